This is an optimization exercise on Yosys and OpenROAD, whose aim is a short achievable clock period and few clock cycles, not a production implementation. In this exercise RTL edits were held to simulation tests only and were not proved equivalent to the original. The runs stand in the order in which they began. Some may have run side by side, so a run need not build on the results above it, and the first need not be the original design. The series may have gaps, and a smaller design here may also do less where the tests do not look.

File: design/flow/config.mk
export PLATFORM = sky130hd
export DESIGN_NAME = Multi_CPU
export DESIGN_NICKNAME = Multi_CPU
export VERILOG_FILES = /design/flow/design.v
export SDC_FILE = /design/flow/constraint.sdc
export NUM_CORES = 4
export LEC_CHECK = 0
export CAP_MARGIN = 20
export CORE_MARGIN = 2
export CORE_UTILIZATION = 40
export PLACE_DENSITY = 0.6
export SLEW_MARGIN = 20
File: design/flow/constraint.sdc
create_clock -name core_clock -period 9.0 [get_ports {clk}]
set_input_delay 1.8000 -clock core_clock [delete_from_list [all_inputs] [get_ports {clk}]]
set_output_delay 1.8000 -clock core_clock [all_outputs]
set_load 0.01 [all_outputs]
File: design/flow/design.v
`timescale 1ns / 1ps
module Ext_32(
	imm_16, SorZ, imm_32
    );
input wire [15:0] imm_16;
input wire SorZ;  
output reg [31:0] imm_32;
always @* begin
	case (SorZ)
		1'b0: begin  
			imm_32 <= {{16'd0}, {imm_16}};
		end
		1'b1: begin  
			imm_32 <= {{16{imm_16[15]}}, {imm_16}};
		end
	endcase
end
endmodule
`timescale 1ns / 1ps
module REG_32(
	input wire clk, rst, EN,
	input wire [31:0] D,
	output reg [31:0] Q
    );
always @ (posedge clk) begin
	if (rst) begin
		Q <= 32'h00000000;
	end
	else if (EN) begin
		Q <= D;
	end
end
endmodule
module alu(	input wire [31:0] A, B,
			input wire [2:0] ALU_operation,
			output reg [31:0] res,
			output wire zero, overflow,
			output reg C
		);
wire sign_xor;
parameter one = 32'h00000001, zero_0 = 32'h00000000;
assign zero = (res == zero_0)? 1'b1 : 1'b0;
assign sign_xor = A[31] ^ B[31];
assign overflow = (~sign_xor) & (A[31] ^ res[31]); 
always @(A, B, ALU_operation) begin
	C = 1'b0;
	case (ALU_operation)
		3'b000: res = A & B;
		3'b001: res = A | B;
		3'b010: {C, res} = A + B ;
		3'b011: res = A ^ B;
		3'b100: res = ~(A | B);
		3'b101: res = A >> B[10:6];
		3'b110: begin res = A - B; C = (A < B)? 1'b1 : 1'b0; end
		3'b111: res = (A < B) ? one : zero_0;
		default: res = {32{1'bx}};
	endcase
end
endmodule
`timescale 1ns / 1ps
module regs(
	input wire clk, rst, WE,
	input wire [4:0] R_addr_A, R_addr_B, W_addr,
	input wire [31:0] W_data,
	output wire [31:0] rdata_A, rdata_B
    );
reg [31:0] R_array [31:0];
integer i;
assign rdata_A = R_array[R_addr_A];
assign rdata_B = R_array[R_addr_B];
always @ (posedge clk) begin
	if (rst) begin
		for (i = 0; i < 32; i = i+1) begin
			R_array[i] <= 32'h00000000;
		end
	end
	else if (WE) begin
		R_array[W_addr] <= W_data;
	end
end
endmodule
`timescale 1ns / 1ps
module ctrl(	input  clk,
				input  reset,
				input  [31:0] Inst_in,
				input  zero,
				input  overflow,
				input  MIO_ready,
				output reg MemRead,
				output reg MemWrite,
				output reg[2:0]ALU_operation,
				output [4:0]state_out,				
				output reg IorD,
				output reg IRWrite,
				output reg [1:0]RegDst,
				output reg RegWrite,
				output reg [1:0]MemtoReg,
				output reg ALUSrcA,
				output reg [1:0]ALUSrcB,
				output reg [1:0]PCSource,
				output reg PCWrite,
				output reg [1:0] Branch
				);
parameter ST_IF = 5'd0;  
parameter ST_ID = 5'd1;  
parameter ST_ERR = 5'd31;  
parameter ST_JP = 5'd2;  
parameter ST_JAL_WB = 5'd10;  
parameter ST_JAL_CPL = 5'd11;  
parameter ST_BEQ = 5'd3;  
parameter ST_BNE = 5'd12;  
parameter ST_R_EXE = 5'd4;  
parameter ST_R_CPL = 5'd5;  
parameter ST_R_JR = 5'd13;  
parameter ST_R_JALR = 5'd14;  
parameter ST_R_SRL = 5'd18;  
parameter ST_I_EXE = 5'd15;  
parameter ST_I_CPL = 5'd16;  
parameter ST_LUI = 5'd17;  
parameter ST_M_ADDR = 5'd6;  
parameter ST_M_SW_ACS = 5'd7;  
parameter ST_M_LW_ACS = 5'd8;  
parameter ST_M_LW_WB = 5'd9;  
parameter ALU_AND = 3'b000;
parameter ALU_OR = 3'b001;
parameter ALU_ADD = 3'b010;
parameter ALU_XOR = 3'b011;
parameter ALU_NOR = 3'b100;
parameter ALU_SRL = 3'b101;
parameter ALU_SUB = 3'b110;
parameter ALU_SLT = 3'b111;
parameter JUMP_INS_OPCD = 6'b000010;
parameter BEQ_INS_OPCD = 6'b000100;
parameter BNQ_INS_OPCD = 6'b001001;  
parameter LW_INS_OPCD = 6'b100011;
parameter SW_INS_OPCD = 6'b101011;
parameter R_TYPE_OPCD = 6'b000000;
parameter JAL_INS_OPCD = 6'b000011;
parameter ADDI_INS_OPCD = 6'b001000;  
parameter ANDI_INS_OPCD = 6'b001100;  
parameter ORI_INS_OPCD = 6'b001101;  
parameter XORI_INS_OPCD = 6'b001110;  
parameter SLTI_INS_OPCD = 6'b001010;  
parameter LUI_INS_OPCD = 6'b001111;  
parameter AND_INS_FUNC = 6'b100100;  
parameter OR_INS_FUNC = 6'b100101;  
parameter ADD_INS_FUNC = 6'b100000;  
parameter XOR_INS_FUNC = 6'b100110;  
parameter NOR_INS_FUNC = 6'b100111;  
parameter SUB_INS_FUNC = 6'b100010;  
parameter SLT_INS_FUNC = 6'b101010;  
parameter SRL_INS_FUNC = 6'b000010;  
parameter JR_INS_FUNC = 6'b001000;  
parameter JALR_INS_FUNC = 6'b001001;  
reg [4:0] State;
assign state_out = State;
always @(posedge clk) begin
	if (reset == 1'b1) begin
		State <= ST_IF;
	end
	else begin
		case (State)
			ST_IF: begin
				if (MIO_ready == 1'b1) begin
					State <= ST_ID;
				end
				else begin
					State <= ST_IF;
				end
			end
			ST_LUI: begin
				State <= ST_IF;
			end
			ST_ID: begin  
				case (Inst_in[31:26])
					LUI_INS_OPCD: begin
						State <= ST_LUI;
					end
					ANDI_INS_OPCD: begin
						State <= ST_I_EXE;
					end
					ADDI_INS_OPCD: begin
						State <= ST_I_EXE;
					end
					ORI_INS_OPCD: begin
						State <= ST_I_EXE;
					end
					XORI_INS_OPCD: begin
						State <= ST_I_EXE;
					end
					SLTI_INS_OPCD: begin
						State <= ST_I_EXE;
					end
					R_TYPE_OPCD: begin
						State <= ST_R_EXE;
					end
					JUMP_INS_OPCD: begin
						State <= ST_JP;
					end
					JAL_INS_OPCD: begin
						State <= ST_JAL_WB;
					end
					BEQ_INS_OPCD: begin
						State <= ST_BEQ;
					end
					BNQ_INS_OPCD: begin
						State <= ST_BNE;
					end
					SW_INS_OPCD: begin
						State <= ST_M_ADDR;
					end
					LW_INS_OPCD: begin
						State <= ST_M_ADDR;
					end
				endcase
			end
			ST_JP: begin
				State <= ST_IF;
			end
			ST_JAL_WB: begin
				State <= ST_JAL_CPL;
			end
			ST_JAL_CPL: begin
				State <= ST_IF;
			end
			ST_BEQ: begin
				State <= ST_IF;
			end
			ST_BNE: begin
				State <= ST_IF;
			end
			ST_I_EXE: begin
				State <= ST_I_CPL;
			end
			ST_I_CPL: begin
				State <= ST_IF;
			end
			ST_R_EXE: begin
				if (Inst_in[5:0] == JR_INS_FUNC)
					State <= ST_R_JR;
				else if (Inst_in[5:0] == JALR_INS_FUNC)
					State <= ST_R_JALR;
				else
					State <= ST_R_CPL;
			end
			ST_R_JR: begin
				State <= ST_IF;
			end
			ST_R_JALR: begin
				State <= ST_IF;
			end
			ST_R_CPL: begin
				State <= ST_IF;
			end
			ST_M_ADDR: begin
				if (Inst_in[31:26] == SW_INS_OPCD) begin
					State <= ST_M_SW_ACS;
				end
				else begin  
					State <= ST_M_LW_ACS;
				end
			end
			ST_M_SW_ACS: begin
				State <= ST_IF;
			end
			ST_M_LW_ACS: begin
				State <= ST_M_LW_WB;
			end
			ST_M_LW_WB: begin
				State <= ST_IF;
			end
			default: State <= ST_ERR;
		endcase
	end
end
always @* begin
	ALU_operation <= ALU_ADD;  
	if (State == ST_BEQ || State == ST_BNE) begin
		ALU_operation <= ALU_SUB;
	end
	else if (State == ST_R_EXE) begin
		case (Inst_in[5:0])  
			AND_INS_FUNC: begin
				ALU_operation <= ALU_AND;
			end
			ADD_INS_FUNC: begin
				ALU_operation <= ALU_ADD;
			end
			SUB_INS_FUNC: begin
				ALU_operation <= ALU_SUB;
			end
			OR_INS_FUNC: begin
				ALU_operation <= ALU_OR;
			end
			SLT_INS_FUNC: begin
				ALU_operation <= ALU_SLT;
			end
			NOR_INS_FUNC: begin
				ALU_operation <= ALU_NOR;
			end
		endcase
	end
	else if (State == ST_I_EXE) begin
		case (Inst_in[31:26])
			ADDI_INS_OPCD: begin
				ALU_operation <= ALU_ADD;	
			end
			ANDI_INS_OPCD: begin
				ALU_operation <= ALU_AND;
			end
			ORI_INS_OPCD: begin
				ALU_operation <= ALU_OR;
			end
			XORI_INS_OPCD: begin
				ALU_operation <= ALU_XOR;
			end
			SLTI_INS_OPCD: begin  
				ALU_operation <= ALU_SLT;
			end
		endcase
	end
end
always @* begin
	RegDst <= 2'b00;
	if (State == ST_R_CPL)
		RegDst <= 2'b01;
	else if (State == ST_JAL_WB || State == ST_R_JALR)
		RegDst <= 2'b10;
end
always @* begin
	MemtoReg <= 2'b00;
	if (State == ST_M_LW_WB)
		MemtoReg <= 2'b01;
	else if (State == ST_JAL_WB || State == ST_R_JALR)
		MemtoReg <= 2'b11;
	else if (State == ST_LUI) 
		MemtoReg <= 2'b10;
end
always @* begin
	ALUSrcB <= 2'b00;
	if (State == ST_IF)
		ALUSrcB <= 2'b01;
	else if (State == ST_ID)  
		ALUSrcB <= 2'b11;
	else if (State == ST_M_ADDR || State == ST_I_EXE)  
		ALUSrcB <= 2'b10;
end
always @* begin
	PCSource <= 2'b00;
	if (State == ST_BEQ || State == ST_BNE)
		PCSource <= 2'b01;
	else if (State == ST_JP || State == ST_JAL_CPL)
		PCSource <= 2'b10;
	else if (State == ST_R_JR || State == ST_R_JALR)
		PCSource <= 2'b11;
end
always @* begin
	MemRead <= (State == ST_IF) || (State == ST_M_LW_ACS);
	MemWrite <= (State == ST_M_SW_ACS);
	IorD <= (State == ST_M_LW_ACS) || (State == ST_M_SW_ACS);
	IRWrite <= (State == ST_IF);
	RegWrite <= (State == ST_R_CPL) || (State == ST_M_LW_WB) || (State == ST_JAL_WB) || (State == ST_R_JALR) || (State == ST_LUI) || (State == ST_I_CPL);
	PCWrite <= (State == ST_IF) || (State == ST_JP) || (State == ST_JAL_CPL) || (State == ST_R_JR) || (State == ST_R_JALR);  
	ALUSrcA <= (State == ST_R_EXE) || (State == ST_M_ADDR) || (State == ST_BEQ) || (State == ST_BNE) || (State == ST_I_EXE);
	Branch[0] <= (State == ST_BEQ);
	Branch[1] <= (State == ST_BNE);
end
endmodule
`timescale 1ns / 1ps
module M_datapath(	   input clk,
					   input reset,
					   input MIO_ready,		 
					   input IorD,
					   input IRWrite,
					   input[1:0] RegDst,
					   input RegWrite,
					   input[1:0]MemtoReg,
					   input ALUSrcA,
					   input[1:0]ALUSrcB,
					   input[1:0]PCSource,
					   input PCWrite,
					   input [1:0] Branch,
					   input[2:0]ALU_operation,
					   input[31:0]data2CPU,
					   output[31:0]PC_Current,  
					   output[31:0]Inst,  
					   output[31:0]data_out,  
					   output[31:0]M_addr,  
					   output zero,
					   output overflow
					  );	
wire [31:0] 
	alu_O_result,
	rf_O_A, rf_O_B,
	alu_reg_O,
	IR_O,
	DR_O,
	ext_O, ext_O_sl2,
	lui,
	jump_addr;
wire [4:0]
	rf_I_addrA, rf_I_addrB;
wire 
	alu_O_zero, alu_O_overflow, alu_O_carry;
reg 
	_PCWrite;
reg [4:0]
	rf_I_addrW;
reg [31:0]
	alu_I_opA, alu_I_opB, rf_I_data, PC_I;
assign rf_I_addrA = Inst[25:21];  
assign rf_I_addrB = Inst[20:16];  
assign ext_O_sl2 = {ext_O[29:0], 2'b00};
assign lui = {Inst[15:0], 16'h0000};
assign jump_addr = {PC_Current[31:28], Inst[25:0], 2'b00};
assign zero = alu_O_zero;
assign Inst = IR_O; 
assign overflow = alu_O_overflow;
assign data_out = rf_O_B;
assign M_addr = (IorD == 1'b0)? PC_Current : alu_reg_O;
REG_32
IR(	
	.clk(clk), .rst(reset), .EN(IRWrite), 
	.D(data2CPU), 
	.Q(IR_O)
	);
REG_32
DR(	
	.clk(clk), .rst(reset), .EN(1'b1),
	.D(data2CPU), 
	.Q(DR_O)
	);
REG_32
ALUOut(	
	.clk(clk), .rst(reset), .EN(1'b1),
	.D(alu_O_result),
	.Q(alu_reg_O)
	);
REG_32 
PC(	
	.clk(clk), .rst(reset), .EN(_PCWrite),
	.D(PC_I), 
	.Q(PC_Current)
	);
alu
alu_unit(
	.ALU_operation(ALU_operation),
	.A(alu_I_opA), .B(alu_I_opB), 
	.res(alu_O_result), .zero(alu_O_zero), .overflow(alu_O_overflow), .C(alu_O_carry)
	);
regs
register_file(
	.clk(clk), .rst(reset), .WE(RegWrite),
	.R_addr_A(rf_I_addrA), .R_addr_B(rf_I_addrB), .W_addr(rf_I_addrW), .W_data(rf_I_data),
	.rdata_A(rf_O_A), .rdata_B(rf_O_B)
	);
Ext_32
ext(
	.imm_16(Inst[15:0]), .SorZ(1'b1),
	.imm_32(ext_O)
		);
always @* begin
	if (MIO_ready == 1'b0) begin
		_PCWrite <= 1'b0;
	end
	else if (PCWrite == 1'b1) begin
		_PCWrite <= 1'b1;
	end
	else begin
		_PCWrite <= (Branch[0] && alu_O_zero) || (Branch[1] && (!alu_O_zero));  
	end
end
always @* begin
	case (PCSource)
		2'b00: begin
			PC_I <= alu_O_result;
		end
		2'b01: begin
			PC_I <= alu_reg_O;
		end
		2'b10: begin
			PC_I <= jump_addr;
		end
		2'b11: begin
			PC_I <= alu_reg_O;
		end
	endcase
end
always @* begin
	case (ALUSrcA) 
		1'b0: begin
			alu_I_opA <= PC_Current;
		end
		1'b1: begin
			alu_I_opA <= rf_O_A;
		end
	endcase
end
always @* begin
	case (ALUSrcB) 
		2'b00: begin
			alu_I_opB <= rf_O_B;
		end
		2'b01: begin
			alu_I_opB <= 32'd4;
		end
		2'b10: begin
			alu_I_opB <= ext_O;
		end
		2'b11: begin
			alu_I_opB <= ext_O_sl2;
		end
	endcase
end
always @* begin
	case (RegDst)
		2'b00: begin  
			rf_I_addrW <= Inst[20:16];
		end
		2'b01: begin  
			rf_I_addrW <= Inst[15:11];
		end
		2'b10: begin  
			rf_I_addrW <= 5'b11111;
		end
		2'b11: begin  
			rf_I_addrW <= 5'd0;
		end
	endcase
end
always @* begin 
	case(MemtoReg)
		2'b00: begin  
			rf_I_data <= alu_reg_O;
		end
		2'b01: begin  
			rf_I_data <= DR_O;
		end
		2'b10: begin  
			rf_I_data <= lui; 
		end
		2'b11: begin  
			rf_I_data <= PC_Current;
		end
	endcase
end
endmodule
`timescale 1ns / 1ps
module Multi_CPU(
	input wire clk, reset,
	input wire [31:0] Data_in, 
	output wire mem_w,
	output wire [31:0] Data_out, Addr_out
    );
wire MIO_ready = 1'b1;
wire [31:0] PC_out, inst_out;
wire [4:0] state;
wire zero, overflow, MemRead, MemWrite, IorD, IRWrite, RegWrite, ALUSrcA, PCWrite;
wire [1:0] RegDst, MemtoReg, ALUSrcB, PCSource, Branch;
wire [2:0] ALU_operation;
assign mem_w = MemWrite & (~MemRead);
ctrl
ctrl_multi_cycle(.clk(clk), .reset(reset), .zero(zero), .overflow(overflow), .MIO_ready(MIO_ready), .Inst_in(inst_out),
				.MemRead(MemRead), .MemWrite(MemWrite), .IorD(IorD), .IRWrite(IRWrite), .RegWrite(RegWrite), .ALUSrcA(ALUSrcA),
				.PCWrite(PCWrite), .Branch(Branch), .RegDst(RegDst), .MemtoReg(MemtoReg), .ALUSrcB(ALUSrcB), .PCSource(PCSource),
				.ALU_operation(ALU_operation), .state_out(state));
M_datapath
M_datapath_multi_cycle(.clk(clk), .reset(reset), .MIO_ready(MIO_ready), .IorD(IorD), .IRWrite(IRWrite), .RegWrite(RegWrite), .ALUSrcA(ALUSrcA),
				.PCWrite(PCWrite), .Branch(Branch), .RegDst(RegDst), .MemtoReg(MemtoReg) , .ALUSrcB(ALUSrcB), .PCSource(PCSource),
				.ALU_operation(ALU_operation), .data2CPU(Data_in),
				.zero(zero), .overflow(overflow), .PC_Current(PC_out), .Inst(inst_out), .data_out(Data_out) , .M_addr(Addr_out)) ;
endmodule
File: design/flow/run.sh
#!/bin/bash
# synth_recipe.tcl (not shown) runs the flow's synth.tcl, then flattens the netlist and writes it again
# the make line also repeats each setting of config.mk as NAME=value (left out here)
make -C /OpenROAD-flow-scripts/flow DESIGN_CONFIG=/design/flow/config.mk WORK_HOME=/design/flow/orfs CLKGATE_MAP_FILE= SYNTH_SCRIPT=/design/flow/synth_recipe.tcl finish
==> qor.txt, run 1 <==
Critical path required time: 9.64 ns
Mapped Cells: 5072
Clk pin slew, worst setup/hold paths: 0.07 ns
RSZ-0062 raised after global routing: false
Fillers: 14.6k
Overflow after GRT: 0
Warnings from Yosys: 6
Reg2Reg Launch Point: ctrl_multi_cycle.State[3]
Top_reg_cell synth: edfxtp_1
CP Max Fanout: 17
WS Path Type: flip-flop to flip-flop
Number of port buffers: 98
Share of cells above drive strength 1: 24.2%
Final wirelength: 264000 µm
Clock sink total: 1167
Max-Cap Viols: 0
Synth Area per Inst: 12.9 µm²
Postcts setup bufs: 0
Vias per inst: 6.61
Worst path cell trace: nor4bb_1 -> o21a_1 -> nor3_2 -> buf_4 -> nor2_1 -> a21oi_1 -> ha_1 -> inv_1 -> fa_1 -> a21oi_1 -> o22ai_1 -> a2111oi_0 -> xnor2_1 -> o32ai_1 -> o32ai_1 -> nand2_1 -> or4_1 -> nor4_2 -> buf_4 -> and4_1 -> o31ai_1 -> o21bai_4 -> buf_12 -> mux2_1
Post-cts sizing count: 0
Startpoint Class: flip-flop
Synthesized netlist net count: 5208
Maximum clock rate: 118 MHz
CP Capture Type: flip-flop
CP max stage delay: 0.93 ns
Hold/Removal Path Class: flip-flop to flip-flop
Clk Latency, worst-skew pair: 0.81 ns
Final instance area: 0.0735 mm²
Worst Skew: 0.0595 ns
Hold buffers post-CTS: 0
Final period utilization: 94.1%
Sequential area share after synthesis: 51.6%
Setup violators final: 0
Slowest-stage cell, CP: nor3_2
Setup TNS: 0 ns
Post-DRT Antenna Nets: 0
Drt initial violations: 8230
Initial Utilization: 40.2%
CTS Buf Count: 131
Nets@finish: 5168
1st-pass router iterations: 7
Rows: 148
Routability Congestion: 0.978
Vias in the first global route: 46.7k
Synth cell types: 100
Die footprint: 0.166 mm²
Residual DRC count: 0
Clock buffer depth: 3
Final hold violation count: 0
Post-DP HPWL: 164000 µm
First-pass GRT wire length: 367000 µm
GRT Total Usage: 31.3%
Synthesis-to-finish area growth: 12.7%
Ys async rst share: 0%
Footprint of the multi-input gates: 0.0296 mm²
CTS H-Tree Depth: 4
Cell Area, Synth: 0.0652 mm²
Initial antenna violation count: 10
Post-synth EDFFs: 1024
Hold path start: M_datapath_multi_cycle.IR.Q[16]
Crit path DAT: 9.11 ns
Storage cell area: 0.0336 mm²
Slew headroom: 23.7%
Slew @ Worst Pin: 1.14 ns
Period minus WS final: 8.47 ns
Final max-slew violation count: 0
Largest net degree at the start of global routing: 68
Register bit total from synthesis: 1167
Chip width: 408 µm
Clk root buf: clkbuf_16
DR vias: 48.3k
Dpl cell area: 0.0693 mm²
Setup crit start: ctrl_multi_cycle.State[3]
Status: complete, no violations
Ports: 99
Drt wl/cell: 36.1 µm
Die height: 408 µm
CTS tree: built
CORE AREA: 0.162 mm²
routing by layer:
| metal | part of all wire, % | GRT usage [%] | vias up |
|---|---|---|---|
| li1 | - | - | 19200 |
| met1 | 36 | 42.2 | 24700 |
| met2 | 44 | 46.6 | 3727 |
| met3 | 15 | 10.4 | 659 |
| met4 | 4.8 | 12.9 | 20 |
| met5 | 0.14 | 0 | - |
sequential cells by signal (all words and copies together), names as in the netlist, named ones only:
| signal | cells |
|---|---|
| M_datapath_multi_cycle.PC.Q | 32 |
| M_datapath_multi_cycle.IR.Q | 32 |
| M_datapath_multi_cycle.ALUOut.Q | 32 |
| M_datapath_multi_cycle.register_file.R_array | 1024 |
| ctrl_multi_cycle.State | 5 |
| M_datapath_multi_cycle.DR.Q | 32 |
synth_stat cells (12+ instances only):
| cell | n | area [µm²] |
|---|---|---|
| o21a_1 | 16 | 120 |
| o21ai_1 | 17 | 85.1 |
| mux4_2 | 640 | 14400 |
| nor2b_1 | 88 | 551 |
| and3_1 | 14 | 87.6 |
| buf_2 | 24 | 120 |
| o211ai_1 | 20 | 150 |
| a31oi_1 | 17 | 106 |
| nand3_1 | 33 | 165 |
| dfxtp_1 | 143 | 2860 |
| mux2_2 | 51 | 574 |
| a21o_1 | 46 | 345 |
| a211oi_1 | 26 | 195 |
| ha_1 | 100 | 1250 |
| a21oi_1 | 158 | 791 |
| nor3_1 | 45 | 225 |
| edfxtp_1 | 1024 | 30700 |
| inv_1 | 119 | 447 |
| o21ai_0 | 87 | 435 |
| clkbuf_1 | 406 | 1520 |
| nand2b_1 | 49 | 307 |
| a221oi_1 | 29 | 254 |
| mux2i_1 | 50 | 500 |
| or3_1 | 16 | 100 |
| a22o_1 | 16 | 140 |
| and2_1 | 15 | 93.8 |
| a22oi_1 | 23 | 173 |
| nor2_1 | 1213 | 4550 |
| nand4_1 | 12 | 75.1 |
| a222oi_1 | 32 | 320 |
| mux2_4 | 20 | 300 |
| buf_1 | 58 | 218 |
| xnor2_1 | 13 | 114 |
| nand2_1 | 236 | 886 |
| o31ai_1 | 18 | 135 |
path summary, 6_finish.rpt:
check,depth (start not counted),slack [ns],to
hold / removal,2,0.50,flip-flop
hold reg to reg,2,0.50,flip-flop
setup reg to reg,24,0.53,M_datapath_multi_cycle.PC.Q[11]
setup / recovery,24,0.53,M_datapath_multi_cycle.PC.Q[11]
critical path, delay by kind of cell (launching register included):
| family | cells | cell delay [ns] |
|---|---|---|
| compound gates | 9 | 3.04 |
| flops | 1 | 0.76 |
| simple gates | 7 | 2.46 |
| buf+inv | 4 | 0.79 |
| xor+xnor | 1 | 0.19 |
| mux | 1 | 0.31 |
| fa+ha+maj | 2 | 0.74 |
final cells by class:
type	instances	area share, %
flip-flops and latches	1167	45.8
multi-input cells	3291	40.3
inverters	121	0.618
repair buffers	320	3.95
well taps	2175	3.70
diodes	5	0.0170
clock buffers	167	4.78
clock inverters	62	0.855
metrics by stage:
| step | cells | setup WS (ns) | utilization, % | hold slack [ns] |
|---|---|---|---|---|
| CTS | 7303 | 0.605 | 45.3 | 0.501 |
| floorplan | 5072 | 1.84 | - | 0.450 |
| global route | 7303 | 0.169 | 45.3 | 0.542 |
| finish | 7308 | 0.533 | 45.3 | 0.498 |
| global placement | 7074 | 0.466 | 42.7 | 0.480 |
| detailed placement | 7074 | 0.675 | 42.7 | 0.483 |
cell families after synthesis:
logic type                 Yosys count  synth area share (%)
AOI/OAI and AO/OA                  634                  6.81
xor gates and xnor gates            16                 0.215
adders and majority gates          102                  1.98
buffers and inverters              614                  3.63
DFF                               1167                  51.6
muxes                              769                  24.4
and+or+nand+nor                   1770                  11.4
placed cells by master, fill, tap and decap left out, types with 100 or more instances in the layout:
master	instances
a21oi_1	155
ha_1	100
dfxtp_1	133
mux4_2	640
nand2_1	204
inv_1	119
clkbuf_16	133
nor2_1	1211
buf_4	202
edfxtp_1	1024
Testbench counts, summed over its fixed seeds: cycles 92,945.
Power of run 1 is not shown: the default activity estimate is doubtful for this run.
==> run 2, diff against run 1 <==
==> design/flow/design.v (replaced) <==
`timescale 1ns / 1ps
module Multi_CPU(
	input wire clk, reset,
	input wire [31:0] Data_in,
	output wire mem_w,
	output wire [31:0] Data_out, Addr_out
    );
reg        w_mem;         
reg        w_st;          
reg        w_ld;          
reg        w_we;          
reg [4:0]  w_dst;
reg [31:0] w_res;         
reg [31:0] w_sd;          
reg [31:0] f_pc;
reg        d_v;
reg [31:0] d_ir, d_pc;
reg        e_v;
reg [31:0] e_x, e_y, e_z, e_pc4, e_alt;
reg [4:0]  e_dst;
reg        e_we, e_ld, e_st, e_br, e_bne, e_pred, e_jr;
reg        e_add, e_sub, e_and, e_or, e_nor, e_xor, e_slt, e_passy, e_link;
assign Addr_out = w_mem ? w_res : f_pc;
assign mem_w    = w_st;
assign Data_out = w_sd;
reg [31:0] rf [0:31];
reg [31:0] rf_v;
wire [31:0] w_wd = w_ld ? Data_in : w_res;
always @(posedge clk)
	if (w_we) rf[w_dst] <= w_wd;
always @(posedge clk)
	if (reset) rf_v <= 32'd0;
	else if (w_we) rf_v[w_dst] <= 1'b1;
wire [31:0] e_sum = e_x + e_y;
wire [32:0] e_dif = {1'b0, e_x} - {1'b0, e_y};
wire        e_lt  = e_dif[32];
wire [31:0] e_res = ({32{e_add}}   & e_sum)
                  | ({32{e_sub}}   & e_dif[31:0])
                  | ({32{e_and}}   & (e_x & e_y))
                  | ({32{e_or}}    & (e_x | e_y))
                  | ({32{e_nor}}   & ~(e_x | e_y))
                  | ({32{e_xor}}   & (e_x ^ e_y))
                  | ({32{e_slt}}   & {31'd0, e_lt})
                  | ({32{e_passy}} & e_y)
                  | ({32{e_link}}  & e_pc4);
wire e_eq    = (e_x == e_y);
wire e_taken = e_bne ? ~e_eq : e_eq;
wire e_redir = e_v & (e_jr | (e_br & (e_taken ^ e_pred)));
wire [31:0] e_tgt = e_jr ? e_sum : e_alt;
wire [5:0] d_op = d_ir[31:26];
wire [5:0] d_fn = d_ir[5:0];
wire [4:0] d_rs = d_ir[25:21];
wire [4:0] d_rt = d_ir[20:16];
wire [4:0] d_rd = d_ir[15:11];
wire d_R     = (d_op == 6'h00);
wire d_radd  = d_R & (d_fn == 6'h20);
wire d_rsub  = d_R & (d_fn == 6'h22);
wire d_rand  = d_R & (d_fn == 6'h24);
wire d_ror   = d_R & (d_fn == 6'h25);
wire d_rnor  = d_R & (d_fn == 6'h27);
wire d_rslt  = d_R & (d_fn == 6'h2a);
wire d_jr    = d_R & (d_fn == 6'h08);
wire d_jalr  = d_R & (d_fn == 6'h09);
wire d_ralu  = d_radd | d_rsub | d_rand | d_ror | d_rnor | d_rslt;
wire d_addi  = (d_op == 6'h08);
wire d_andi  = (d_op == 6'h0c);
wire d_ori   = (d_op == 6'h0d);
wire d_xori  = (d_op == 6'h0e);
wire d_slti  = (d_op == 6'h0a);
wire d_lui   = (d_op == 6'h0f);
wire d_lw    = (d_op == 6'h23);
wire d_sw    = (d_op == 6'h2b);
wire d_beq   = (d_op == 6'h04);
wire d_bne   = (d_op == 6'h09);
wire d_j     = (d_op == 6'h02);
wire d_jal   = (d_op == 6'h03);
wire d_ialu  = d_addi | d_andi | d_ori | d_xori | d_slti;
wire d_br    = d_beq | d_bne;
wire d_use_rs = d_ralu | d_jr | d_jalr | d_ialu | d_lw | d_sw | d_br;
wire d_use_rt = d_ralu | d_jr | d_jalr | d_sw | d_br;
wire d_we     = d_ralu | d_jalr | d_ialu | d_lui | d_lw | d_jal;
wire [4:0] d_dst = (d_jal | d_jalr) ? 5'd31 : d_ralu ? d_rd : d_rt;
wire [31:0] d_sext = {{16{d_ir[15]}}, d_ir[15:0]};
wire [31:0] d_pc4  = d_pc + 32'd4;
wire [31:0] d_bt   = d_pc4 + {d_sext[29:0], 2'b00};
wire [31:0] d_jt   = {d_pc4[31:28], d_ir[25:0], 2'b00};
wire        d_pred = d_br & d_ir[15];              
function [31:0] rd_fwd(input [4:0] r);
	if (e_v & e_we & ~e_ld & (e_dst == r)) rd_fwd = e_res;
	else if (w_we & (w_dst == r))          rd_fwd = w_wd;
	else                                   rd_fwd = rf_v[r] ? rf[r] : 32'd0;
endfunction
wire [31:0] d_rsv = rd_fwd(d_rs);
wire [31:0] d_rtv = rd_fwd(d_rt);
wire d_stall = d_v & e_v & e_ld &
               ((d_use_rs & (e_dst == d_rs)) | (d_use_rt & (e_dst == d_rt)));
wire d_adv   = d_v & ~d_stall;
wire d_redir = d_adv & ~e_redir & (d_j | d_jal | d_pred);
wire [31:0] d_tgt = d_br ? d_bt : d_jt;
wire f_fetch = ~w_mem & (~d_v | d_adv);
always @(posedge clk) begin
	if (reset) begin
		f_pc <= 32'd0;
		d_v  <= 1'b0;
	end else begin
		if (e_redir)      f_pc <= e_tgt;
		else if (d_redir) f_pc <= d_tgt;
		else if (f_fetch) f_pc <= f_pc + 32'd4;
		if (e_redir | d_redir) d_v <= 1'b0;
		else if (f_fetch)      d_v <= 1'b1;
		else if (d_adv)        d_v <= 1'b0;
	end
	if (f_fetch) begin
		d_ir <= Data_in;
		d_pc <= f_pc;
	end
end
always @(posedge clk) begin
	if (reset) e_v <= 1'b0;
	else       e_v <= d_adv & ~e_redir;
	e_x    <= d_rsv;
	e_y    <= d_lui ? {d_ir[15:0], 16'h0000} : (d_ialu | d_lw | d_sw) ? d_sext : d_rtv;
	e_z    <= d_rtv;
	e_pc4  <= d_pc4;
	e_alt  <= d_pred ? d_pc4 : d_bt;
	e_dst  <= d_dst;
	e_we   <= d_we;
	e_ld   <= d_lw;
	e_st   <= d_sw;
	e_br   <= d_br;
	e_bne  <= d_bne;
	e_pred <= d_pred;
	e_jr   <= d_jr | d_jalr;
	e_add  <= d_radd | d_addi | d_lw | d_sw;
	e_sub  <= d_rsub;
	e_and  <= d_rand | d_andi;
	e_or   <= d_ror | d_ori;
	e_nor  <= d_rnor;
	e_xor  <= d_xori;
	e_slt  <= d_rslt | d_slti;
	e_passy<= d_lui;
	e_link <= d_jal | d_jalr;
end
always @(posedge clk) begin
	if (reset) begin
		w_mem <= 1'b0;
		w_st  <= 1'b0;
		w_we  <= 1'b0;
	end else begin
		w_mem <= e_v & (e_ld | e_st);
		w_st  <= e_v & e_st;
		w_we  <= e_v & e_we;
	end
	w_ld  <= e_ld;
	w_dst <= e_dst;
	w_res <= e_res;
	w_sd  <= e_z;
end
endmodule
--- a/design/flow/config.mk
+++ b/design/flow/config.mk
@@ -5,8 +5,10 @@
 export SDC_FILE = /design/flow/constraint.sdc
 export NUM_CORES = 4
 export LEC_CHECK = 0
+export ABC_CLOCK_PERIOD_IN_PS = 2500
 export CAP_MARGIN = 20
 export CORE_MARGIN = 2
 export CORE_UTILIZATION = 40
 export PLACE_DENSITY = 0.6
+export SETUP_SLACK_MARGIN = 5
 export SLEW_MARGIN = 20
==> run 2 against run 1 <==
Sequential share of layout area increased by 3.1 points. First-iteration DRC count decreased by 29%. Wire length decreased by 11%. Flip-flop and latch count increased by 249. Final area increased by 9.3%. Critical path depth decreased by 7. Hold slack got worse by 0.18 ns. Clock skew decreased by 0.019 ns. Synthesized cell count decreased by 10%. Non-clock buffer count decreased by 36.
==> qor.txt, run 2 <==
Synthesis-to-finish area growth: 15.2%
Overflow after GRT: 0
Residual DRC count: 0
Synth area leader: edfxtp_1
CP dominant cell by count: nor3_1
Ys async rst share: 0%
Hold/Removal Path Class: flip-flop to flip-flop
Clk pin slew, worst setup/hold paths: 0.06 ns
Post-synth EDFFs: 1088
Commonest non-fill, non-tap cells in the layout: edfxtp_1, mux4_2, dfxtp_1, nand2_1, nor2_1
Slew headroom: 30.8%
Synthesized netlist net count: 4729
CTS tree: built
Top_reg_cell synth: edfxtp_1
Drt initial violations: 5803
Die footprint: 0.178 mm²
Setup crit start: d_pc[2]
Initial antenna violation count: 2
CP Max Fanout: 6
Fillers: 15.0k
Crit path DAT: 4.84 ns
DR vias: 44.8k
Post-DRT Antenna Nets: 0
Clock buffer depth: 3
Status: complete, no violations
Count leader, synth: edfxtp_1
CORE AREA: 0.173 mm²
Routability Congestion: 0.942
Largest net degree at the start of global routing: 109
Vias per inst: 6.28
Nets@finish: 4855
Number of port buffers: 98
Clk Latency, worst-skew pair: 0.83 ns
Drt wl/cell: 33.0 µm
CTS Buf Count: 150
Synth cell types: 93
Share of cells above drive strength 1: 28.8%
GRT Total Usage: 25.9%
Hold buffers post-CTS: 0
Hold path depth: 0
1st-pass router iterations: 6
Setup TNS: 0 ns
Ports: 99
Final period utilization: 46.5%
Slowest-stage cell, CP: edfxtp_1
Warnings from Yosys: 1
RSZ-0062 raised after global routing: true
Post-DP HPWL: 140000 µm
First-pass GRT wire length: 329000 µm
Setup violators final: 0
Sequential area share after synthesis: 56.3%
Max-Cap Viols: 0
CTS H-Tree Depth: 4
Synth Area per Inst: 15.3 µm²
Chip width: 422 µm
Worst path cell trace: ha_2 -> and4_4 -> nor3b_4 -> nand3_4 -> buf_4 -> xnor2_4 -> ha_4 -> nor3_1 -> nor2_1 -> a32oi_2 -> o21ai_4 -> a31o_4 -> o311a_1 -> a311oi_2 -> nor3_1 -> nor4b_1 -> nor3_1
Critical Path Stages: 17
Startpoint Class: flip-flop
Final hold violation count: 0
Die height: 422 µm
Top cell type's share of synthesized area: 46.9%
Hold path start: e_z[11]
Mapped Cells: 4547
Slew @ Worst Pin: 1.04 ns
Maximum clock rate: 239 MHz
CP max stage delay: 0.40 ns
Cell Area, Synth: 0.0697 mm²
CP delay by family, top: simple AND/OR/NAND/NOR gates
Critical path required time: 9.66 ns
WS Path Type: flip-flop to flip-flop
Clock sink total: 1416
Final wirelength: 235000 µm
Worst Skew: 0.0404 ns
Buf/Inv on CP: 1
Reg2Reg Launch Point: d_pc[2]
CP Capture Type: flip-flop
R2R cell count: 17
Register bit total from synthesis: 1416
Commonest non-fill, non-tap cell in the layout: edfxtp_1
Final max-slew violation count: 0
Vias in the first global route: 44.1k
Top cells by count, synth: edfxtp_1, mux4_2, dfxtp_1
Area contributors post-synth: edfxtp_1, mux4_2, dfxtp_1
Rows: 153
Most flop-heavy register: rf
Clk root buf: clkbuf_16
Max FFs per register: 1024
Period minus WS final: 4.18 ns
Initial Utilization: 40.2%
-- run 2: cell count changes in the layout (fill, tap and decap cells not counted), sizes merged, moves of 62 or more --
cell    delta
dfxtp    +185
edfxtp    +64
nor2     -968
inv       +62
xnor2     +70
nor2b     -75
mux2i     +89
-- run 2: final timing paths --
kind / to / slack, ns
worst min-delay path: w_sd[11] / 0.32
worst min register to register: w_sd[11] / 0.32
worst max-delay path: f_pc[30] / 4.82
worst max register to register: f_pc[30] / 4.82
-- run 2: layout make-up --
cell class	count	area [µm²]	area share, %
Antenna cell	4	10.0	0.0125
Clock buffer	185	4000	4.98
Clock inverter	90	726	0.904
Inverter	183	687	0.856
Multi-Input combinational cell	2638	30000	37.4
Sequential cell	1416	39300	48.9
Tap cell	2325	2910	3.62
Timing Repair Buffer	284	2660	3.31
-- run 2: metal layers --
layer  share of wire [%]  global-route usage [%]  vias up
met3                 8.4                    5.19      498
li1                    -                       -    18600
met1                  38                    33.4    23300
met4                 5.4                    12.5        0
met2                  48                    41.9     2364
met5                   0                       0        -
-- run 2: worst reg2reg max path, delay by kind of cell, from the launching register on --
kind	cells	cell delay, ns
and+or+nand+nor	8	1.58
AOI/OAI and AO/OA	5	1.24
adders and majority gates	2	0.46
DFF	1	0.40
buffers and inverters	1	0.19
xor gates and xnor gates	1	0.19
-- run 2: logic make-up (layout without fill, tap and decap cells) --
group,Yosys count,after routing,share of synthesized area (%)
buf+inv,494,742,2.73
mux,864,864,24.4
xor+xnor,128,128,1.61
other cells,0,4,0
fa+ha+maj,148,148,2.69
compound gates,731,731,7.23
simple gates,766,767,5.11
flops,1416,1416,56.3
-- run 2: metrics by stage --
stage	instance area [µm²]	worst slack (ns)	cells	utilization (%)	hold slack, ns
after global placement	73600	4.17	6757	42.4	0.312
final	80300	4.82	7125	46.3	0.321
after global routing	80300	4.78	7121	46.3	0.328
after detailed placement	73600	4.09	6757	42.4	0.312
after CTS	79400	4.81	7083	45.8	0.321
after floorplan	69700	5.04	4547	-	0.310
-- run 2: repair_timing --
action / in CTS / in global routing
gates cloned: 5 / 1
pin swaps: 39 / 38
setup endpoints to repair: 168 / 79
setup buffers: 46 / 37
gates resized for setup: 199 / 138
Testbench counts for the RTL of run 2, summed over its fixed seeds: cycles 33,904.
Power of run 2 is not shown: the default activity estimate is doubtful for this run.
==> run 3, diff against run 2 <==
==> design/flow/design.v (replaced) <==
`timescale 1ns / 1ps
module Multi_CPU(
	input wire clk, reset,
	input wire [31:0] Data_in,
	output wire mem_w,
	output wire [31:0] Data_out, Addr_out
    );
localparam HB = 6;               
localparam HN = 1 << HB;
reg        w_mem;         
reg        w_st;          
reg        w_ld;          
reg        w_we;          
reg [4:0]  w_dst;
reg [31:0] w_res;         
reg [31:0] w_sd;          
reg [31:0] a_q;           
reg [31:0] f_pc;
reg        d_v;
reg [31:0] d_ir, d_pc, d_pc4, d_bt;
reg        d_pred;                
reg [31:0] d_rs_oh, d_rt_oh;      
reg        e_v;
reg [31:0] e_x, e_y, e_z, e_pc, e_pc4, e_bt;
reg        e_bx, e_by, e_bz;      
reg [4:0]  e_dst;
reg        e_we, e_ld, e_st, e_br, e_bne, e_pred, e_jr;
reg        e_add, e_sub, e_and, e_or, e_nor, e_xor, e_slt, e_passy, e_link;
reg          bh_v [0:HN-1];
reg [1:0]    bh_c [0:HN-1];
assign Addr_out = a_q;
assign mem_w    = w_st;
assign Data_out = w_sd;
reg [31:0] rf [0:31];
reg [31:0] rf_v;
wire [31:0] w_wd = w_ld ? Data_in : w_res;
always @(posedge clk)
	if (w_we) rf[w_dst] <= w_wd;
always @(posedge clk)
	if (reset) rf_v <= 32'd0;
	else if (w_we) rf_v[w_dst] <= 1'b1;
wire smc_e = w_st & e_v & (w_res[31:2] == e_pc[31:2]);
wire smc_d = w_st & d_v & (w_res[31:2] == d_pc[31:2]);
wire        e_go  = e_v & ~smc_e;
wire [31:0] xv = e_bx ? w_res : e_x;
wire [31:0] yv = e_by ? w_res : e_y;
wire [31:0] zv = e_bz ? w_res : e_z;
wire [31:0] e_sum = xv + yv;
wire [32:0] e_dif = {1'b0, xv} - {1'b0, yv};
wire        e_lt  = e_dif[32];
wire [31:0] e_res = ({32{e_add}}   & e_sum)
                  | ({32{e_sub}}   & e_dif[31:0])
                  | ({32{e_and}}   & (xv & yv))
                  | ({32{e_or}}    & (xv | yv))
                  | ({32{e_nor}}   & ~(xv | yv))
                  | ({32{e_xor}}   & (xv ^ yv))
                  | ({32{e_slt}}   & {31'd0, e_lt})
                  | ({32{e_passy}} & yv)
                  | ({32{e_link}}  & e_pc4);
wire e_eq    = (xv == yv);
wire e_taken = e_bne ? ~e_eq : e_eq;
wire e_redir = e_go & (e_jr | (e_br & (e_taken ^ e_pred)));
wire [31:0] e_tgt = e_jr ? e_sum : e_pred ? e_pc4 : e_bt;
wire e_mem   = e_go & (e_ld | e_st);
wire [HB-1:0] e_hidx = e_pc[HB+1:2];
wire [1:0] e_hc = bh_c[e_hidx];
wire [1:0] e_nc = ~bh_v[e_hidx] ? (e_taken ? 2'b10 : 2'b01) :
                  e_taken ? ((e_hc == 2'b11) ? 2'b11 : e_hc + 2'd1)
                          : ((e_hc == 2'b00) ? 2'b00 : e_hc - 2'd1);
integer k;
always @(posedge clk) begin
	if (reset) begin
		for (k = 0; k < HN; k = k + 1) bh_v[k] <= 1'b0;
	end else if (e_go & e_br) begin
		bh_v[e_hidx] <= 1'b1;
	end
	if (e_go & e_br) bh_c[e_hidx] <= e_nc;
end
wire [5:0] d_op = d_ir[31:26];
wire [5:0] d_fn = d_ir[5:0];
wire [4:0] d_rs = d_ir[25:21];
wire [4:0] d_rt = d_ir[20:16];
wire [4:0] d_rd = d_ir[15:11];
wire d_R     = (d_op == 6'h00);
wire d_radd  = d_R & (d_fn == 6'h20);
wire d_rsub  = d_R & (d_fn == 6'h22);
wire d_rand  = d_R & (d_fn == 6'h24);
wire d_ror   = d_R & (d_fn == 6'h25);
wire d_rnor  = d_R & (d_fn == 6'h27);
wire d_rslt  = d_R & (d_fn == 6'h2a);
wire d_jr    = d_R & (d_fn == 6'h08);
wire d_jalr  = d_R & (d_fn == 6'h09);
wire d_ralu  = d_radd | d_rsub | d_rand | d_ror | d_rnor | d_rslt;
wire d_addi  = (d_op == 6'h08);
wire d_andi  = (d_op == 6'h0c);
wire d_ori   = (d_op == 6'h0d);
wire d_xori  = (d_op == 6'h0e);
wire d_slti  = (d_op == 6'h0a);
wire d_lui   = (d_op == 6'h0f);
wire d_lw    = (d_op == 6'h23);
wire d_sw    = (d_op == 6'h2b);
wire d_beq   = (d_op == 6'h04);
wire d_bne   = (d_op == 6'h09);
wire d_jal   = (d_op == 6'h03);
wire d_ialu  = d_addi | d_andi | d_ori | d_xori | d_slti;
wire d_br    = d_beq | d_bne;
wire d_use_rs = d_ralu | d_jr | d_jalr | d_ialu | d_lw | d_sw | d_br;
wire d_use_rt = d_ralu | d_jr | d_jalr | d_sw | d_br;
wire d_yimm   = d_ialu | d_lw | d_sw | d_lui;
wire d_we     = d_ralu | d_jalr | d_ialu | d_lui | d_lw | d_jal;
wire [4:0] d_dst = (d_jal | d_jalr) ? 5'd31 : d_ralu ? d_rd : d_rt;
wire [31:0] d_imm = d_lui ? {d_ir[15:0], 16'h0000} : {{16{d_ir[15]}}, d_ir[15:0]};
reg [31:0] d_rf_rs, d_rf_rt;
integer r;
always @* begin
	d_rf_rs = 32'd0;
	d_rf_rt = 32'd0;
	for (r = 0; r < 32; r = r + 1) begin
		d_rf_rs = d_rf_rs | ({32{d_rs_oh[r] & rf_v[r]}} & rf[r]);
		d_rf_rt = d_rf_rt | ({32{d_rt_oh[r] & rf_v[r]}} & rf[r]);
	end
end
wire [31:0] d_rsv = (w_we & (w_dst == d_rs)) ? w_wd : d_rf_rs;
wire [31:0] d_rtv = (w_we & (w_dst == d_rt)) ? w_wd : d_rf_rt;
wire e_fw   = e_v & e_we & ~e_ld;
wire d_bx   = e_fw & (e_dst == d_rs);
wire d_bt_r = e_fw & (e_dst == d_rt);
wire d_stall = d_v & e_v & e_ld &
               ((d_use_rs & (e_dst == d_rs)) | (d_use_rt & (e_dst == d_rt)));
wire d_adv   = d_v & ~d_stall & ~smc_d;
wire [31:0] f_pc4 = f_pc + 32'd4;
wire [5:0]  f_op  = Data_in[31:26];
wire        f_j   = (f_op == 6'h02) | (f_op == 6'h03);
wire        f_br  = (f_op == 6'h04) | (f_op == 6'h09);
wire [HB-1:0] f_hidx = f_pc[HB+1:2];
wire        f_dir = bh_v[f_hidx] ? bh_c[f_hidx][1] : Data_in[15];
wire        f_tk  = f_j | (f_br & f_dir);
wire [16:0] f_blo  = {1'b0, f_pc4[17:2]} + {1'b0, Data_in[15:0]};
wire [13:0] f_phi  = f_pc4[31:18];
wire [13:0] f_bhi  = (Data_in[15] == f_blo[16]) ? f_phi :
                     Data_in[15] ? f_phi - 14'd1 : f_phi + 14'd1;
wire [31:0] f_bt   = {f_bhi, f_blo[15:0], 2'b00};
wire [31:0] f_jt   = {f_pc4[31:28], Data_in[25:0], 2'b00};
wire [31:0] f_next = f_tk ? (f_br ? f_bt : f_jt) : f_pc4;
wire f_fetch = ~w_mem & (~d_v | d_adv);
reg [31:0] f_pc_n;
always @* begin
	if (smc_e)        f_pc_n = e_pc;
	else if (e_redir) f_pc_n = e_tgt;
	else if (smc_d)   f_pc_n = d_pc;
	else if (f_fetch) f_pc_n = f_next;
	else              f_pc_n = f_pc;
end
always @(posedge clk) begin
	if (reset) begin
		f_pc <= 32'd0;
		a_q  <= 32'd0;
		d_v  <= 1'b0;
	end else begin
		f_pc <= f_pc_n;
		a_q  <= e_mem ? e_sum : f_pc_n;
		if (smc_e | e_redir | smc_d) d_v <= 1'b0;
		else if (f_fetch)            d_v <= 1'b1;
		else if (d_adv)              d_v <= 1'b0;
	end
	if (f_fetch) begin
		d_ir    <= Data_in;
		d_pc    <= f_pc;
		d_pc4   <= f_pc4;
		d_bt    <= f_bt;
		d_pred  <= f_tk;
		d_rs_oh <= 32'd1 << Data_in[25:21];
		d_rt_oh <= 32'd1 << Data_in[20:16];
	end
end
always @(posedge clk) begin
	if (reset) e_v <= 1'b0;
	else       e_v <= d_adv & ~e_redir & ~smc_e;
	e_x    <= d_rsv;
	e_y    <= d_yimm ? d_imm : d_rtv;
	e_z    <= d_rtv;
	e_bx   <= d_bx;
	e_by   <= d_bt_r & ~d_yimm;
	e_bz   <= d_bt_r;
	e_pc   <= d_pc;
	e_pc4  <= d_pc4;
	e_bt   <= d_bt;
	e_dst  <= d_dst;
	e_we   <= d_we;
	e_ld   <= d_lw;
	e_st   <= d_sw;
	e_br   <= d_br;
	e_bne  <= d_bne;
	e_pred <= d_pred;
	e_jr   <= d_jr | d_jalr;
	e_add  <= d_radd | d_addi | d_lw | d_sw;
	e_sub  <= d_rsub;
	e_and  <= d_rand | d_andi;
	e_or   <= d_ror | d_ori;
	e_nor  <= d_rnor;
	e_xor  <= d_xori;
	e_slt  <= d_rslt | d_slti;
	e_passy<= d_lui;
	e_link <= d_jal | d_jalr;
end
always @(posedge clk) begin
	if (reset) begin
		w_mem <= 1'b0;
		w_st  <= 1'b0;
		w_we  <= 1'b0;
	end else begin
		w_mem <= e_mem;
		w_st  <= e_go & e_st;
		w_we  <= e_go & e_we;
	end
	w_ld  <= e_ld;
	w_dst <= e_dst;
	w_res <= e_res;
	w_sd  <= zv;
end
endmodule
==> run 3 against run 2 <==
Register-to-register slack worse by 0.09 ns. Worst setup slack worse by 0.090 ns. Critical path depth up 1. Wire length grew 60%. Non-clock buffer count up 235. Utilization grew 1.6 points. Count of clock-buffer cells in the layout grew 48. Die area rose by 14%. Final cell count grew 32%. Critical path type unchanged.
==> qor.txt, run 3 <==
Status: complete, no violations
Startpoint Class: flip-flop
CP delay by family, top: simple AND/OR/NAND/NOR gates
Routability Congestion: 0.981
Final Worst Setup Slack: 4.73 ns
CTS tree: built
Synth cell types: 102
Sequential area share after synthesis: 61.6%
Mapped Cells: 6345
Top_reg_cell synth: edfxtp_1
Die footprint: 0.203 mm²
Critical path required time: 9.80 ns
Final wirelength: 377000 µm
Top cells by count, synth: edfxtp_1, dfxtp_1, a22oi_1
Post-place setup slack: 3.18 ns
Max-Cap Viols: 0
Synth Area per Inst: 12.6 µm²
Number of port buffers: 98
Xor/xnor share of the synthesized area: 1.95%
Setup violators final: 0
Initial Utilization: 40.1%
Critical Path Stages: 18
Clock sink total: 1788
Initial antenna violation count: 20
Commonest non-fill, non-tap cell in the layout: edfxtp_1
Drt wl/cell: 40.1 µm
Rows: 164
Most flop-heavy register: rf
Cell Area, Synth: 0.0799 mm²
Ys async rst share: 0%
Max FFs per register: 1024
Post-synthesis compound-gate area fraction: 18.6%
Largest regs: rf x1024, bh_c x128, bh_v x64
CORE AREA: 0.199 mm²
Clock buffer depth: 3
Share of cells above drive strength 1: 19.6%
Count leader, synth: edfxtp_1
Clk pin slew, worst setup/hold paths: 0.07 ns
Synthesis-to-finish area growth: 19.3%
Synthesized netlist net count: 6512
RSZ-0062 raised after global routing: true
CP max stage delay: 0.42 ns
CP Capture Type: flip-flop
Largest family of logic cells by synthesized area: compound AO/OA/AOI/OAI gates
Chip width: 451 µm
DR vias: 67.7k
CTS Buf Count: 186
Top cell type's share of synthesized area: 50.4%
R2R cell count: 18
Die height: 451 µm
Hold buffers post-CTS: 0
Post-synth EDFFs: 1341
Clk root buf: clkbuf_16
Post-DP HPWL: 217000 µm
Slew @ Worst Pin: 1.36 ns
CTS H-Tree Depth: 4
Synth Area in Adders: 2.13%
Vias per inst: 7.21
Warnings from Yosys: 1
Buf/Inv on CP: 2
Simple-gate share of the synthesized area: 8.67%
GRT Total Usage: 35.3%
Worst Skew: 0.0774 ns
CP Max Fanout: 7
Hold/Removal Path Class: flip-flop to flip-flop
Commonest non-fill, non-tap cells in the layout: edfxtp_1, a22oi_1, dfxtp_1, buf_4, nor2_1
Nets@finish: 6728
Slew headroom: 8.32%
Overflow after GRT: 0
Final max-slew violation count: 0
Drt initial violations: 14.5k
Synth area leader: edfxtp_1
Vias in the first global route: 62.3k
Crit path DAT: 5.08 ns
1st-pass router iterations: 9
Area contributors post-synth: edfxtp_1, dfxtp_1, a22oi_1
Period minus WS final: 4.27 ns
CP dominant cell by count: buf_4
Largest net degree at the start of global routing: 82
Slowest-stage cell, CP: dfxtp_4
Mux share of post-synthesis cell area: 3.85%
Clk Latency, worst-skew pair: 0.90 ns
Maximum clock rate: 234 MHz
Post-DRT Antenna Nets: 0
Hold path depth: 0
First-pass GRT wire length: 506000 µm
Ports: 99
WS Path Type: flip-flop to flip-flop
Final hold violation count: 0
Setup TNS: 0 ns
Residual DRC count: 0
Final period utilization: 47.5%
Worst path cell trace: nand3_2 -> nor3_4 -> buf_4 -> nor4b_4 -> buf_4 -> nand2_1 -> xnor2_2 -> ha_1 -> and4_1 -> and2_1 -> a32oi_2 -> a31o_1 -> or3_4 -> a211oi_2 -> xnor2_1 -> a21o_1 -> a311oi_2 -> a22o_1
Register bit total from synthesis: 1788
[run 3: final timing paths]
kind / from / endpoint / slack, ns
worst max register to register: f_pc[7] / a_q[31] / 4.73
worst min register to register: d_bt[23] / e_bt[23] / 0.33
worst min-delay path: d_bt[23] / e_bt[23] / 0.33
worst max-delay path: f_pc[7] / a_q[31] / 4.73
[run 3: layer usage]
layer	GRT usage (%)	wire, µm
met3	15.2	61000
met4	22.0	31100
met2	50.4	154000
met5	1.33	780
met1	43.8	130000
[run 3: logic make-up (layout without fill, tap and decap cells)]
| group | count (synthesis) | after routing |
|---|---|---|
| adders and majority gates | 134 | 134 |
| muxes | 271 | 271 |
| DFF | 1788 | 1788 |
| and+or+nand+nor | 1363 | 1364 |
| xor gates and xnor gates | 176 | 176 |
| AOI/OAI and AO/OA | 1951 | 1953 |
| other | 0 | 17 |
| buffers and inverters | 662 | 1034 |
[run 3: area by class of cell]
type / count / area (µm²)
Clock buffer: 233 / 4970
Tap cell: 2656 / 3320
Inverter: 166 / 682
Fill cell: 17400 / 104000
Multi-Input combinational cell: 3898 / 30900
Timing Repair Buffer: 519 / 4760
Antenna cell: 17 / 42.5
Sequential cell: 1788 / 49300
Clock inverter: 114 / 1360
Timing Repair inverter: 2 / 17.5
[run 3: what timing repair did]
item                       CTS  global route
setup endpoints to repair  336           173
cloned                      16             3
setup buffers              133            91
gates resized for setup    391           199
pin swaps                  107            93
[run 3: metrics by stage]
step | util [%] | hold slack [ns] | instances | area [µm²]
2_1_floorplan | - | 0.323 | 6345 | 80100
3_3_place_gp | 42.3 | 0.323 | 8785 | 84200
3_5_place_dp | 42.3 | 0.327 | 8785 | 84200
4_1_cts | 47.0 | 0.336 | 9281 | 93600
5_1_grt | 47.9 | 0.340 | 9380 | 95300
6_report | 47.9 | 0.335 | 9393 | 95300
Testbench counts for the RTL of run 3, summed over its fixed seeds: cycles 31,088.
Power of run 3 is not shown: the default activity estimate is doubtful for this run.
==> run 4, diff against run 3 <==
==> design/flow/design.v (replaced) <==
`timescale 1ns / 1ps
module ks_add #(parameter W = 32) (
	input  wire [W-1:0] a, b,
	input  wire         cin,
	output wire [W-1:0] s,
	output wire         cout
	);
wire [W-1:0] p = a ^ b;
wire [W-1:0] g = (a & b) | {{(W-1){1'b0}}, p[0] & cin};
reg  [W-1:0] G, P;
integer d, i;
always @* begin
	G = g;
	P = p;
	for (d = 1; d < W; d = d * 2)
		for (i = W - 1; i >= d; i = i - 1) begin
			G[i] = G[i] | (P[i] & G[i-d]);
			P[i] = P[i] & P[i-d];
		end
end
assign s    = p ^ {G[W-2:0], cin};
assign cout = G[W-1];
endmodule
`timescale 1ns / 1ps
module Multi_CPU(
	input wire clk, reset,
	input wire [31:0] Data_in,
	output wire mem_w,
	output wire [31:0] Data_out, Addr_out
    );
reg        w_mem;         
reg        w_st;          
reg        w_ld;          
reg        w_we;          
reg [4:0]  w_dst;
reg [31:0] w_res;         
reg [31:0] w_sd;          
reg [31:0] a_q;           
reg [31:0] f_pc;
reg        d_v;
reg [31:0] d_ir, d_pc, d_pc4;
reg        d_pred;                
reg [31:0] d_rs_oh, d_rt_oh;      
reg        e_v;
reg [31:0] e_x, e_y, e_z, e_pc, e_pc4, e_bt;
reg        e_bx, e_by, e_bz;      
reg [4:0]  e_dst;
reg        e_we, e_ld, e_st, e_br, e_bne, e_pred, e_jr, e_ret;
reg        e_add, e_sub, e_and, e_or, e_nor, e_xor, e_slt, e_passy, e_link;
assign Addr_out = a_q;
assign mem_w    = w_st;
assign Data_out = w_sd;
reg [31:0] rf [0:31];
reg [31:0] rf_v;
wire [31:0] w_wd = w_ld ? Data_in : w_res;
always @(posedge clk)
	if (w_we) rf[w_dst] <= w_wd;
always @(posedge clk)
	if (reset) rf_v <= 32'd0;
	else if (w_we) rf_v[w_dst] <= 1'b1;
wire smc_e = w_st & e_v & (a_q[31:2] == e_pc[31:2]);
wire smc_d = w_st & d_v & (a_q[31:2] == d_pc[31:2]);
wire        e_go  = e_v & ~smc_e;
wire [31:0] xv = e_bx ? w_res : e_x;
wire [31:0] yv = e_by ? w_res : e_y;
wire [31:0] zv = e_bz ? w_res : e_z;
wire [31:0] e_sum, e_dsum;
wire        e_cs, e_cd;
ks_add #(32) add_sum (.a(xv), .b(yv),  .cin(1'b0), .s(e_sum),  .cout(e_cs));
ks_add #(32) add_dif (.a(xv), .b(~yv), .cin(1'b1), .s(e_dsum), .cout(e_cd));
wire [32:0] e_dif = {~e_cd, e_dsum};
wire        e_lt  = ~e_cd;            
wire [31:0] e_res = ({32{e_add}}   & e_sum)
                  | ({32{e_sub}}   & e_dif[31:0])
                  | ({32{e_and}}   & (xv & yv))
                  | ({32{e_or}}    & (xv | yv))
                  | ({32{e_nor}}   & ~(xv | yv))
                  | ({32{e_xor}}   & (xv ^ yv))
                  | ({32{e_slt}}   & {31'd0, e_lt})
                  | ({32{e_passy}} & yv)
                  | ({32{e_link}}  & e_pc4);
wire [31:0] e_ad = e_x + e_y;
wire e_eq_xy = (e_x == e_y);
wire e_eq_wy = (w_res == e_y);
wire e_eq_xw = (e_x == w_res);
wire e_eq    = e_bx ? (e_by | e_eq_wy) : (e_by ? e_eq_xw : e_eq_xy);
wire e_taken = e_bne ? ~e_eq : e_eq;
wire [31:0] e_kc = {(e_x[30:0] & e_y[30:0]) | ((e_x[30:0] | e_y[30:0]) & ~e_bt[30:0]), 1'b0};
wire        e_jok = &(~(e_x ^ e_y ^ e_bt ^ e_kc));
wire e_redir = e_go & (e_jr & ~(e_pred & e_jok) | (e_br & (e_taken ^ e_pred)));
wire [31:0] e_tgt = e_jr ? e_ad : e_pred ? e_pc4 : e_bt;
wire e_mem   = e_go & (e_ld | e_st);
reg          u_v, u_tk, u_xv;
reg [31:2]   u_pc, u_xt;
always @(posedge clk) begin
	if (reset) begin
		u_v  <= 1'b0;
		u_xv <= 1'b0;
	end else begin
		u_v  <= e_go & e_br;
		u_xv <= e_go & e_jr & ~e_ret;
	end
	u_tk <= e_taken;
	u_pc <= e_pc[31:2];
	u_xt <= e_ad[31:2];
end
wire [5:0] d_op = d_ir[31:26];
wire [5:0] d_fn = d_ir[5:0];
wire [4:0] d_rs = d_ir[25:21];
wire [4:0] d_rt = d_ir[20:16];
wire [4:0] d_rd = d_ir[15:11];
wire d_R     = (d_op == 6'h00);
wire d_radd  = d_R & (d_fn == 6'h20);
wire d_rsub  = d_R & (d_fn == 6'h22);
wire d_rand  = d_R & (d_fn == 6'h24);
wire d_ror   = d_R & (d_fn == 6'h25);
wire d_rnor  = d_R & (d_fn == 6'h27);
wire d_rslt  = d_R & (d_fn == 6'h2a);
wire d_jr    = d_R & (d_fn == 6'h08);
wire d_jalr  = d_R & (d_fn == 6'h09);
wire d_ralu  = d_radd | d_rsub | d_rand | d_ror | d_rnor | d_rslt;
wire d_addi  = (d_op == 6'h08);
wire d_andi  = (d_op == 6'h0c);
wire d_ori   = (d_op == 6'h0d);
wire d_xori  = (d_op == 6'h0e);
wire d_slti  = (d_op == 6'h0a);
wire d_lui   = (d_op == 6'h0f);
wire d_lw    = (d_op == 6'h23);
wire d_sw    = (d_op == 6'h2b);
wire d_beq   = (d_op == 6'h04);
wire d_bne   = (d_op == 6'h09);
wire d_jal   = (d_op == 6'h03);
wire d_ialu  = d_addi | d_andi | d_ori | d_xori | d_slti;
wire d_br    = d_beq | d_bne;
wire d_ret   = d_jr & (d_rs == 5'd31);
wire d_use_rs = d_ralu | d_jr | d_jalr | d_ialu | d_lw | d_sw | d_br;
wire d_use_rt = d_ralu | d_jr | d_jalr | d_sw | d_br;
wire d_yimm   = d_ialu | d_lw | d_sw | d_lui;
wire d_we     = d_ralu | d_jalr | d_ialu | d_lui | d_lw | d_jal;
wire [4:0] d_dst = (d_jal | d_jalr) ? 5'd31 : d_ralu ? d_rd : d_rt;
wire [31:0] d_imm = d_lui ? {d_ir[15:0], 16'h0000} : {{16{d_ir[15]}}, d_ir[15:0]};
wire [31:0] d_bt  = d_pc4 + {{14{d_ir[15]}}, d_ir[15:0], 2'b00};
wire [31:0] d_jt  = {d_pc4[31:28], d_ir[25:0], 2'b00};
wire [31:0] d_tgt = d_ic | d_ret ? d_tt : d_br ? d_bt : d_jt;
wire d_guess = (d_rs == d_rt) ? d_beq : (d_bne | d_ir[15]);
wire d_gtk   = d_br & ~d_ic & d_guess;
wire d_tk    = d_pred | d_gtk;
reg [31:0] d_rf_rs, d_rf_rt;
integer r;
always @* begin
	d_rf_rs = 32'd0;
	d_rf_rt = 32'd0;
	for (r = 0; r < 32; r = r + 1) begin
		d_rf_rs = d_rf_rs | ({32{d_rs_oh[r] & rf_v[r]}} & rf[r]);
		d_rf_rt = d_rf_rt | ({32{d_rt_oh[r] & rf_v[r]}} & rf[r]);
	end
end
wire [31:0] d_rsv = (w_we & (w_dst == d_rs)) ? w_wd : d_rf_rs;
wire [31:0] d_rtv = (w_we & (w_dst == d_rt)) ? w_wd : d_rf_rt;
wire e_fw   = e_v & e_we & ~e_ld;
wire d_bx   = e_fw & (e_dst == d_rs);
wire d_bt_r = e_fw & (e_dst == d_rt);
wire d_stall = d_v & e_v & e_ld &
               ((d_use_rs & (e_dst == d_rs)) | (d_use_rt & (e_dst == d_rt)))
             | d_v & e_fw & ((d_lw | d_sw | d_jr | d_jalr) & (e_dst == d_rs) |
                             (d_jr | d_jalr) & (e_dst == d_rt));
wire d_adv   = d_v & ~d_stall & ~smc_d;
wire d_redir = d_adv & d_gtk;
localparam CE = 16;
reg          ic_v  [0:CE-1];
reg [31:2]   ic_tag[0:CE-1];
reg [31:0]   ic_w  [0:CE-1];
reg [31:2]   ic_tt [0:CE-1];
reg          ic_j  [0:CE-1];
reg          ic_b  [0:CE-1];
reg          ic_r  [0:CE-1];     
reg          ic_x  [0:CE-1];     
reg [1:0]    ic_c  [0:CE-1];     
reg [3:0]    ic_ptr;
reg          d_mf;               
reg [31:0]   d_tt;               
reg          d_ic;               
reg [CE-1:0] ic_m;
reg [31:0]   ic_ws;
reg [31:2]   ic_tts;
reg          ic_js, ic_bs, ic_ds, ic_rs, ic_xs;
integer q;
always @* begin
	ic_ws = 32'd0; ic_tts = 30'd0; ic_js = 1'b0; ic_bs = 1'b0; ic_ds = 1'b0; ic_rs = 1'b0; ic_xs = 1'b0;
	for (q = 0; q < CE; q = q + 1) begin
		ic_m[q] = ic_v[q] & (ic_tag[q] == f_pc[31:2]);
		ic_ws  = ic_ws  | ({32{ic_m[q]}} & ic_w[q]);
		ic_tts = ic_tts | ({30{ic_m[q]}} & ic_tt[q]);
		ic_js  = ic_js  | (ic_m[q] & ic_j[q]);
		ic_bs  = ic_bs  | (ic_m[q] & ic_b[q]);
		ic_ds  = ic_ds  | (ic_m[q] & ic_c[q][1]);
		ic_rs  = ic_rs  | (ic_m[q] & ic_r[q]);
		ic_xs  = ic_xs  | (ic_m[q] & ic_x[q]);
	end
end
wire ic_any = |ic_m;
wire ic_hit = ic_any & ~(w_st & (a_q[31:2] == f_pc[31:2]));
wire d_fill = d_mf & ~w_st;
always @(posedge clk) begin
	if (reset) begin
		for (q = 0; q < CE; q = q + 1) ic_v[q] <= 1'b0;
		ic_ptr <= 4'd0;
	end else begin
		for (q = 0; q < CE; q = q + 1)
			if (w_st & (ic_tag[q] == a_q[31:2])) ic_v[q] <= 1'b0;
			else if (d_fill & (ic_ptr == q))        ic_v[q] <= 1'b1;
		if (d_fill) ic_ptr <= ic_ptr + 4'd1;
	end
	for (q = 0; q < CE; q = q + 1)
		if (d_fill & (ic_ptr == q))
			ic_x[q] <= 1'b0;
		else if (u_xv & (ic_tag[q] == u_pc)) begin
			ic_x[q]  <= 1'b1;
			ic_tt[q] <= u_xt;
		end
	for (q = 0; q < CE; q = q + 1)
		if (d_fill & (ic_ptr == q))
			ic_c[q] <= d_guess ? 2'b10 : 2'b01;
		else if (u_v & (ic_tag[q] == u_pc))
			ic_c[q] <= u_tk ? ((ic_c[q] == 2'b11) ? 2'b11 : ic_c[q] + 2'd1)
			                : ((ic_c[q] == 2'b00) ? 2'b00 : ic_c[q] - 2'd1);
	for (q = 0; q < CE; q = q + 1)
		if (d_fill & (ic_ptr == q))
			ic_tt[q] <= d_tgt[31:2];
	if (d_fill) begin
		ic_tag[ic_ptr] <= d_pc[31:2];
		ic_w[ic_ptr]   <= d_ir;
		ic_j[ic_ptr]   <= d_op == 6'h02 | d_op == 6'h03;
		ic_b[ic_ptr]   <= d_br;
		ic_r[ic_ptr]   <= d_ret;
	end
end
reg [31:0] ra_q;
always @(posedge clk)
	if (reset)                             ra_q <= 32'd0;
	else if (d_adv & (d_jal | d_jalr))     ra_q <= d_pc4;
wire [29:0] f_pcw = f_pc[31:2];
wire [31:0] f_pc4 = {f_pcw + 30'd1, 2'b00};
wire [5:0]  f_op   = Data_in[31:26];
wire        f_j    = (f_op == 6'h02) | (f_op == 6'h03);
wire        f_ret  = (f_op == 6'h00) & (Data_in[5:0] == 6'h08) & (Data_in[25:21] == 5'd31);
wire [3:0]  f_jhi  = f_pcw[29:26] + {3'd0, &f_pcw[25:0]};
wire [31:0] f_next_d = f_j ? {f_jhi, Data_in[25:0], 2'b00} : f_ret ? ra_q : f_pc4;
wire        f_tk_c   = ic_js | ic_xs | ic_rs | (ic_bs & ic_ds);
wire [31:0] f_next_c = ic_rs ? ra_q : f_tk_c ? {ic_tts, 2'b00} : f_pc4;
wire f_fetch = (~w_mem | ic_hit) & (~d_v | d_adv);
wire        redir_any = smc_e | e_redir | smc_d | d_redir;
wire [31:0] tgt_any   = smc_e ? e_pc : e_redir ? e_tgt : smc_d ? d_pc : d_tgt;
wire [31:0] f_other   = redir_any ? tgt_any : f_pc;
wire        sel_d     = f_fetch & ~redir_any & ~ic_any;
wire        sel_c     = f_fetch & ~redir_any & ic_any;
wire [31:0] f_other_c = sel_c ? f_next_c : f_other;
wire [31:0] f_pc_n    = sel_d ? f_next_d : f_other_c;
wire [31:0] a_q_n     = (sel_d & ~e_mem) ? f_next_d : e_mem ? e_ad : f_other_c;
wire [31:0] f_iw = w_mem ? ic_ws : Data_in;
always @(posedge clk) begin
	if (reset) begin
		f_pc <= 32'd0;
		a_q  <= 32'd0;
		d_v  <= 1'b0;
		d_mf <= 1'b0;
	end else begin
		f_pc <= f_pc_n;
		a_q  <= a_q_n;
		if (redir_any)               d_v <= 1'b0;
		else if (f_fetch)            d_v <= 1'b1;
		else if (d_adv)              d_v <= 1'b0;
		d_mf <= f_fetch & ~w_mem & ~ic_any;
	end
	if (~d_v | d_adv) begin
		d_ir    <= f_iw;
		d_pc    <= f_pc;
		d_pc4   <= f_pc4;
		d_ic    <= ic_any;
		d_tt    <= ic_any & ~ic_rs | ~ic_any & ~f_ret ? {ic_tts, 2'b00} : ra_q;
		d_pred  <= ic_any ? f_tk_c : f_j | f_ret;
		d_rs_oh <= 32'd1 << f_iw[25:21];
		d_rt_oh <= 32'd1 << f_iw[20:16];
	end
end
always @(posedge clk) begin
	if (reset) e_v <= 1'b0;
	else       e_v <= d_adv & ~e_redir & ~smc_e;
	e_x    <= d_rsv;
	e_y    <= d_yimm ? d_imm : d_rtv;
	e_z    <= d_rtv;
	e_bx   <= d_bx;
	e_by   <= d_bt_r & ~d_yimm;
	e_bz   <= d_bt_r;
	e_pc   <= d_pc;
	e_pc4  <= d_pc4;
	e_bt   <= d_tgt;
	e_dst  <= d_dst;
	e_we   <= d_we;
	e_ld   <= d_lw;
	e_st   <= d_sw;
	e_br   <= d_br;
	e_bne  <= d_bne;
	e_pred <= d_tk;
	e_jr   <= d_jr | d_jalr;
	e_ret  <= d_ret;
	e_add  <= d_radd | d_addi;
	e_sub  <= d_rsub;
	e_and  <= d_rand | d_andi;
	e_or   <= d_ror | d_ori;
	e_nor  <= d_rnor;
	e_xor  <= d_xori;
	e_slt  <= d_rslt | d_slti;
	e_passy<= d_lui;
	e_link <= d_jal | d_jalr;
end
always @(posedge clk) begin
	if (reset) begin
		w_mem <= 1'b0;
		w_st  <= 1'b0;
		w_we  <= 1'b0;
	end else begin
		w_mem <= e_mem;
		w_st  <= e_go & e_st;
		w_we  <= e_go & e_we;
	end
	w_ld  <= e_ld;
	w_dst <= e_dst;
	w_res <= e_res;
	w_sd  <= zv;
end
endmodule
==> design/flow/flow/run.sh (new file) <==
#!/bin/bash
# Layout by the standard flow (standard.sh, synthesis unchanged).  The
# one change: the port buffers that buffer_ports inserts are
# sky130_fd_sc_hd__buf_4 cells instead of the delay-type buffers it picks by
# default.  Every input and output port still gets its own buffer.
set -o pipefail
bash standard.sh "BUFFER_PORTS_ARGS=-buffer_cell sky130_fd_sc_hd__buf_4" finish > standard.log 2>&1
==> design/flow/standard.sh (new file) <==
#!/bin/bash
# synth_recipe.tcl (not shown) runs the flow's synth.tcl, then flattens the netlist and writes it again
# the make line also repeats each setting of config.mk as NAME=value (left out here)
make -C /OpenROAD-flow-scripts/flow DESIGN_CONFIG=/design/flow/config.mk WORK_HOME=/design/flow/orfs CLKGATE_MAP_FILE= SYNTH_SCRIPT=/design/flow/synth_recipe.tcl "${@:-finish}"
removed: design/flow/run.sh
==> run 4 against run 3 <==
Via count rose by 97%. Register-to-register slack got worse by 0.07 ns. Non-clock buffer count rose by 557.
==> qor.txt, run 4 <==
Setup TNS: 0 ns
Final max-slew violation count: 0
CTS tree: built
Final hold violation count: 0
Sequential area share after synthesis: 59.4%
Commonest non-fill, non-tap cells in the layout: edfxtp_1, xnor2_1, nand2_1, buf_4, a22oi_1
Drt wl/cell: 42.3 µm
Flop2flop setup slack: 4.66 ns
Top_reg_cell synth: edfxtp_1
Critical path required time: 9.88 ns
Largest net degree at the start of global routing: 100
Nets@finish: 13.8k
Hold/Removal Path Class: flip-flop to flip-flop
Setup violators final: 0
Post-DP HPWL: 484000 µm
Post-synth EDFFs: 2766
Synthesis-to-finish area growth: 19.2%
CP Capture Type: flip-flop
Hold buffers post-CTS: 0
Post-DRT Antenna Nets: 0
Top cell type's share of synthesized area: 52.9%
Die height: 631 µm
RSZ-0062 raised after global routing: true
Vias per inst: 6.96
Number of port buffers: 98
Maximum clock rate: 230 MHz
Crit path DAT: 5.22 ns
Vias in the first global route: 121k
Count leader, synth: edfxtp_1
Most flop-heavy register: rf
Largest regs: rf x1024, ic_w x512
Overflow after GRT: 0
Initial antenna violation count: 79
Routability Congestion: 1.05
CTS Buf Count: 353
Slew @ Worst Pin: 1.35 ns
Startpoint Class: flip-flop
CTS H-Tree Depth: 5
Share of cells above drive strength 1: 17.8%
GRT Total Usage: 39.2%
Synthesized netlist net count: 13.4k
Clk Latency, worst-skew pair: 1.06 ns
Status: complete, no violations
Mapped Cells: 13.1k
Clk root buf: clkbuf_16
DR vias: 133k
Warnings from Yosys: 6
Residual DRC count: 0
Worst Skew: 0.0957 ns
Max FFs per register: 1024
Chip width: 631 µm
Final wirelength: 809000 µm
First-pass GRT wire length: 1070000 µm
WS Path Type: flip-flop to flip-flop
Period minus WS final: 4.34 ns
Clk pin slew, worst setup/hold paths: 0.06 ns
Synth Area per Inst: 12.0 µm²
Slew headroom: 9.47%
Drt initial violations: 26.9k
Worst hold slack: 0.396 ns
Ys async rst share: 0%
Commonest non-fill, non-tap cell in the layout: edfxtp_1
1st-pass router iterations: 10
Die footprint: 0.398 mm²
Max-Cap Viols: 0
Synth area leader: edfxtp_1
R2R cell count: 19
CORE AREA: 0.392 mm²
Ports: 99
Rows: 230
Synth cell types: 95
Hold path depth: 0
Clock buffer depth: 4
Cell Area, Synth: 0.157 mm²
Final period utilization: 48.2%
Initial Utilization: 40.1%
Area contributors post-synth: edfxtp_1, xnor2_1, dfxtp_1
Top cells by count, synth: edfxtp_1, xnor2_1, nand2_1
CP Max Fanout: 8
Core Util, Final: 47.8%
Clock sink total: 3280
Register bit total from synthesis: 3280
[run 4: cell types whose count changed in the layout (fill, tap and decap cells not counted), sizes merged, moves of 433 or more]
cell    previous run  this run
nand2            228       992
xnor2             96      1277
nand4            237       670
buf              416      1044
edfxtp          1341      2766
o21ai            132       626
[run 4: per-layer routing]
metal | GRT usage [%] | wire [µm] | vias to the layer above
met4 | 34.4 | 88700 | 40
met2 | 54.0 | 321000 | 13700
li1 | - | - | 50800
met5 | 0.616 | 474 | -
met3 | 15.6 | 128000 | 4044
met1 | 47.2 | 272000 | 64600
[run 4: what timing repair did]
item	CTS	global route
setup endpoints to repair	887	510
buffers inserted	350	132
pin swaps	143	163
cloned	34	7
resized for setup	653	460
[run 4: critical path: stages, from the launching register on]
cell and delay (ns):
dfxtp_4 0.36, buf_12 0.12, clkinvlp_4 0.15, buf_6 0.16, buf_16 0.14, a21boi_4 0.19
inv_2 0.08, ha_4 0.18, o21ai_4 0.16, nand3_2 0.11, a2111oi_4 0.56, nor3_4 0.10
o211ai_1 0.27, a32oi_2 0.18, a221o_1 0.37, a211o_1 0.36, or4_1 0.41, nand3_1 0.09
a21oi_1 0.06, o311ai_1 0.09
[run 4: through the flow]
stage | cell area, µm² | std cells | worst slack [ns]
after global placement | 165000 | 17900 | 2.85
after floorplan | 157000 | 13100 | 2.86
after detailed placement | 165000 | 17900 | 2.84
final | 187000 | 19100 | 4.66
after global routing | 187000 | 19100 | 4.51
after CTS | 184000 | 18900 | 4.73
[run 4: final timing paths]
path / start / end
max: e_bx / w_res[31]
min: e_pc[27] / u_pc[27]
max reg2reg: e_bx / w_res[31]
min reg2reg: e_pc[27] / u_pc[27]
[run 4: logic make-up after synthesis]
kind of cell | count (synthesis) | synth area share (%)
buf+inv | 1378 | 3.40
flops | 3280 | 59.4
mux | 203 | 1.33
compound gates | 3028 | 13.8
xor+xnor | 1760 | 9.81
simple gates | 3207 | 10.1
fa+ha+maj | 247 | 2.10
[run 4: cell type report]
class | instances | area (µm²)
clock buffers | 468 | 9840
fillers | 34500 | 204000
clock inverters | 190 | 2010
well taps | 5220 | 6530
flip-flops and latches | 3280 | 93600
repair buffers | 1076 | 11000
inverters | 356 | 1400
diodes | 96 | 240
multi-input cells | 8450 | 62600
Testbench counts for the RTL of run 4, summed over its fixed seeds: cycles 28,292.
Power of run 4 is not shown: the default activity estimate is doubtful for this run.
==> run 5, diff against run 4 <==
--- a/design/flow/design.v
+++ b/design/flow/design.v
@@ -43,7 +43,6 @@
 reg [31:0] d_rs_oh, d_rt_oh;      
 reg        e_v;
 reg [31:0] e_x, e_y, e_z, e_pc, e_pc4, e_bt;
-reg        e_bx, e_by, e_bz;      
 reg [4:0]  e_dst;
 reg        e_we, e_ld, e_st, e_br, e_bne, e_pred, e_jr, e_ret;
 reg        e_add, e_sub, e_and, e_or, e_nor, e_xor, e_slt, e_passy, e_link;
@@ -58,12 +57,15 @@
 always @(posedge clk)
 	if (reset) rf_v <= 32'd0;
 	else if (w_we) rf_v[w_dst] <= 1'b1;
-wire smc_e = w_st & e_v & (a_q[31:2] == e_pc[31:2]);
-wire smc_d = w_st & d_v & (a_q[31:2] == d_pc[31:2]);
-wire        e_go  = e_v & ~smc_e;
-wire [31:0] xv = e_bx ? w_res : e_x;
-wire [31:0] yv = e_by ? w_res : e_y;
-wire [31:0] zv = e_bz ? w_res : e_z;
+wire smc_e = w_st & e_v & (a_q[11:2] == e_pc[11:2]);
+wire smc_d = w_st & d_v & (a_q[11:2] == d_pc[11:2]);
+reg        w_jc;                  
+reg [31:0] w_jt, w_jp;            
+wire       w_redir = w_jc & (w_jt != w_jp);
+wire        e_go  = e_v & ~smc_e & ~w_redir;
+wire [31:0] xv = e_x;
+wire [31:0] yv = e_y;
+wire [31:0] zv = e_z;
 wire [31:0] e_sum, e_dsum;
 wire        e_cs, e_cd;
 ks_add #(32) add_sum (.a(xv), .b(yv),  .cin(1'b0), .s(e_sum),  .cout(e_cs));
@@ -81,13 +83,9 @@
                   | ({32{e_link}}  & e_pc4);
 wire [31:0] e_ad = e_x + e_y;
 wire e_eq_xy = (e_x == e_y);
-wire e_eq_wy = (w_res == e_y);
-wire e_eq_xw = (e_x == w_res);
-wire e_eq    = e_bx ? (e_by | e_eq_wy) : (e_by ? e_eq_xw : e_eq_xy);
+wire e_eq    = e_eq_xy;
 wire e_taken = e_bne ? ~e_eq : e_eq;
-wire [31:0] e_kc = {(e_x[30:0] & e_y[30:0]) | ((e_x[30:0] | e_y[30:0]) & ~e_bt[30:0]), 1'b0};
-wire        e_jok = &(~(e_x ^ e_y ^ e_bt ^ e_kc));
-wire e_redir = e_go & (e_jr & ~(e_pred & e_jok) | (e_br & (e_taken ^ e_pred)));
+wire e_redir = e_go & (e_jr & ~e_pred | (e_br & (e_taken ^ e_pred)));
 wire [31:0] e_tgt = e_jr ? e_ad : e_pred ? e_pc4 : e_bt;
 wire e_mem   = e_go & (e_ld | e_st);
 reg          u_v, u_tk, u_xv;
@@ -143,8 +141,7 @@
 wire [31:0] d_jt  = {d_pc4[31:28], d_ir[25:0], 2'b00};
 wire [31:0] d_tgt = d_ic | d_ret ? d_tt : d_br ? d_bt : d_jt;
 wire d_guess = (d_rs == d_rt) ? d_beq : (d_bne | d_ir[15]);
-wire d_gtk   = d_br & ~d_ic & d_guess;
-wire d_tk    = d_pred | d_gtk;
+wire d_tk    = d_pred;
 reg [31:0] d_rf_rs, d_rf_rt;
 integer r;
 always @* begin
@@ -158,17 +155,15 @@
 wire [31:0] d_rsv = (w_we & (w_dst == d_rs)) ? w_wd : d_rf_rs;
 wire [31:0] d_rtv = (w_we & (w_dst == d_rt)) ? w_wd : d_rf_rt;
 wire e_fw   = e_v & e_we & ~e_ld;
-wire d_bx   = e_fw & (e_dst == d_rs);
-wire d_bt_r = e_fw & (e_dst == d_rt);
+wire d_fx   = e_fw & (e_dst == d_rs);
+wire d_fy   = e_fw & (e_dst == d_rt);
 wire d_stall = d_v & e_v & e_ld &
-               ((d_use_rs & (e_dst == d_rs)) | (d_use_rt & (e_dst == d_rt)))
-             | d_v & e_fw & ((d_lw | d_sw | d_jr | d_jalr) & (e_dst == d_rs) |
-                             (d_jr | d_jalr) & (e_dst == d_rt));
+               ((d_use_rs & (e_dst == d_rs)) | (d_use_rt & (e_dst == d_rt)));
 wire d_adv   = d_v & ~d_stall & ~smc_d;
-wire d_redir = d_adv & d_gtk;
 localparam CE = 16;
 reg          ic_v  [0:CE-1];
-reg [31:2]   ic_tag[0:CE-1];
+reg [13:2]   ic_tag[0:CE-1];     
+reg [31:14]  ic_up;              
 reg [31:0]   ic_w  [0:CE-1];
 reg [31:2]   ic_tt [0:CE-1];
 reg          ic_j  [0:CE-1];
@@ -181,6 +176,9 @@
 reg [31:0]   d_tt;               
 reg          d_ic;               
 reg [CE-1:0] ic_m;
+wire         f_upok = (ic_up == f_pc[31:14]);
+wire         u_upok = (ic_up == u_pc[31:14]);
+wire         d_upok = (ic_up == d_pc[31:14]);
 reg [31:0]   ic_ws;
 reg [31:2]   ic_tts;
 reg          ic_js, ic_bs, ic_ds, ic_rs, ic_xs;
@@ -188,7 +186,7 @@
 always @* begin
 	ic_ws = 32'd0; ic_tts = 30'd0; ic_js = 1'b0; ic_bs = 1'b0; ic_ds = 1'b0; ic_rs = 1'b0; ic_xs = 1'b0;
 	for (q = 0; q < CE; q = q + 1) begin
-		ic_m[q] = ic_v[q] & (ic_tag[q] == f_pc[31:2]);
+		ic_m[q] = ic_v[q] & (ic_tag[q] == f_pc[13:2]) & f_upok;
 		ic_ws  = ic_ws  | ({32{ic_m[q]}} & ic_w[q]);
 		ic_tts = ic_tts | ({30{ic_m[q]}} & ic_tt[q]);
 		ic_js  = ic_js  | (ic_m[q] & ic_j[q]);
@@ -199,7 +197,7 @@
 	end
 end
 wire ic_any = |ic_m;
-wire ic_hit = ic_any & ~(w_st & (a_q[31:2] == f_pc[31:2]));
+wire ic_hit = ic_any & ~(w_st & (a_q[11:2] == f_pc[11:2]));
 wire d_fill = d_mf & ~w_st;
 always @(posedge clk) begin
 	if (reset) begin
@@ -207,28 +205,30 @@
 		ic_ptr <= 4'd0;
 	end else begin
 		for (q = 0; q < CE; q = q + 1)
-			if (w_st & (ic_tag[q] == a_q[31:2])) ic_v[q] <= 1'b0;
-			else if (d_fill & (ic_ptr == q))        ic_v[q] <= 1'b1;
+			if (d_fill & (ic_ptr == q))                      ic_v[q] <= 1'b1;
+			else if (w_st & (ic_tag[q][11:2] == a_q[11:2]) |
+			         d_fill & ~d_upok)                       ic_v[q] <= 1'b0;
 		if (d_fill) ic_ptr <= ic_ptr + 4'd1;
 	end
 	for (q = 0; q < CE; q = q + 1)
 		if (d_fill & (ic_ptr == q))
 			ic_x[q] <= 1'b0;
-		else if (u_xv & (ic_tag[q] == u_pc)) begin
+		else if (u_xv & u_upok & (ic_tag[q] == u_pc[13:2])) begin
 			ic_x[q]  <= 1'b1;
 			ic_tt[q] <= u_xt;
 		end
 	for (q = 0; q < CE; q = q + 1)
 		if (d_fill & (ic_ptr == q))
 			ic_c[q] <= d_guess ? 2'b10 : 2'b01;
-		else if (u_v & (ic_tag[q] == u_pc))
+		else if (u_v & (ic_tag[q] == u_pc[13:2]))
 			ic_c[q] <= u_tk ? ((ic_c[q] == 2'b11) ? 2'b11 : ic_c[q] + 2'd1)
 			                : ((ic_c[q] == 2'b00) ? 2'b00 : ic_c[q] - 2'd1);
 	for (q = 0; q < CE; q = q + 1)
 		if (d_fill & (ic_ptr == q))
 			ic_tt[q] <= d_tgt[31:2];
 	if (d_fill) begin
-		ic_tag[ic_ptr] <= d_pc[31:2];
+		ic_tag[ic_ptr] <= d_pc[13:2];
+		ic_up          <= d_pc[31:14];
 		ic_w[ic_ptr]   <= d_ir;
 		ic_j[ic_ptr]   <= d_op == 6'h02 | d_op == 6'h03;
 		ic_b[ic_ptr]   <= d_br;
@@ -245,18 +245,32 @@
 wire        f_j    = (f_op == 6'h02) | (f_op == 6'h03);
 wire        f_ret  = (f_op == 6'h00) & (Data_in[5:0] == 6'h08) & (Data_in[25:21] == 5'd31);
 wire [3:0]  f_jhi  = f_pcw[29:26] + {3'd0, &f_pcw[25:0]};
-wire [31:0] f_next_d = f_j ? {f_jhi, Data_in[25:0], 2'b00} : f_ret ? ra_q : f_pc4;
+wire        f_br   = (f_op == 6'h04) | (f_op == 6'h09);
+wire        f_guess = (Data_in[25:21] == Data_in[20:16]) ? (f_op == 6'h04)
+                                                         : (f_op == 6'h09) | Data_in[15];
+wire        f_short = (Data_in[15:7] == 9'h000) | (Data_in[15:7] == 9'h1ff);
+wire        f_sbr  = f_br & f_guess & f_short;
+wire [8:0]  f_slo  = {1'b0, f_pcw[7:0]} + {1'b0, Data_in[7:0]} + 9'd1;
+wire [21:0] f_shi  = f_pcw[29:8];
+wire [21:0] f_shp  = f_shi + 22'd1;
+wire [21:0] f_shm  = f_shi - 22'd1;
+wire [21:0] f_sbhi = (Data_in[15] == f_slo[8]) ? f_shi : Data_in[15] ? f_shm : f_shp;
+wire [31:0] f_sbt  = {f_sbhi, f_slo[7:0], 2'b00};
+wire [31:0] f_next_d = f_j ? {f_jhi, Data_in[25:0], 2'b00} : f_ret ? ra_q : f_sbr ? f_sbt : f_pc4;
 wire        f_tk_c   = ic_js | ic_xs | ic_rs | (ic_bs & ic_ds);
 wire [31:0] f_next_c = ic_rs ? ra_q : f_tk_c ? {ic_tts, 2'b00} : f_pc4;
 wire f_fetch = (~w_mem | ic_hit) & (~d_v | d_adv);
-wire        redir_any = smc_e | e_redir | smc_d | d_redir;
-wire [31:0] tgt_any   = smc_e ? e_pc : e_redir ? e_tgt : smc_d ? d_pc : d_tgt;
-wire [31:0] f_other   = redir_any ? tgt_any : f_pc;
-wire        sel_d     = f_fetch & ~redir_any & ~ic_any;
-wire        sel_c     = f_fetch & ~redir_any & ic_any;
+wire        redir_x   = w_redir | smc_e | smc_d;
+wire        redir_any = redir_x | e_redir;
+wire [31:0] tgt_x     = w_redir ? w_jt : smc_e ? e_pc : d_pc;
+wire [31:0] f_other   = redir_x ? tgt_x : f_pc;
+wire        sel_d     = f_fetch & ~redir_x & ~ic_any;
+wire        sel_c     = f_fetch & ~redir_x & ic_any;
 wire [31:0] f_other_c = sel_c ? f_next_c : f_other;
-wire [31:0] f_pc_n    = sel_d ? f_next_d : f_other_c;
-wire [31:0] a_q_n     = (sel_d & ~e_mem) ? f_next_d : e_mem ? e_ad : f_other_c;
+wire [31:0] f_pc_x    = sel_d ? f_next_d : f_other_c;
+wire [31:0] a_q_x     = (sel_d & ~e_mem) ? f_next_d : e_mem ? e_ad : f_other_c;
+wire [31:0] f_pc_n    = e_redir ? e_tgt : f_pc_x;
+wire [31:0] a_q_n     = e_redir ? e_tgt : a_q_x;
 wire [31:0] f_iw = w_mem ? ic_ws : Data_in;
 always @(posedge clk) begin
 	if (reset) begin
@@ -278,20 +292,17 @@
 		d_pc4   <= f_pc4;
 		d_ic    <= ic_any;
 		d_tt    <= ic_any & ~ic_rs | ~ic_any & ~f_ret ? {ic_tts, 2'b00} : ra_q;
-		d_pred  <= ic_any ? f_tk_c : f_j | f_ret;
+		d_pred  <= ic_any ? f_tk_c : f_j | f_ret | f_sbr;
 		d_rs_oh <= 32'd1 << f_iw[25:21];
 		d_rt_oh <= 32'd1 << f_iw[20:16];
 	end
 end
 always @(posedge clk) begin
 	if (reset) e_v <= 1'b0;
-	else       e_v <= d_adv & ~e_redir & ~smc_e;
-	e_x    <= d_rsv;
-	e_y    <= d_yimm ? d_imm : d_rtv;
-	e_z    <= d_rtv;
-	e_bx   <= d_bx;
-	e_by   <= d_bt_r & ~d_yimm;
-	e_bz   <= d_bt_r;
+	else       e_v <= d_adv & ~e_redir & ~smc_e & ~w_redir;
+	e_x    <= d_fx ? e_res : d_rsv;
+	e_y    <= (d_fy & ~d_yimm) ? e_res : d_yimm ? d_imm : d_rtv;
+	e_z    <= d_fy ? e_res : d_rtv;
 	e_pc   <= d_pc;
 	e_pc4  <= d_pc4;
 	e_bt   <= d_tgt;
@@ -319,14 +330,18 @@
 		w_mem <= 1'b0;
 		w_st  <= 1'b0;
 		w_we  <= 1'b0;
+		w_jc  <= 1'b0;
 	end else begin
 		w_mem <= e_mem;
 		w_st  <= e_go & e_st;
 		w_we  <= e_go & e_we;
+		w_jc  <= e_go & e_jr & e_pred;
 	end
 	w_ld  <= e_ld;
 	w_dst <= e_dst;
 	w_res <= e_res;
 	w_sd  <= zv;
+	w_jt  <= e_ad;
+	w_jp  <= e_bt;
 end
 endmodule
==> run 5 against run 4 <==
Global-route usage is essentially flat. Count of clock-buffer cells in the layout shrank 33. Area after synthesis shrank 11%. Final area shrank 12%. Non-clock buffer count shrank 248. Via count shrank 9.8%. Critical path depth shrank 11.
==> qor.txt, run 5 <==
Startpoint Class: flip-flop
Worst path cell trace: xnor2_1 -> nand4_1 -> o41ai_4 -> buf_12 -> nand3_2 -> or2_2 -> o21ai_0 -> a22oi_1
Final max-slew violation count: 0
Post-synth EDFFs: 2496
Worst R2R End: a_q[21]
GRT Total Usage: 39.2%
Period minus WS final: 4.20 ns
First-pass GRT wire length: 958000 µm
Initial Utilization: 40.2%
Warnings from Yosys: 6
Final period utilization: 46.6%
Nets@finish: 12.0k
Setup violators final: 0
Ys async rst share: 0%
Max-Cap Viols: 0
Commonest non-fill, non-tap cell in the layout: edfxtp_1
GRT Max-Usage Layer: met2
Met2 GRT Util: 56.2%
CTS tree: built
Most flop-heavy register: rf
Slowest-stage cell, CP: or2_2
Hold path depth: 0
CP Capture Type: flip-flop
Post-DRT Antenna Nets: 0
R2R cell count: 8
Largest regs: rf x1024, ic_w x512, ic_tt x480
Flop2flop setup slack: 4.80 ns
CTS H-Tree Depth: 5
Area contributors post-synth: edfxtp_1, dfxtp_1, a22oi_1
Met1 GRT Util: 46.3%
Reg2Reg Launch Point: u_xt[18]
CP Max Fanout: 29
Residual DRC count: 0
Max FFs per register: 1024
CORE AREA: 0.349 mm²
Slew @ Worst Pin: 1.39 ns
Count leader, synth: edfxtp_1
Ports: 99
Rows: 217
Synth area leader: edfxtp_1
RSZ-0062 raised after global routing: true
Core Util, Final: 47.3%
Clk root buf: clkbuf_16
Top_reg_cell synth: edfxtp_1
Setup TNS: 0 ns
Die height: 597 µm
Drt initial violations: 24.3k
Vias in the first global route: 111k
Status: complete, no violations
Share of cells above drive strength 1: 18.1%
Die footprint: 0.356 mm²
Synth Area per Inst: 12.1 µm²
Routability Congestion: 1.06
Sequential area share after synthesis: 61.1%
Crit path DAT: 5.00 ns
CTS Buf Count: 333
Slew headroom: 7.52%
Number of port buffers: 98
Top cells by count, synth: edfxtp_1, a22oi_1, nand2_1
Final wirelength: 727000 µm
Clk Latency, worst-skew pair: 1.01 ns
Vias per inst: 7.17
Clk pin slew, worst setup/hold paths: 0.06 ns
CP max stage delay: 0.77 ns
Critical path required time: 9.80 ns
Clock buffer depth: 4
Hold Path End: w_jp[23]
Maximum clock rate: 238 MHz
Met3 Use GR: 16.0%
Clock sink total: 3040
Mapped Cells: 11.6k
Synthesized netlist net count: 11.8k
1st-pass router iterations: 11
Drt wl/cell: 43.4 µm
Initial antenna violation count: 73
Chip width: 597 µm
Synth cell types: 104
DR vias: 120k
Cell Area, Synth: 0.140 mm²
Post-DP HPWL: 432000 µm
Register bit total from synthesis: 3040
Hold/Removal Path Class: flip-flop to flip-flop
Commonest non-fill, non-tap cells in the layout: edfxtp_1, a22oi_1, nand2_1, buf_4, o21ai_0
Final hold violation count: 0
Synthesis-to-finish area growth: 17.8%
Worst Skew: 0.0802 ns
Hold path start: e_bt[23]
WS Path Type: flip-flop to flip-flop
Overflow after GRT: 0
Top cell type's share of synthesized area: 53.4%
Largest net degree at the start of global routing: 143
run 5: changes by cell type after synthesis, moves of 114 or more:
| cell | delta |
|---|---|
| inv_1 | -114 |
| a22oi_1 | +331 |
| xnor2_1 | -792 |
| nand4_1 | -256 |
| xor2_1 | -163 |
| edfxtp_1 | -270 |
| a222oi_1 | -147 |
run 5: worst max-delay path, delay by kind of cell, from the launching register on:
kind                      cells  cell delay [ns]
xor gates and xnor gates      1             0.19
buffers and inverters         1             0.24
DFF                           1             0.76
AOI/OAI and AO/OA             3             1.39
and+or+nand+nor               3             1.36
run 5: worst max path at each step:
stage	start	endpoint	slack [ns]	cells after the start
detailed placement	f_pc[2]	d_rs_oh[30]	3.06	12
global placement	f_pc[9]	d_ir[15]	2.14	11
CTS	e_y[0]	f_pc[30]	4.93	14
finish	u_xt[18]	a_q[21]	4.80	8
floorplan	Data_in[0]	f_pc[20]	4.77	15
global route	f_pc[7]	f_pc[30]	4.82	16
run 5: what timing repair did:
action                     CTS  global route
resized for setup          455           339
pin swaps                   64           122
setup endpoints to repair  848           544
gates cloned                20            13
buffers inserted           185           129
hold buffers                 0             0
run 5: per-stage QoR:
step / hold WS (ns) / cell area [µm²] / instances / setup WS (ns)
2_1_floorplan: 0.310 / 141000 / 11600 / 4.77
3_3_place_gp: 0.318 / 147000 / 15700 / 2.14
3_5_place_dp: 0.315 / 147000 / 15700 / 3.06
4_1_cts: 0.326 / 162000 / 16600 / 4.93
5_1_grt: 0.322 / 165000 / 16700 / 4.82
6_report: 0.320 / 165000 / 16700 / 4.80
run 5: kinds of logic after synthesis:
| family | Yosys count | share of synthesized area (%) |
|---|---|---|
| AO/OA/AOI/OAI | 3361 | 17.0 |
| flip-flops | 3040 | 61.1 |
| AND/OR/NAND/NOR | 2756 | 9.77 |
| buffers and inverters | 1163 | 3.37 |
| XOR/XNOR | 811 | 5.11 |
| multiplexers | 265 | 2.01 |
| adder cells (fa/ha/maj) | 185 | 1.65 |
run 5: layout make-up:
type	instances	area [µm²]
repair buffers	828	7950
clock inverters	179	1840
multi-input cells	7392	53700
flip-flops and latches	3040	86000
diodes	45	113
inverters	230	925
clock buffers	435	9030
fillers	30700	184000
well taps	4599	5750
run 5: metal layers:
metal | vias to the layer above | share of wire, %
met1 | 58300 | 33
met5 | - | 0.092
met4 | 56 | 10
met3 | 3840 | 16
met2 | 12200 | 41
li1 | 45600 | -
Testbench counts for the RTL of run 5, summed over its fixed seeds: cycles 27,245.
Power of run 5 is not shown: the default activity estimate is doubtful for this run.
==> run 6, diff against run 5 <==
--- a/design/flow/design.v
+++ b/design/flow/design.v
@@ -41,10 +41,13 @@
 reg [31:0] d_ir, d_pc, d_pc4;
 reg        d_pred;                
 reg [31:0] d_rs_oh, d_rt_oh;      
+reg        d_mf;                  
+reg        d_ic;                  
+reg [31:0] d_tt;                  
 reg        e_v;
 reg [31:0] e_x, e_y, e_z, e_pc, e_pc4, e_bt;
 reg [4:0]  e_dst;
-reg        e_we, e_ld, e_st, e_br, e_bne, e_pred, e_jr, e_ret;
+reg        e_we, e_ld, e_st, e_br, e_bne, e_pred, e_jr;
 reg        e_add, e_sub, e_and, e_or, e_nor, e_xor, e_slt, e_passy, e_link;
 assign Addr_out = a_q;
 assign mem_w    = w_st;
@@ -63,44 +66,37 @@
 reg [31:0] w_jt, w_jp;            
 wire       w_redir = w_jc & (w_jt != w_jp);
 wire        e_go  = e_v & ~smc_e & ~w_redir;
-wire [31:0] xv = e_x;
-wire [31:0] yv = e_y;
-wire [31:0] zv = e_z;
 wire [31:0] e_sum, e_dsum;
 wire        e_cs, e_cd;
-ks_add #(32) add_sum (.a(xv), .b(yv),  .cin(1'b0), .s(e_sum),  .cout(e_cs));
-ks_add #(32) add_dif (.a(xv), .b(~yv), .cin(1'b1), .s(e_dsum), .cout(e_cd));
+ks_add #(32) add_sum (.a(e_x), .b(e_y),  .cin(1'b0), .s(e_sum),  .cout(e_cs));
+ks_add #(32) add_dif (.a(e_x), .b(~e_y), .cin(1'b1), .s(e_dsum), .cout(e_cd));
 wire [32:0] e_dif = {~e_cd, e_dsum};
 wire        e_lt  = ~e_cd;            
 wire [31:0] e_res = ({32{e_add}}   & e_sum)
                   | ({32{e_sub}}   & e_dif[31:0])
-                  | ({32{e_and}}   & (xv & yv))
-                  | ({32{e_or}}    & (xv | yv))
-                  | ({32{e_nor}}   & ~(xv | yv))
-                  | ({32{e_xor}}   & (xv ^ yv))
+                  | ({32{e_and}}   & (e_x & e_y))
+                  | ({32{e_or}}    & (e_x | e_y))
+                  | ({32{e_nor}}   & ~(e_x | e_y))
+                  | ({32{e_xor}}   & (e_x ^ e_y))
                   | ({32{e_slt}}   & {31'd0, e_lt})
-                  | ({32{e_passy}} & yv)
+                  | ({32{e_passy}} & e_y)
                   | ({32{e_link}}  & e_pc4);
 wire [31:0] e_ad = e_x + e_y;
-wire e_eq_xy = (e_x == e_y);
-wire e_eq    = e_eq_xy;
+wire e_eq    = (e_x == e_y);
 wire e_taken = e_bne ? ~e_eq : e_eq;
 wire e_redir = e_go & (e_jr & ~e_pred | (e_br & (e_taken ^ e_pred)));
 wire [31:0] e_tgt = e_jr ? e_ad : e_pred ? e_pc4 : e_bt;
 wire e_mem   = e_go & (e_ld | e_st);
-reg          u_v, u_tk, u_xv;
-reg [31:2]   u_pc, u_xt;
+reg          u_v, u_tk;
+reg [31:2]   u_pc;
 always @(posedge clk) begin
 	if (reset) begin
 		u_v  <= 1'b0;
-		u_xv <= 1'b0;
 	end else begin
 		u_v  <= e_go & e_br;
-		u_xv <= e_go & e_jr & ~e_ret;
 	end
 	u_tk <= e_taken;
 	u_pc <= e_pc[31:2];
-	u_xt <= e_ad[31:2];
 end
 wire [5:0] d_op = d_ir[31:26];
 wire [5:0] d_fn = d_ir[5:0];
@@ -169,22 +165,17 @@
 reg          ic_j  [0:CE-1];
 reg          ic_b  [0:CE-1];
 reg          ic_r  [0:CE-1];     
-reg          ic_x  [0:CE-1];     
 reg [1:0]    ic_c  [0:CE-1];     
 reg [3:0]    ic_ptr;
-reg          d_mf;               
-reg [31:0]   d_tt;               
-reg          d_ic;               
 reg [CE-1:0] ic_m;
 wire         f_upok = (ic_up == f_pc[31:14]);
-wire         u_upok = (ic_up == u_pc[31:14]);
 wire         d_upok = (ic_up == d_pc[31:14]);
 reg [31:0]   ic_ws;
 reg [31:2]   ic_tts;
-reg          ic_js, ic_bs, ic_ds, ic_rs, ic_xs;
+reg          ic_js, ic_bs, ic_ds, ic_rs;
 integer q;
 always @* begin
-	ic_ws = 32'd0; ic_tts = 30'd0; ic_js = 1'b0; ic_bs = 1'b0; ic_ds = 1'b0; ic_rs = 1'b0; ic_xs = 1'b0;
+	ic_ws = 32'd0; ic_tts = 30'd0; ic_js = 1'b0; ic_bs = 1'b0; ic_ds = 1'b0; ic_rs = 1'b0;
 	for (q = 0; q < CE; q = q + 1) begin
 		ic_m[q] = ic_v[q] & (ic_tag[q] == f_pc[13:2]) & f_upok;
 		ic_ws  = ic_ws  | ({32{ic_m[q]}} & ic_w[q]);
@@ -193,7 +184,6 @@
 		ic_bs  = ic_bs  | (ic_m[q] & ic_b[q]);
 		ic_ds  = ic_ds  | (ic_m[q] & ic_c[q][1]);
 		ic_rs  = ic_rs  | (ic_m[q] & ic_r[q]);
-		ic_xs  = ic_xs  | (ic_m[q] & ic_x[q]);
 	end
 end
 wire ic_any = |ic_m;
@@ -212,13 +202,6 @@
 	end
 	for (q = 0; q < CE; q = q + 1)
 		if (d_fill & (ic_ptr == q))
-			ic_x[q] <= 1'b0;
-		else if (u_xv & u_upok & (ic_tag[q] == u_pc[13:2])) begin
-			ic_x[q]  <= 1'b1;
-			ic_tt[q] <= u_xt;
-		end
-	for (q = 0; q < CE; q = q + 1)
-		if (d_fill & (ic_ptr == q))
 			ic_c[q] <= d_guess ? 2'b10 : 2'b01;
 		else if (u_v & (ic_tag[q] == u_pc[13:2]))
 			ic_c[q] <= u_tk ? ((ic_c[q] == 2'b11) ? 2'b11 : ic_c[q] + 2'd1)
@@ -257,7 +240,7 @@
 wire [21:0] f_sbhi = (Data_in[15] == f_slo[8]) ? f_shi : Data_in[15] ? f_shm : f_shp;
 wire [31:0] f_sbt  = {f_sbhi, f_slo[7:0], 2'b00};
 wire [31:0] f_next_d = f_j ? {f_jhi, Data_in[25:0], 2'b00} : f_ret ? ra_q : f_sbr ? f_sbt : f_pc4;
-wire        f_tk_c   = ic_js | ic_xs | ic_rs | (ic_bs & ic_ds);
+wire        f_tk_c   = ic_js | ic_rs | (ic_bs & ic_ds);
 wire [31:0] f_next_c = ic_rs ? ra_q : f_tk_c ? {ic_tts, 2'b00} : f_pc4;
 wire f_fetch = (~w_mem | ic_hit) & (~d_v | d_adv);
 wire        redir_x   = w_redir | smc_e | smc_d;
@@ -314,7 +297,6 @@
 	e_bne  <= d_bne;
 	e_pred <= d_tk;
 	e_jr   <= d_jr | d_jalr;
-	e_ret  <= d_ret;
 	e_add  <= d_radd | d_addi;
 	e_sub  <= d_rsub;
 	e_and  <= d_rand | d_andi;
@@ -340,7 +322,7 @@
 	w_ld  <= e_ld;
 	w_dst <= e_dst;
 	w_res <= e_res;
-	w_sd  <= zv;
+	w_sd  <= e_z;
 	w_jt  <= e_ad;
 	w_jp  <= e_bt;
 end
==> run 6 against run 5 <==
Hold slack worse by 0.053 ns. Largest cell class unchanged. Sequential share of layout area is 3.0 points higher. Register-to-register slack hardly changed. First-iteration DRC count is 14% lower. Flip-flop and latch count is 36 lower. Die area is 5.5% lower. Clock skew is 0.0029 ns lower. Final area is 6.4% lower. Count of clock-buffer cells in the layout is 11 lower. Synthesized cell count is 13% lower. Maximum frequency is 0.22% lower. Highest routed layer unchanged.
==> qor.txt, run 6 <==
Setup TNS: 0 ns
Startpoint Class: flip-flop
Flop2flop setup slack: 4.79 ns
Synth area leader: edfxtp_1
Crit path DAT: 4.96 ns
Clock buffer depth: 4
Synthesis-to-finish area growth: 16.7%
Simple-gate share of the synthesized area: 8.95%
Register bit total from synthesis: 3004
Clk root buf: clkbuf_16
Die footprint: 0.336 mm²
DR vias: 106k
CTS tree: built
Slew @ Worst Pin: 1.30 ns
Top cells by count, synth: edfxtp_1, a22oi_1, xnor2_1
Rows: 211
Hold/Removal Path Class: flip-flop to flip-flop
Commonest non-fill, non-tap cells in the layout: edfxtp_1, a22oi_1, buf_4, xnor2_1, nor2_1
Die height: 580 µm
Warnings from Yosys: 5
Drt wl/cell: 41.8 µm
Final max-slew violation count: 0
Ports: 99
Top cell type's share of synthesized area: 56.5%
Clk pin slew, worst setup/hold paths: 0.06 ns
Synth Area in Adders: 1.74%
Worst R2R End: e_x[8]
Mapped Cells: 10.1k
Setup violators final: 0
Synth cell types: 123
Largest net degree at the start of global routing: 127
Initial Utilization: 40.2%
Slew headroom: 13.4%
Routability Congestion: 1.00
Synthesized netlist net count: 10.3k
Vias per inst: 7.01
CORE AREA: 0.330 mm²
Ys async rst share: 0%
Final period utilization: 46.7%
Maximum clock rate: 238 MHz
Fillers: 28.8k
First-pass GRT wire length: 836000 µm
RSZ-0062 raised after global routing: true
Period minus WS final: 4.21 ns
Status: complete, no violations
Synth Area per Inst: 13.1 µm²
Hold path start: e_z[26]
Number of port buffers: 98
Initial antenna violation count: 42
Xor/xnor share of the synthesized area: 5.32%
Reg2Reg Launch Point: d_ir[23]
Clk Latency, worst-skew pair: 1.02 ns
Commonest non-fill, non-tap cell in the layout: edfxtp_1
1st-pass router iterations: 10
Post-DRT Antenna Nets: 0
Clock sink total: 3004
Vias in the first global route: 98.0k
Drt initial violations: 20.9k
Chip width: 580 µm
Largest regs: rf x1024, ic_w x512, ic_tt x480
Worst Skew: 0.0773 ns
Count leader, synth: edfxtp_1
Mux share of post-synthesis cell area: 0.936%
Sequential area share after synthesis: 64.2%
Placed insts: 14.2k
GRT Total Usage: 35.8%
Final wirelength: 630000 µm
Overflow after GRT: 0
Hold Path End: w_sd[26]
CP Max Fanout: 30
Hold path depth: 0
Non-filler cells, final: 15.1k
Nets@finish: 10.6k
Post-DP HPWL: 369000 µm
Area contributors post-synth: edfxtp_1, dfxtp_1, a22oi_1
Top_reg_cell synth: edfxtp_1
Max FFs per register: 1024
Post-synthesis compound-gate area fraction: 15.9%
Residual DRC count: 0
Critical path required time: 9.76 ns
CTS Buf Count: 322
R2R cell count: 8
Cell Area, Synth: 0.133 mm²
Max-Cap Viols: 0
WS Path Type: flip-flop to flip-flop
CP Capture Type: flip-flop
CTS H-Tree Depth: 5
Share of cells above drive strength 1: 16.5%
Final hold violation count: 0
Post-synth EDFFs: 2496
Largest family of logic cells by synthesized area: compound AO/OA/AOI/OAI gates
Most flop-heavy register: rf
-- run 6: changes by cell type after synthesis, sizes merged, moves of 25 or more --
cell    change
nand2     -470
buf        +42
mux2       -94
clkbuf    -263
a22oi      -53
xnor2      +42
mux2i      -52
o22ai      -27
nand3      -25
a21oi      -26
nor4       -29
xor2       -51
o21ai     -415
dfxtp      -36
-- run 6: logic make-up after synthesis --
family | Yosys count
flops | 3004
compound gates | 2812
simple gates | 2253
buf+inv | 918
xor+xnor | 802
fa+ha+maj | 185
mux | 119
-- run 6: worst max-delay path by stage --
| stage | cells after the start | start | slack [ns] | end |
|---|---|---|---|---|
| 6_report | 8 | d_ir[23] | 4.79 | e_x[8] |
| 5_1_grt | 18 | Data_in[0] | 4.77 | f_pc[22] |
| 4_1_cts | 14 | w_jt[25] | 4.84 | a_q[31] |
| 3_5_place_dp | 15 | Data_in[15] | 2.94 | a_q[22] |
| 3_3_place_gp | 15 | Data_in[15] | 3.03 | f_pc[22] |
| 2_1_floorplan | 13 | d_ir[0] | 2.77 | a_q[29] |
-- run 6: metal layers --
| metal | share of wire, % | GRT usage [%] | vias to the layer above |
|---|---|---|---|
| met5 | 0.040 | 0.113 | - |
| met4 | 9.0 | 25.6 | 26 |
| met3 | 15 | 11.8 | 2667 |
| met2 | 41 | 51.1 | 10000 |
| met1 | 35 | 45.4 | 52400 |
| li1 | - | - | 40500 |
-- run 6: area by class of cell --
cell class | count | area [µm²] | share of cell area (%)
timing repair buffer | 696 | 6750 | 4.36
clock inverter | 158 | 1680 | 1.08
multi-input combinational | 6181 | 45900 | 29.6
sequential | 3004 | 85200 | 55.1
antenna | 29 | 72.6 | 0.0469
clock buffer | 424 | 8920 | 5.76
tap | 4366 | 5460 | 3.53
inverter | 206 | 837 | 0.541
-- run 6: worst max-delay path, cell delays in order (launching register included) --
cell and delay [ns]:
edfxtp_1 0.96, xor2_1 0.14, nor4_1 0.49, nand3_4 0.73, nand4_1 0.30, nor3_1 0.11, nand4_1 0.20, o21ai_0 0.17
o21ai_0 0.88
-- run 6: per-stage QoR --
step / utilization, % / hold WS [ns] / worst slack, ns / area (µm²)
floorplan: - / 0.310 / 2.77 / 133000
global placement: 42.1 / 0.316 / 3.03 / 139000
detailed placement: 42.1 / 0.312 / 2.94 / 139000
CTS: 46.3 / 0.232 / 4.84 / 153000
global route: 46.9 / 0.252 / 4.77 / 155000
finish: 46.9 / 0.267 / 4.79 / 155000
-- run 6: repair_timing --
item	4_1_cts	5_1_grt
hold buffers	0	0
setup buffers	177	73
pin swaps	56	74
gates resized for setup	305	215
gates cloned	17	11
endpoints found under the setup margin	894	483
Testbench counts for the RTL of run 6, summed over its fixed seeds: cycles 27,245.
Power of run 6 is not shown: the default activity estimate is doubtful for this run.

port drivers added, routing unchanged:
The flow's constraints put no driver on any port. The routed layouts listed below were extracted and timed again, unchanged, in two steps.
Step 1 assumes that a clkbuf_16 drives the clock port and a buf_2 every other input.
Step 2 also shifts input and output timing later by t, the mid clock arrival at the registers, as if the neighbouring blocks saw the same clock.
Slacks: ideal ports / drivers / drivers and shift; pairs: ideal ports / drivers.
run | t, ns | setup WS [ns] | cell pins on the clock port's net
run 1 | 0.865 | 0.533 / 0.533 / 0.533 | 1
run 2 | 0.895 | 4.818 / 4.818 / 4.693 | 1
run 3 | 0.950 | 4.729 / 4.729 / 3.950 | 1
run 4 | 1.129 | 4.660 / 4.660 / 3.701 | 1
run 5 | 1.103 | 4.803 / 4.803 / 3.842 | 1
run 6 | 1.085 | 4.794 / 4.769 / 3.684 | 1
After both steps setup and hold are still met in every run listed. For run 6, which loses most, drivers alone change the setup slack by -0.025 ns; drivers and shift together by -1.110 ns.
